Context: an optimization exercise on an open-source flow, tuned for small area and a short achievable clock period. The choices shown serve that exercise and are no tape-out recipe. Runs are listed by start time; runs that overlapped did not see each other's results, and the first one shown may already differ from the original design. Some runs may be left out. An edit can pass the tests and still lose a function that they never use. No functional check of the RTL was part of any run shown here. No activity file was given, so power comes from the tool's default toggle rates.

**config.mk**
```make
export PLATFORM = sky130hd
export DESIGN_NAME = ModulatorFrontEnd
export DESIGN_NICKNAME = ModulatorFrontEnd
export VERILOG_FILES = /design/flow/design.v
export SDC_FILE = /design/flow/constraint.sdc
export NUM_CORES = 4
export LEC_CHECK = 0
export ABC_AREA = 1
export CAP_MARGIN = 20
export CORE_MARGIN = 2
export CORE_UTILIZATION = 40
export SLEW_MARGIN = 20
```
**constraint.sdc**
```tcl
create_clock -name core_clock -period 4.5 [get_ports {SYMBOL_CLK}]
set_input_delay 0.9000 -clock core_clock [delete_from_list [all_inputs] [get_ports {SYMBOL_CLK}]]
set_output_delay 0.9000 -clock core_clock [all_outputs]
set_load 0.01 [all_outputs]
```
**design.v**
```verilog
`timescale 1 ns / 1 ps
module ModulatorFrontEnd(
	input SYMBOL_CLK,
	input RST,
	input [15:0] SUBCARRIER_INDEX,
	input [3:0] ALLOCATED_BIT_NUM,
	input [9:0] PARALLEL_BIT_IN,
	input PARALLEL_BIT_IN_VALID,
	output [27:0] DATA_OUT_RE,
	output [27:0] DATA_OUT_IM,
	output [15:0] DATA_OUT_INDEX,
	output DATA_OUT_VALID,
	output [27:0] DATA_OUT_RE_HER,
	output [27:0] DATA_OUT_IM_HER,
	output [15:0] DATA_OUT_INDEX_HER,
	output DATA_OUT_VALID_HER
);
wire en = (SUBCARRIER_INDEX >= 16'd3) && (SUBCARRIER_INDEX <= 16'd49);
wire [3:0] nb = ALLOCATED_BIT_NUM;
wire s_re = (nb == 4'd1) ? ~PARALLEL_BIT_IN[9] :
		(nb == 4'd2) ? ~PARALLEL_BIT_IN[9] :
		(nb == 4'd3) ? ~PARALLEL_BIT_IN[9] :
		(nb == 4'd4) ? ~PARALLEL_BIT_IN[9] :
		(nb == 4'd5) ? ~PARALLEL_BIT_IN[9] :
		(nb == 4'd6) ? ~PARALLEL_BIT_IN[9] :
		(nb == 4'd7) ? ~PARALLEL_BIT_IN[9] :
		(nb == 4'd8) ? ~PARALLEL_BIT_IN[9] :
		1'b0;
wire [12:0] m_re = en ? ((nb == 4'd1) ? 13'd4096 :
		(nb == 4'd2) ? 13'd2896 :
		(nb == 4'd3) ? (PARALLEL_BIT_IN[8] ? 13'd1672 : 13'd5017) :
		(nb == 4'd4) ? (PARALLEL_BIT_IN[8] ? 13'd1295 : 13'd3886) :
		(nb == 4'd5) ? (PARALLEL_BIT_IN[8] ? (PARALLEL_BIT_IN[7] ? 13'd2748 : 13'd916) : (PARALLEL_BIT_IN[7] ? 13'd4579 : (PARALLEL_BIT_IN[5] ? 13'd916 : 13'd2748))) :
		(nb == 4'd6) ? (PARALLEL_BIT_IN[8] ? (PARALLEL_BIT_IN[7] ? 13'd1896 : 13'd632) : (PARALLEL_BIT_IN[7] ? 13'd3160 : 13'd4424)) :
		(nb == 4'd7) ? (PARALLEL_BIT_IN[8] ? (PARALLEL_BIT_IN[7] ? (PARALLEL_BIT_IN[6] ? 13'd2262 : 13'd3166) : (PARALLEL_BIT_IN[6] ? 13'd1357 : 13'd452)) : (PARALLEL_BIT_IN[7] ? (PARALLEL_BIT_IN[6] ? 13'd4976 : 13'd4071) : (PARALLEL_BIT_IN[6] ? (PARALLEL_BIT_IN[4] ? 13'd1357 : 13'd2262) : (PARALLEL_BIT_IN[4] ? 13'd452 : 13'd3166)))) :
		(nb == 4'd8) ? (PARALLEL_BIT_IN[8] ? (PARALLEL_BIT_IN[7] ? (PARALLEL_BIT_IN[6] ? 13'd1571 : 13'd2199) : (PARALLEL_BIT_IN[6] ? 13'd942 : 13'd314)) : (PARALLEL_BIT_IN[7] ? (PARALLEL_BIT_IN[6] ? 13'd3456 : 13'd2827) : (PARALLEL_BIT_IN[6] ? 13'd4084 : 13'd4712))) :
		13'd0) : 13'd0;
wire [12:0] l_re;
assign l_re[0] = 1'b0;
genvar g_re;
generate for (g_re = 1; g_re < 13; g_re = g_re + 1) begin : low_re
	assign l_re[g_re] = l_re[g_re-1] | m_re[g_re-1];
end endgenerate
wire nz_re = l_re[12] | m_re[12];
wire [13:0] p_re = {s_re & nz_re, m_re ^ ({13{s_re}} & l_re)};
wire [13:0] n_re = {~s_re & nz_re, m_re ^ ({13{~s_re}} & l_re)};
wire s_im = (nb == 4'd1) ? 1'b0 :
		(nb == 4'd2) ? PARALLEL_BIT_IN[8] :
		(nb == 4'd3) ? PARALLEL_BIT_IN[7] :
		(nb == 4'd4) ? PARALLEL_BIT_IN[7] :
		(nb == 4'd5) ? PARALLEL_BIT_IN[6] :
		(nb == 4'd6) ? PARALLEL_BIT_IN[6] :
		(nb == 4'd7) ? PARALLEL_BIT_IN[5] :
		(nb == 4'd8) ? PARALLEL_BIT_IN[5] :
		1'b0;
wire [12:0] m_im = en ? ((nb == 4'd1) ? 13'd0 :
		(nb == 4'd2) ? 13'd2896 :
		(nb == 4'd3) ? 13'd1672 :
		(nb == 4'd4) ? (PARALLEL_BIT_IN[6] ? 13'd1295 : 13'd3886) :
		(nb == 4'd5) ? (PARALLEL_BIT_IN[8] ? (PARALLEL_BIT_IN[5] ? 13'd916 : 13'd2748) : (PARALLEL_BIT_IN[7] ? (PARALLEL_BIT_IN[5] ? 13'd916 : 13'd2748) : 13'd4579)) :
		(nb == 4'd6) ? (PARALLEL_BIT_IN[5] ? (PARALLEL_BIT_IN[4] ? 13'd1896 : 13'd632) : (PARALLEL_BIT_IN[4] ? 13'd3160 : 13'd4424)) :
		(nb == 4'd7) ? (PARALLEL_BIT_IN[8] ? (PARALLEL_BIT_IN[4] ? (PARALLEL_BIT_IN[3] ? 13'd1357 : 13'd452) : (PARALLEL_BIT_IN[3] ? 13'd2262 : 13'd3166)) : (PARALLEL_BIT_IN[7] ? (PARALLEL_BIT_IN[4] ? (PARALLEL_BIT_IN[3] ? 13'd1357 : 13'd452) : (PARALLEL_BIT_IN[3] ? 13'd2262 : 13'd3166)) : (PARALLEL_BIT_IN[3] ? 13'd4976 : 13'd4071))) :
		(nb == 4'd8) ? (PARALLEL_BIT_IN[4] ? (PARALLEL_BIT_IN[3] ? (PARALLEL_BIT_IN[2] ? 13'd1571 : 13'd2199) : (PARALLEL_BIT_IN[2] ? 13'd942 : 13'd314)) : (PARALLEL_BIT_IN[3] ? (PARALLEL_BIT_IN[2] ? 13'd3456 : 13'd2827) : (PARALLEL_BIT_IN[2] ? 13'd4084 : 13'd4712))) :
		13'd0) : 13'd0;
wire [12:0] l_im;
assign l_im[0] = 1'b0;
genvar g_im;
generate for (g_im = 1; g_im < 13; g_im = g_im + 1) begin : low_im
	assign l_im[g_im] = l_im[g_im-1] | m_im[g_im-1];
end endgenerate
wire nz_im = l_im[12] | m_im[12];
wire [13:0] p_im = {s_im & nz_im, m_im ^ ({13{s_im}} & l_im)};
wire [13:0] n_im = {~s_im & nz_im, m_im ^ ({13{~s_im}} & l_im)};
reg [13:0] q_re, q_im, q_imn;
reg [15:0] q_index;
reg q_valid;
always @(posedge SYMBOL_CLK) begin
	q_re <= p_re;
	q_im <= p_im;
	q_imn <= n_im;
	q_index <= SUBCARRIER_INDEX;
	q_valid <= PARALLEL_BIT_IN_VALID & ~RST;
end
assign DATA_OUT_RE = {{2{q_re[13]}}, q_re, 12'd0};
assign DATA_OUT_IM = {{2{q_im[13]}}, q_im, 12'd0};
assign DATA_OUT_RE_HER = {{2{q_re[13]}}, q_re, 12'd0};
assign DATA_OUT_IM_HER = {{2{q_imn[13]}}, q_imn, 12'd0};
assign DATA_OUT_INDEX = q_index;
assign DATA_OUT_INDEX_HER = q_index;
assign DATA_OUT_VALID = q_valid;
assign DATA_OUT_VALID_HER = q_valid;
endmodule
```
**flow/run.sh**
```bash
#!/bin/bash
# Standard ORFS layout, with the port buffers made of buf_1 cells instead of
# the delay buffers buffer_ports picks by default.
set -euo pipefail
bash standard.sh BUFFER_PORTS_ARGS="-buffer_cell sky130_fd_sc_hd__buf_1" finish > standard.log 2>&1
```
**standard.sh**
```bash
#!/bin/bash
# synth_recipe.tcl (not shown) runs the flow's synth.tcl, then flattens the netlist and writes it again
# the make line also repeats each setting of config.mk as NAME=value (left out here)
make -C /OpenROAD-flow-scripts/flow DESIGN_CONFIG=/design/flow/config.mk WORK_HOME=/design/flow/orfs CLKGATE_MAP_FILE= SYNTH_SCRIPT=/design/flow/synth_recipe.tcl "${@:-finish}"
```
==> results.sh, run 1 <==
export IMPL_core_um2=10400
export IMPL_synth_seq_cells=58
export IMPL_syn_to_final_growth_pct=7.20
export IMPL_placed_cells=838
export IMPL_cts_hold_buf=0
export IMPL_cts_sinks=58
export IMPL_cts_tree="built"
export IMPL_hold_viol_final=0
export IMPL_met2_length_um=5130
export IMPL_drc=0
export IMPL_finalSetupViolCount=0
export IMPL_nNetsFinal=764
export IMPL_dr_pass1_iters=6
export IMPL_drt_initial_drc_count=210
export IMPL_initial_core_util_pct=41.6
export IMPL_syn_area_per_cell_um2=6.94
export IMPL_grt_pass1_wl_um=16900
export IMPL_grt_max_degree=16
export IMPL_start_kind="primary input"
export IMPL_cts_made_buffers=9
export IMPL_worst_pin_slew_ns=0.686
export IMPL_cp_required_ns=4.73
export IMPL_ctsResizeCount=0
export IMPL_final_common_cell="nand2_1"
export IMPL_cp_arrival_ns=3.48
export IMPL_layout_drive_gt1_share_pct=8.77
export IMPL_diodes=0
export IMPL_outcome="complete, no violations"
export IMPL_hpwl_um=8780
export IMPL_grt_antenna_before_repair=0
export IMPL_die_w_um=108
export IMPL_rsz0062_at_grt="no"
export IMPL_finalCritPeriodShare_pct=72.2
export IMPL_rows=37
export IMPL_die_area_um2=11700
export IMPL_synth_distinct_cells=47
export IMPL_ys_warn_count=1
export IMPL_top_layer="met4"
export IMPL_dr_wl_met3_um=740
export IMPL_final_cell_mix="nand2_1, buf_1, inv_1"
export IMPL_stdcell_count=854
export IMPL_fmax_mhz=308
export IMPL_cp_end_kind="flip-flop"
export IMPL_synth_edf_count=0
export IMPL_p_leak_nw=2.42
export IMPL_root_buffer="clkbuf_8"
export IMPL_slew_viol_final=0
export IMPL_ios=179
export IMPL_num_vias=3912
export IMPL_drtAntennaViolNets=0
export IMPL_hp_start="SUBCARRIER_INDEX[15]"
export IMPL_ir_worst_vdd_v=0.000251
export IMPL_maxCapViolations=0
export IMPL_wl_per_cell_um=12.6
export IMPL_wirelength_um=10800
export IMPL_wl_met1_um=4770
export IMPL_nFillCells=1137
export IMPL_grt_overflow=0
export IMPL_clock_path_buffers=2
export IMPL_slew_headroom_pct=54.3
export IMPL_crit_start="PARALLEL_BIT_IN[8]"
export IMPL_postCtsSetupBuffers=0
export IMPL_synth_ff_type="dfxtp_1"
export IMPL_path_class="primary input to flip-flop"
export IMPL_gp_congestion=0.921
export IMPL_min_path_type="primary input to flip-flop"
export IMPL_finalSetupTns_ns=0
export IMPL_cts_clk_slew_worst_paths_ns=0.06
export IMPL_fin_crit_ns=3.25
export IMPL_vias_per_cell=4.58
export IMPL_die_y_um=108
export IMPL_cts_htree_levels=3
export IMPL_syn_area_um2=4330
export IMPL_grt_use_total_pct=18.2
export IMPL_p_per_area_nw_per_um2=251
export IMPL_postSynth_asyncResetShare_pct=0
export IMPL_crit_path_max_fanout=14
export IMPL_yosysSeqAreaShare_pct=26.8
export IMPL_synthesis_instances=624
export IMPL_grt_pass1_vias=3466
export IMPL_port_buffers=128
layer usage:
layer | track usage, % | vias up
li1 | - | 1994
met3 | 2.41 | 10
met4 | 5.31 | 0
met2 | 31.2 | 170
met1 | 23.8 | 1738
met5 | 0 | -
critical path, stage by stage:
cell      delay [ns]
buf_1           0.46
inv_1           0.25
ha_1            0.32
o211ai_1        0.26
nand3_1         0.14
nand4_1         0.20
nand3_4         0.17
nor2_8          0.15
nand4_4         0.18
o21bai_2        0.25
nand2_1         0.08
nand2_1         0.07
inv_1           0.04
flip-flops by register name, indices dropped and copies added, names as in the netlist:
| register | cells |
|---|---|
| q_re | 14 |
| q_valid | 1 |
| q_im | 13 |
| q_imn | 14 |
| q_index | 16 |
power breakdown:
part / leakage (nW) / switching, W / internal (W)
logic: 1.86 / 0.000129 / 0.0000478
clock network: 0.0954 / 0.000206 / 0.000254
registers: 0.473 / 0.00000385 / 0.000522
total: 2.42 / 0.000340 / 0.000823
stage by stage:
| stage | area, um2 | power [W] | hold slack (ns) | worst slack [ns] | utilization, % |
|---|---|---|---|---|---|
| 6_report | 4640 | 0.00116 | 0.687 | 1.25 | 44.6 |
| 5_1_grt | 4640 | 0.00122 | 0.684 | 0.949 | 44.6 |
| 4_1_cts | 4640 | 0.00118 | 0.664 | 1.28 | 44.6 |
| 3_5_place_dp | 4450 | 0.000712 | 1.02 | 0.915 | 42.7 |
| 3_3_place_gp | 4450 | 0.000712 | 1.02 | 0.916 | 42.7 |
| 2_1_floorplan | 4510 | 0.000697 | 0.928 | 1.73 | - |
synthesized netlist by cell type, types with 5 or more instances:
| library cell | number | area [um2] |
|---|---|---|
| xor2_1 | 13 | 114 |
| a21oi_1 | 14 | 70.1 |
| buf_4 | 90 | 676 |
| dfxtp_1 | 58 | 1160 |
| ha_1 | 18 | 225 |
| inv_2 | 9 | 33.8 |
| buf_2 | 5 | 25.0 |
| nor2_1 | 46 | 173 |
| inv_1 | 81 | 304 |
| nor2_2 | 5 | 31.3 |
| o21ai_0 | 34 | 170 |
| nand2_2 | 8 | 50.1 |
| xnor2_1 | 5 | 43.8 |
| nand3_1 | 35 | 175 |
| o211ai_1 | 8 | 60.1 |
| nand2_1 | 139 | 522 |
area by class of cell:
type | instances | area [um2] | share of cell area [%]
flip-flops and latches | 58 | 1160 | 25.0
well taps | 136 | 170 | 3.67
clock buffers | 9 | 124 | 2.67
repair buffers | 130 | 495 | 10.7
inverters | 91 | 347 | 7.47
clock inverters | 7 | 68.8 | 1.48
multi-input cells | 423 | 2270 | 49.0
kinds of logic (layout without fill, tap and decap cells):
family          Yosys count  in the layout  share of synthesized area (%)
xor+xnor                 18             18                           3.64
mux                       2              2                          0.520
other cells               1             48                         0.0866
fa+ha+maj                18             18                           5.20
buf+inv                 190            237                           24.7
simple gates            260            260                           27.7
flops                    58             58                           26.8
compound gates           77             77                           11.4
path summary, 6_finish.rpt:
check,endpoint,slack (ns),cells after the start
setup / recovery,q_re[12],1.25,13
hold / removal,q_index[15],0.69,1
==> run 2, diff against run 1 <==
==> design.v (replaced) <==
`timescale 1 ns / 1 ps
module ModulatorFrontEnd(
	input SYMBOL_CLK,
	input RST,
	input [15:0] SUBCARRIER_INDEX,
	input [3:0] ALLOCATED_BIT_NUM,
	input [9:0] PARALLEL_BIT_IN,
	input PARALLEL_BIT_IN_VALID,
	output [27:0] DATA_OUT_RE,
	output [27:0] DATA_OUT_IM,
	output [15:0] DATA_OUT_INDEX,
	output DATA_OUT_VALID,
	output [27:0] DATA_OUT_RE_HER,
	output [27:0] DATA_OUT_IM_HER,
	output [15:0] DATA_OUT_INDEX_HER,
	output DATA_OUT_VALID_HER
);
reg [15:0] ix;
reg [3:0] nbx;
reg [9:2] bx;
reg vx;
always @(posedge SYMBOL_CLK) begin
	ix <= SUBCARRIER_INDEX;
	nbx <= ALLOCATED_BIT_NUM;
	bx <= PARALLEL_BIT_IN[9:2];
	vx <= PARALLEL_BIT_IN_VALID & ~RST;
end
wire [5:0] sl = ix[5:0];
wire en = ~|ix[15:6] & (sl[5] ? (sl[4] ? (sl[3] ? 1'b0 : (sl[2] ? 1'b0 : (sl[1] ? 1'b0 : 1'b1))) : 1'b1) : (sl[4] ? 1'b1 : (sl[3] ? 1'b1 : (sl[2] ? 1'b1 : (sl[1] ? (sl[0] ? 1'b1 : 1'b0) : 1'b0)))));
wire [3:0] nb = nbx;
wire [8:1] D;
assign D[1] = en & (nb == 4'd1);
assign D[2] = en & (nb == 4'd2);
assign D[3] = en & (nb == 4'd3);
assign D[4] = en & (nb == 4'd4);
assign D[5] = en & (nb == 4'd5);
assign D[6] = en & (nb == 4'd6);
assign D[7] = en & (nb == 4'd7);
assign D[8] = en & (nb == 4'd8);
wire s_re = ({1{D[1]}} & ~bx[9]) |
		({1{D[2]}} & ~bx[9]) |
		({1{D[3]}} & ~bx[9]) |
		({1{D[4]}} & ~bx[9]) |
		({1{D[5]}} & ~bx[9]) |
		({1{D[6]}} & ~bx[9]) |
		({1{D[7]}} & ~bx[9]) |
		({1{D[8]}} & ~bx[9]);
wire [12:0] m_re = ({13{D[1]}} & 13'd4096) |
		({13{D[2]}} & 13'd2896) |
		({13{D[3]}} & (bx[8] ? 13'd1672 : 13'd5017)) |
		({13{D[4]}} & (bx[8] ? 13'd1295 : 13'd3886)) |
		({13{D[5]}} & (bx[8] ? (bx[7] ? 13'd2748 : 13'd916) : (bx[7] ? 13'd4579 : (bx[5] ? 13'd916 : 13'd2748)))) |
		({13{D[6]}} & (bx[8] ? (bx[7] ? 13'd1896 : 13'd632) : (bx[7] ? 13'd3160 : 13'd4424))) |
		({13{D[7]}} & (bx[8] ? (bx[7] ? (bx[6] ? 13'd2262 : 13'd3166) : (bx[6] ? 13'd1357 : 13'd452)) : (bx[7] ? (bx[6] ? 13'd4976 : 13'd4071) : (bx[6] ? (bx[4] ? 13'd1357 : 13'd2262) : (bx[4] ? 13'd452 : 13'd3166))))) |
		({13{D[8]}} & (bx[8] ? (bx[7] ? (bx[6] ? 13'd1571 : 13'd2199) : (bx[6] ? 13'd942 : 13'd314)) : (bx[7] ? (bx[6] ? 13'd3456 : 13'd2827) : (bx[6] ? 13'd4084 : 13'd4712))));
wire [12:0] l_re = ({13{D[2]}} & 13'd8160) |
		({13{D[3]}} & (bx[8] ? 13'd8176 : 13'd8190)) |
		({13{D[4]}} & (bx[8] ? 13'd8190 : 13'd8188)) |
		({13{D[5]}} & (bx[8] ? 13'd8184 : (bx[7] ? 13'd8190 : 13'd8184))) |
		({13{D[6]}} & 13'd8176) |
		({13{D[7]}} & (bx[8] ? (bx[7] ? 13'd8188 : (bx[6] ? 13'd8190 : 13'd8184)) : (bx[7] ? (bx[6] ? 13'd8160 : 13'd8190) : (bx[6] ? (bx[4] ? 13'd8190 : 13'd8188) : (bx[4] ? 13'd8184 : 13'd8188))))) |
		({13{D[8]}} & (bx[8] ? (bx[7] ? 13'd8190 : 13'd8188) : (bx[7] ? (bx[6] ? 13'd7936 : 13'd8190) : (bx[6] ? 13'd8184 : 13'd8176))));
wire nz_re = l_re[12] | m_re[12];
wire [13:0] p_re = {s_re & nz_re, m_re ^ ({13{s_re}} & l_re)};
wire [13:0] n_re = {~s_re & nz_re, m_re ^ ({13{~s_re}} & l_re)};
wire s_im = ({1{D[2]}} & bx[8]) |
		({1{D[3]}} & bx[7]) |
		({1{D[4]}} & bx[7]) |
		({1{D[5]}} & bx[6]) |
		({1{D[6]}} & bx[6]) |
		({1{D[7]}} & bx[5]) |
		({1{D[8]}} & bx[5]);
wire [12:0] m_im = ({13{D[2]}} & 13'd2896) |
		({13{D[3]}} & 13'd1672) |
		({13{D[4]}} & (bx[6] ? 13'd1295 : 13'd3886)) |
		({13{D[5]}} & (bx[8] ? (bx[5] ? 13'd916 : 13'd2748) : (bx[7] ? (bx[5] ? 13'd916 : 13'd2748) : 13'd4579))) |
		({13{D[6]}} & (bx[5] ? (bx[4] ? 13'd1896 : 13'd632) : (bx[4] ? 13'd3160 : 13'd4424))) |
		({13{D[7]}} & (bx[8] ? (bx[4] ? (bx[3] ? 13'd1357 : 13'd452) : (bx[3] ? 13'd2262 : 13'd3166)) : (bx[7] ? (bx[4] ? (bx[3] ? 13'd1357 : 13'd452) : (bx[3] ? 13'd2262 : 13'd3166)) : (bx[3] ? 13'd4976 : 13'd4071)))) |
		({13{D[8]}} & (bx[4] ? (bx[3] ? (bx[2] ? 13'd1571 : 13'd2199) : (bx[2] ? 13'd942 : 13'd314)) : (bx[3] ? (bx[2] ? 13'd3456 : 13'd2827) : (bx[2] ? 13'd4084 : 13'd4712))));
wire [12:0] l_im = ({13{D[2]}} & 13'd8160) |
		({13{D[3]}} & 13'd8176) |
		({13{D[4]}} & (bx[6] ? 13'd8190 : 13'd8188)) |
		({13{D[5]}} & (bx[8] ? 13'd8184 : (bx[7] ? 13'd8184 : 13'd8190))) |
		({13{D[6]}} & 13'd8176) |
		({13{D[7]}} & (bx[8] ? (bx[4] ? (bx[3] ? 13'd8190 : 13'd8184) : 13'd8188) : (bx[7] ? (bx[4] ? (bx[3] ? 13'd8190 : 13'd8184) : 13'd8188) : (bx[3] ? 13'd8160 : 13'd8190)))) |
		({13{D[8]}} & (bx[4] ? (bx[3] ? 13'd8190 : 13'd8188) : (bx[3] ? (bx[2] ? 13'd7936 : 13'd8190) : (bx[2] ? 13'd8184 : 13'd8176))));
wire nz_im = l_im[12] | m_im[12];
wire [13:0] p_im = {s_im & nz_im, m_im ^ ({13{s_im}} & l_im)};
wire [13:0] n_im = {~s_im & nz_im, m_im ^ ({13{~s_im}} & l_im)};
reg [13:0] q_re, q_im, q_imn;
reg [15:0] q_index;
reg q_valid;
always @(posedge SYMBOL_CLK) begin
	q_re <= p_re;
	q_im <= p_im;
	q_imn <= n_im;
	q_index <= ix;
	q_valid <= vx & ~RST;
end
assign DATA_OUT_RE = {{2{q_re[13]}}, q_re, 12'd0};
assign DATA_OUT_IM = {{2{q_im[13]}}, q_im, 12'd0};
assign DATA_OUT_RE_HER = {{2{q_re[13]}}, q_re, 12'd0};
assign DATA_OUT_IM_HER = {{2{q_imn[13]}}, q_imn, 12'd0};
assign DATA_OUT_INDEX = q_index;
assign DATA_OUT_INDEX_HER = q_index;
assign DATA_OUT_VALID = q_valid;
assign DATA_OUT_VALID_HER = q_valid;
endmodule
--- a/config.mk
+++ b/config.mk
@@ -9,4 +9,4 @@
 export CAP_MARGIN = 20
 export CORE_MARGIN = 2
-export CORE_UTILIZATION = 40
+export CORE_UTILIZATION = 30
 export SLEW_MARGIN = 20
==> results.sh, run 2 <==
export IMPL_outcome="complete, no violations"
export IMPL_nNetsFinal=838
export IMPL_place_area_um2=5140
export IMPL_stdcell_count=1011
export IMPL_crit_path_max_fanout=42
export IMPL_clk_latency_ns=0.35
export IMPL_synth_top_family_by_area="simple AND/OR/NAND/NOR gates"
export IMPL_hpwl_um=8860
export IMPL_layout_drive_gt1_share_pct=5.69
export IMPL_worst_pin_slew_ns=0.911
export IMPL_cts_hold_buf=0
export IMPL_synth_xor_area_share_pct=0.881
export IMPL_grt_overflow=0
export IMPL_synth_seq_cells=87
export IMPL_hp_start="ix[9]"
export IMPL_yosys_top_cells_count="nand2_1, buf_4, dfxtp_1"
export IMPL_fin_ws_ns=1.68
export IMPL_yosysSeqAreaShare_pct=35.0
export IMPL_cts_htree_levels=3
export IMPL_drc=0
export IMPL_whs_ns=0.350
export IMPL_wirelength_um=11800
export IMPL_synthesis_instances=706
export IMPL_finalSetupViolCount=0
export IMPL_reg2reg_from="ix[3]"
export IMPL_min_path_type="flip-flop to flip-flop"
export IMPL_ys_warn_count=1
export IMPL_ir_worst_vdd_v=0.000176
export IMPL_slew_headroom_pct=39.2
export IMPL_path_class="flip-flop to flip-flop"
export IMPL_grt_pass1_vias=3655
export IMPL_grt_use_total_pct=13.1
export IMPL_start_kind="flip-flop"
export IMPL_syn_area_um2=4970
export IMPL_p_leak_nw=2.81
export IMPL_vias_per_cell=4.32
export IMPL_die_area_um2=17600
export IMPL_p_sw_share_pct=26.2
export IMPL_grt_max_degree=43
export IMPL_final_cell_mix="nand2_1, buf_1, dfxtp_1"
export IMPL_synth_top_area_share_pct=35.0
export IMPL_cts_made_buffers=9
export IMPL_grt_antenna_before_repair=0
export IMPL_die_y_um=133
export IMPL_synth_fa_ha_area_share_pct=4.78
export IMPL_post_place_ws_ns=1.66
export IMPL_cts_clk_slew_worst_paths_ns=0.07
export IMPL_synth_mux_area_share_pct=0
export IMPL_maxCapViolations=0
export IMPL_p_per_area_nw_per_um2=302
export IMPL_syn_to_final_growth_pct=9.28
export IMPL_skew_ns=0.00923
export IMPL_reg_top3="ix: 16 flops, q_index: 16 flops"
export IMPL_wl_per_cell_um=11.6
export IMPL_gp_congestion=0.913
export IMPL_synth_ff_type="dfxtp_1"
export IMPL_diodes=0
export IMPL_cts_sinks=87
export IMPL_rsz0062_at_grt="no"
export IMPL_grt_pass1_wl_um=18300
export IMPL_slew_viol_final=0
export IMPL_finalSetupTns_ns=0
export IMPL_fin_crit_ns=2.82
export IMPL_cp_arrival_ns=3.06
export IMPL_design_area_um2=5440
export IMPL_combPwrFrac_pct=6.9
export IMPL_yosysMostFrequentCell="nand2_1"
export IMPL_crit_start="ix[3]"
export IMPL_root_buffer="clkbuf_16"
export IMPL_cp_required_ns=4.74
export IMPL_synth_compound_area_share_pct=4.48
export IMPL_hold_viol_final=0
export IMPL_synth_edf_count=0
export IMPL_final_common_cell="nand2_1"
export IMPL_synthSimpleGateAreaFrac_pct=32.3
export IMPL_ctsResizeCount=0
export IMPL_cellInternalPower_w=0.00121
export IMPL_port_buffers=128
export IMPL_placed_cells=995
export IMPL_pwr_share_clk_pct=43.6
export IMPL_finalCritPeriodShare_pct=62.7
export IMPL_synth_distinct_cells=32
export IMPL_num_vias=4366
export IMPL_syn_area_per_cell_um2=7.04
export IMPL_postSynth_asyncResetShare_pct=0
export IMPL_core_um2=16400
export IMPL_cts_tree="built"
export IMPL_postCtsSetupBuffers=0
export IMPL_die_w_um=133
export IMPL_share_seq_of_total_power_pct=49.5
export IMPL_drtAntennaViolNets=0
export IMPL_ios=179
export IMPL_clock_path_buffers=2
export IMPL_cp_end_kind="flip-flop"
export IMPL_synth_area_leaders="dfxtp_1, buf_4, nand2_1"
export IMPL_fmax_mhz=355
export IMPL_drt_initial_drc_count=291
export IMPL_synth_area_leader_cell="dfxtp_1"
export IMPL_initial_core_util_pct=30.3
export IMPL_power_net_switching_w=0.000431
export IMPL_rows=47
export IMPL_dr_pass1_iters=5
[run 2: cell type report]
type / instances / area (um2)
Inverter: 85 / 319
Fill cell: 1806 / 11000
Clock inverter: 7 / 67.6
Multi-Input combinational cell: 471 / 2300
Sequential cell: 87 / 1740
Timing Repair Buffer: 132 / 510
Clock buffer: 9 / 225
Tap cell: 220 / 275
[run 2: worst paths after layout]
kind	endpoint	slack (ns)	cells past startpoint
setup / recovery	q_re[8]	1.68	12
hold / removal	q_index[9]	0.35	0
setup reg to reg	q_re[8]	1.68	12
hold reg to reg	q_index[9]	0.35	0
[run 2: power groups by stage]
stage	sequential, W	clock, W	combinational (W)
2_1_floorplan	0.000826	0	0.000119
3_3_place_gp	0.000830	0	0.000112
3_5_place_dp	0.000831	0	0.000112
4_1_cts	0.000813	0.000748	0.000113
5_1_grt	0.000816	0.000773	0.000128
6_report	0.000813	0.000715	0.000113
[run 2: cell families (layout without fill, tap and decap cells)]
| group | after synthesis | count (layout) |
|---|---|---|
| simple gates | 361 | 361 |
| buf+inv | 195 | 233 |
| fa+ha+maj | 19 | 19 |
| other cells | 1 | 48 |
| xor+xnor | 5 | 5 |
| compound gates | 38 | 38 |
| flops | 87 | 87 |
[run 2: per-stage QoR]
stage,total power [W],util (%)
6_report,0.00164,33.1
5_1_grt,0.00172,33.1
4_1_cts,0.00167,33.1
3_5_place_dp,0.000943,31.3
3_3_place_gp,0.000943,31.3
2_1_floorplan,0.000946,-
[run 2: metal layers]
layer / GRT usage (%) / wire, um
met5: 0 / 0
met4: 4.84 / 202
met3: 3.45 / 899
met2: 20.6 / 5340
met1: 17.3 / 5320
[run 2: critical path, stage by stage, from the launching register on]
cell	delay, ns
dfxtp_1	0.31
nor2_1	0.15
nand2_1	0.07
nand2_1	0.05
nand2_1	0.11
nor2_4	0.69
o21ai_1	0.37
nand2_1	0.16
nor2_1	0.07
nor2_4	0.34
nand2_1	0.20
nand2_1	0.10
nand2_1	0.05
==> run 3, diff against run 2 <==
--- a/config.mk
+++ b/config.mk
@@ -10,3 +10,5 @@
 export CORE_MARGIN = 2
 export CORE_UTILIZATION = 30
+export SETUP_SLACK_MARGIN = 2.0
 export SLEW_MARGIN = 20
+export TNS_END_PERCENT = 100
==> results.sh, run 3 <==
export IMPL_slew_headroom_pct=56.4
export IMPL_grt_use_total_pct=13.5
export IMPL_grt_antenna_before_repair=0
export IMPL_synth_area_leader_cell="dfxtp_1"
export IMPL_finalCritPeriodShare_pct=50.8
export IMPL_hpwl_um=8860
export IMPL_drtAntennaViolNets=0
export IMPL_crit_family="flip-flops"
export IMPL_path_class="flip-flop to flip-flop"
export IMPL_maxCapViolations=0
export IMPL_ys_warn_count=1
export IMPL_worst_pin_slew_ns=0.647
export IMPL_synth_ff_type="dfxtp_1"
export IMPL_initial_core_util_pct=30.3
export IMPL_clk_latency_ns=0.35
export IMPL_slew_viol_final=0
export IMPL_cp_arrival_ns=2.52
export IMPL_yosysSeqAreaShare_pct=35.0
export IMPL_syn_area_um2=4970
export IMPL_yosysMostFrequentCell="nand2_1"
export IMPL_crit_path_max_fanout=17
export IMPL_start_kind="flip-flop"
export IMPL_synth_distinct_cells=32
export IMPL_cts_tree="built"
export IMPL_cts_made_buffers=9
export IMPL_dr_pass1_iters=5
export IMPL_cts_clk_slew_worst_paths_ns=0.07
export IMPL_cp_required_ns=4.73
export IMPL_p_leak_nw=2.87
export IMPL_reg2reg_from="bx[4]"
export IMPL_port_buffers=128
export IMPL_grt_max_degree=26
export IMPL_reg_top3="ix: 16 flops, q_index: 16 flops"
export IMPL_finalSetupTns_ns=0
export IMPL_die_w_um=133
export IMPL_final_cell_mix="nand2_1, buf_1, dfxtp_1"
export IMPL_final_common_cell="nand2_1"
export IMPL_rsz0062_at_grt="no"
export IMPL_clock_path_buffers=2
export IMPL_drc=0
export IMPL_ir_worst_vdd_v=0.000176
export IMPL_die_area_um2=17600
export IMPL_hold_viol_final=0
export IMPL_die_y_um=133
export IMPL_synth_edf_count=0
export IMPL_fmax_mhz=437
export IMPL_postSynth_asyncResetShare_pct=0
export IMPL_core_um2=16400
export IMPL_whs_ns=0.350
export IMPL_yosys_top_cells_count="nand2_1, buf_4, dfxtp_1"
export IMPL_grt_use_met1_pct=17.9
export IMPL_nNetsFinal=853
export IMPL_gr_usage_met3_pct=3.45
export IMPL_path_cells="clkinv_1 > ha_1 > nor2_1 > o21ai_0 > nor2_1 > clkinv_1 > nand2_1 > nand2_1"
export IMPL_busiest_layer="met2"
export IMPL_min_path_type="flip-flop to flip-flop"
export IMPL_synth_top_area_share_pct=35.0
export IMPL_p_per_area_nw_per_um2=295
export IMPL_cts_hold_buf=0
export IMPL_path_buf_inv=2
export IMPL_synth_seq_cells=87
export IMPL_cp_slowest_cell="dfxtp_2"
export IMPL_cts_sinks=87
export IMPL_outcome="complete, no violations"
export IMPL_rows=47
export IMPL_wl_per_cell_um=11.9
export IMPL_cpPeakStageDelay_ns=0.58
export IMPL_synthesis_instances=706
export IMPL_grt_pass1_wl_um=18700
export IMPL_grt_util_met2_pct=21.2
export IMPL_cts_htree_levels=3
export IMPL_gp_congestion=0.913
export IMPL_layout_drive_gt1_share_pct=8.06
export IMPL_skew_ns=0.00915
export IMPL_syn_to_final_growth_pct=12.1
export IMPL_crit_start="bx[4]"
export IMPL_drt_initial_drc_count=316
export IMPL_ios=179
export IMPL_diodes=0
export IMPL_cp_end_kind="flip-flop"
export IMPL_syn_area_per_cell_um2=7.04
export IMPL_finalSetupViolCount=0
export IMPL_grt_pass1_vias=3698
export IMPL_grt_overflow=0
export IMPL_wirelength_um=12200
export IMPL_num_vias=4457
export IMPL_vias_per_cell=4.34
export IMPL_fin_crit_ns=2.29
export IMPL_root_buffer="clkbuf_16"
export IMPL_hp_start="ix[9]"
export IMPL_nFillCells=1800
export IMPL_synth_area_leaders="dfxtp_1, buf_4, nand2_1"
==> run 3: cell counts after synthesis <==
Identical to the previous run, type by type.
==> run 3: final cells by class <==
cell class	count	area, um2	share of cell area [%]
Timing Repair inverter	1	5.00	0.0897
Clock buffer	9	225	4.04
Tap cell	220	275	4.94
Multi-Input combinational cell	473	2320	41.7
Clock inverter	7	67.6	1.21
Inverter	85	323	5.79
Sequential cell	87	1740	31.3
Timing Repair Buffer	144	613	11.0
==> run 3: path summary, 6_finish.rpt <==
path | endpoint | slack, ns | depth (start not counted)
setup / recovery | q_imn[7] | 2.21 | 8
hold / removal | q_index[9] | 0.35 | 0
setup reg to reg | q_imn[7] | 2.21 | 8
hold reg to reg | q_index[9] | 0.35 | 0
==> run 3: logic make-up (layout without fill, tap and decap cells) <==
| group | count (synthesis) | count (layout) | share of synthesized area (%) |
|---|---|---|---|
| AOI/OAI and AO/OA | 38 | 38 | 4.48 |
| and+or+nand+nor | 361 | 363 | 32.3 |
| buffers and inverters | 195 | 246 | 22.5 |
| DFF | 87 | 87 | 35.0 |
| xor gates and xnor gates | 5 | 5 | 0.880 |
| adders and majority gates | 19 | 19 | 4.78 |
| other | 1 | 48 | 0.0754 |
==> run 3: report_power, final <==
group / internal, W / switching (W) / total [W] / leakage (nW)
clock network: 0.000387 / 0.000328 / 0.000716 / 0.145
logic: 0.0000326 / 0.0000838 / 0.000116 / 2.00
registers: 0.000792 / 0.0000216 / 0.000814 / 0.718
total: 0.00121 / 0.000434 / 0.00165 / 2.87
==> run 3: repair_timing <==
item | CTS | global route
gates cloned | 2 | 1
setup buffers | 0 | 12
resized for setup | 2 | 5
pin swaps | 1 | 3
setup endpoints to repair | 34 | 32
==> run 3: per-stage QoR <==
step	power (W)	instances	worst slack (ns)	utilization, %	area (um2)
6_report	0.00165	1026	2.21	34.0	5580
4_1_cts	0.00167	1013	2.10	33.2	5450
3_3_place_gp	0.000943	995	1.74	31.3	5140
5_1_grt	0.00172	1026	2.01	34.0	5580
2_1_floorplan	0.000946	753	2.65	-	5150
3_5_place_dp	0.000943	995	1.66	31.3	5140
==> run 3: per-layer routing <==
metal | share of wire (%) | wire length (um)
met5 | 0 | 0
met4 | 1.5 | 182
met3 | 7.5 | 922
met2 | 47 | 5710
met1 | 44 | 5420
==> run 4, diff against run 3 <==
--- a/config.mk
+++ b/config.mk
@@ -10,5 +10,5 @@
 export CORE_MARGIN = 2
 export CORE_UTILIZATION = 30
-export SETUP_SLACK_MARGIN = 2.0
+export SETUP_SLACK_MARGIN = 2.8
 export SLEW_MARGIN = 20
 export TNS_END_PERCENT = 100
==> results.sh, run 4 <==
export IMPL_outcome="complete, no violations"
export IMPL_grt_pass1_wl_um=21800
export IMPL_final_seq_area_um2=1830
export IMPL_root_buffer="clkbuf_16"
export IMPL_hold_path_depth=0
export IMPL_synth_area_leader_cell="dfxtp_1"
export IMPL_r2r_end="q_im[9]"
export IMPL_grt_use_total_pct=15.7
export IMPL_clock_path_buffers=2
export IMPL_final_cell_mix="nand2_1, buf_6, inv_1"
export IMPL_post_place_ws_ns=1.84
export IMPL_p_leak_nw=3.65
export IMPL_grt_pass1_vias=4277
export IMPL_slew_headroom_pct=57.9
export IMPL_yosysMostFrequentCell="nand2_1"
export IMPL_p_per_area_nw_per_um2=249
export IMPL_synth_area_leaders="dfxtp_1, buf_4, nand2_1"
export IMPL_min_path_type="flip-flop to flip-flop"
export IMPL_port_buffers=128
export IMPL_syn_area_per_cell_um2=7.04
export IMPL_multi_input_area_um2=2650
export IMPL_met2_length_um=6960
export IMPL_synth_top_area_share_pct=35.0
export IMPL_synth_distinct_cells=32
export IMPL_syn_to_final_growth_pct=42.0
export IMPL_fin_crit_ns=1.92
export IMPL_core_um2=16400
export IMPL_finalSetupViolCount=0
export IMPL_cts_made_buffers=9
export IMPL_drc=0
export IMPL_cp_arrival_ns=2.14
export IMPL_cts_hold_buf=0
export IMPL_finalCritPeriodShare_pct=42.7
export IMPL_vias_per_cell=4.52
export IMPL_crit_path_max_fanout=8
export IMPL_nFillCells=1616
export IMPL_cts_clk_slew_worst_paths_ns=0.07
export IMPL_whs_ns=0.343
export IMPL_wl_met1_um=5710
export IMPL_postSynth_asyncResetShare_pct=0
export IMPL_reg2reg_from="ix[2]"
export IMPL_crit_start="ix[2]"
export IMPL_initial_core_util_pct=30.3
export IMPL_clk_latency_ns=0.35
export IMPL_cts_tree="built"
export IMPL_hp_start="ix[14]"
export IMPL_fmax_mhz=520
export IMPL_maxCapViolations=0
export IMPL_cp_required_ns=4.72
export IMPL_drtAntennaViolNets=0
export IMPL_syn_area_um2=4970
export IMPL_fin_ws_ns=2.58
export IMPL_yosysSeqAreaShare_pct=35.0
export IMPL_dr_wl_met3_um=1380
export IMPL_cp_end_kind="flip-flop"
export IMPL_diodes=0
export IMPL_synth_edf_count=0
export IMPL_slew_viol_final=0
export IMPL_hold_viol_final=0
export IMPL_ir_worst_vdd_v=0.000174
export IMPL_post_route_util_pct=43.0
export IMPL_cts_sinks=87
export IMPL_start_kind="flip-flop"
export IMPL_wirelength_um=14500
export IMPL_die_y_um=133
export IMPL_synthesis_instances=706
export IMPL_cts_htree_levels=3
export IMPL_reg_top3="ix: 16 flops, q_index: 16 flops"
export IMPL_grt_max_degree=30
export IMPL_skew_ns=0.00728
export IMPL_final_common_cell="nand2_1"
export IMPL_nNetsFinal=885
export IMPL_dr_pass1_iters=7
export IMPL_finalSetupTns_ns=0
export IMPL_r2r_cells=12
export IMPL_worst_pin_slew_ns=0.630
export IMPL_grt_overflow=0
export IMPL_hold_end="q_index[14]"
export IMPL_p_total_w=0.00176
export IMPL_wl_per_cell_um=13.7
export IMPL_layout_drive_gt1_share_pct=36.0
export IMPL_die_area_um2=17600
export IMPL_die_w_um=133
export IMPL_rsz0062_at_grt="yes"
export IMPL_gp_congestion=0.883
export IMPL_top_layer="met4"
export IMPL_path_class="flip-flop to flip-flop"
export IMPL_yosys_top_cells_count="nand2_1, buf_4, dfxtp_1"
export IMPL_synth_ff_type="dfxtp_1"
export IMPL_hpwl_um=8910
export IMPL_drt_initial_drc_count=438
export IMPL_num_vias=4784
export IMPL_synth_seq_cells=87
export IMPL_r2r_setup_slack_ns=2.58
export IMPL_ios=179
export IMPL_ys_warn_count=1
export IMPL_grt_antenna_before_repair=0
export IMPL_rows=47
-- run 4: cell counts after synthesis --
No cell type changed its count.
-- run 4: how the worst max path moves through the flow --
stage | to | slack, ns | depth (start not counted)
6_report | q_im[9] | 2.58 | 12
5_1_grt | q_imn[3] | 2.42 | 15
4_1_cts | q_re[4] | 2.59 | 15
3_5_place_dp | q_imn[8] | 1.84 | 12
3_3_place_gp | q_imn[8] | 1.82 | 12
2_1_floorplan | q_re[10] | 2.82 | 15
-- run 4: critical path: stages, from the launching register on --
cell	delay, ns
dfxtp_2	0.33
nor2_4	0.11
nand2_1	0.06
nand2_1	0.10
nand2_4	0.07
nor2_4	0.15
buf_6	0.14
buf_12	0.12
o211ai_1	0.09
nand2_2	0.17
nor2_4	0.10
buf_4	0.16
xor2_1	0.16
-- run 4: final cells by class --
class                      count  share of cell area, %
inverter                      85                   4.84
sequential                    87                   25.9
multi-input combinational    475                   37.6
timing repair inverter         1                 0.0709
clock inverter                 7                   1.21
clock buffer                   9                   3.19
tap                          220                   3.90
timing repair buffer         174                   23.3
-- run 4: layer usage --
layer | up-vias | GRT usage [%]
li1 | 2351 | -
met3 | 40 | 4.98
met1 | 2154 | 19.6
met4 | 0 | 6.03
met2 | 239 | 25.4
met5 | - | 0
-- run 4: timing repair --
item	in CTS	in global routing
setup endpoints to repair	134	131
resized for setup	259	80
setup buffers	28	10
pin swaps	10	33
gates cloned	7	4
-- run 4: logic make-up after synthesis --
logic type | Yosys count | share of synthesized area [%]
AO/OA/AOI/OAI | 38 | 4.48
flip-flops | 87 | 35.0
adder cells (fa/ha/maj) | 19 | 4.78
buffers and inverters | 195 | 22.5
other | 1 | 0.0754
XOR/XNOR | 5 | 0.880
AND/OR/NAND/NOR | 361 | 32.3
-- run 4: where the power goes --
| group | leakage [nW] | internal (W) | switching [W] |
|---|---|---|---|
| Clock | 0.146 | 0.000442 | 0.000332 |
| Combinational | 2.77 | 0.0000648 | 0.0000981 |
| Sequential | 0.733 | 0.000792 | 0.0000275 |
| Total | 3.65 | 0.00130 | 0.000457 |
-- run 4: stage by stage --
stage	cells	instance area (um2)
floorplan	753	5160
global placement	993	5130
detailed placement	993	5130
CTS	1044	6590
global route	1058	7060
finish	1058	7060
==> run 5, diff against run 4 <==
==> design.v (replaced) <==
`timescale 1 ns / 1 ps
module ModulatorFrontEnd(
	input SYMBOL_CLK,
	input RST,
	input [15:0] SUBCARRIER_INDEX,
	input [3:0] ALLOCATED_BIT_NUM,
	input [9:0] PARALLEL_BIT_IN,
	input PARALLEL_BIT_IN_VALID,
	output [27:0] DATA_OUT_RE,
	output [27:0] DATA_OUT_IM,
	output [15:0] DATA_OUT_INDEX,
	output DATA_OUT_VALID,
	output [27:0] DATA_OUT_RE_HER,
	output [27:0] DATA_OUT_IM_HER,
	output [15:0] DATA_OUT_INDEX_HER,
	output DATA_OUT_VALID_HER
);
wire [15:0] ix = SUBCARRIER_INDEX;
wire [3:0] nbx = ALLOCATED_BIT_NUM;
wire [9:2] bx = PARALLEL_BIT_IN[9:2];
wire vx = PARALLEL_BIT_IN_VALID;
wire [5:0] sl = ix[5:0];
wire en = ~|ix[15:6] & (sl[5] ? (sl[4] ? (sl[3] ? 1'b0 : (sl[2] ? 1'b0 : (sl[1] ? 1'b0 : 1'b1))) : 1'b1) : (sl[4] ? 1'b1 : (sl[3] ? 1'b1 : (sl[2] ? 1'b1 : (sl[1] ? (sl[0] ? 1'b1 : 1'b0) : 1'b0)))));
wire [3:0] nb = nbx;
wire [8:1] D;
assign D[1] = (nb == 4'd1);
assign D[2] = (nb == 4'd2);
assign D[3] = (nb == 4'd3);
assign D[4] = (nb == 4'd4);
assign D[5] = (nb == 4'd5);
assign D[6] = (nb == 4'd6);
assign D[7] = (nb == 4'd7);
assign D[8] = (nb == 4'd8);
wire s_re = ({1{D[1]}} & ~bx[9]) |
		({1{D[2]}} & ~bx[9]) |
		({1{D[3]}} & ~bx[9]) |
		({1{D[4]}} & ~bx[9]) |
		({1{D[5]}} & ~bx[9]) |
		({1{D[6]}} & ~bx[9]) |
		({1{D[7]}} & ~bx[9]) |
		({1{D[8]}} & ~bx[9]);
wire [12:0] m_re = en ? (({13{D[1]}} & 13'd4096) |
		({13{D[2]}} & 13'd2896) |
		({13{D[3]}} & (bx[8] ? 13'd1672 : 13'd5017)) |
		({13{D[4]}} & (bx[8] ? 13'd1295 : 13'd3886)) |
		({13{D[5]}} & (bx[8] ? (bx[7] ? 13'd2748 : 13'd916) : (bx[7] ? 13'd4579 : (bx[5] ? 13'd916 : 13'd2748)))) |
		({13{D[6]}} & (bx[8] ? (bx[7] ? 13'd1896 : 13'd632) : (bx[7] ? 13'd3160 : 13'd4424))) |
		({13{D[7]}} & (bx[8] ? (bx[7] ? (bx[6] ? 13'd2262 : 13'd3166) : (bx[6] ? 13'd1357 : 13'd452)) : (bx[7] ? (bx[6] ? 13'd4976 : 13'd4071) : (bx[6] ? (bx[4] ? 13'd1357 : 13'd2262) : (bx[4] ? 13'd452 : 13'd3166))))) |
		({13{D[8]}} & (bx[8] ? (bx[7] ? (bx[6] ? 13'd1571 : 13'd2199) : (bx[6] ? 13'd942 : 13'd314)) : (bx[7] ? (bx[6] ? 13'd3456 : 13'd2827) : (bx[6] ? 13'd4084 : 13'd4712))))) : 13'd0;
wire [12:0] l_re = en ? (({13{D[2]}} & 13'd8160) |
		({13{D[3]}} & (bx[8] ? 13'd8176 : 13'd8190)) |
		({13{D[4]}} & (bx[8] ? 13'd8190 : 13'd8188)) |
		({13{D[5]}} & (bx[8] ? 13'd8184 : (bx[7] ? 13'd8190 : 13'd8184))) |
		({13{D[6]}} & 13'd8176) |
		({13{D[7]}} & (bx[8] ? (bx[7] ? 13'd8188 : (bx[6] ? 13'd8190 : 13'd8184)) : (bx[7] ? (bx[6] ? 13'd8160 : 13'd8190) : (bx[6] ? (bx[4] ? 13'd8190 : 13'd8188) : (bx[4] ? 13'd8184 : 13'd8188))))) |
		({13{D[8]}} & (bx[8] ? (bx[7] ? 13'd8190 : 13'd8188) : (bx[7] ? (bx[6] ? 13'd7936 : 13'd8190) : (bx[6] ? 13'd8184 : 13'd8176))))) : 13'd0;
wire nz_re = l_re[12] | m_re[12];
wire [13:0] p_re = {s_re & nz_re, m_re ^ ({13{s_re}} & l_re)};
wire [13:0] n_re = {~s_re & nz_re, m_re ^ ({13{~s_re}} & l_re)};
wire s_im = ({1{D[2]}} & bx[8]) |
		({1{D[3]}} & bx[7]) |
		({1{D[4]}} & bx[7]) |
		({1{D[5]}} & bx[6]) |
		({1{D[6]}} & bx[6]) |
		({1{D[7]}} & bx[5]) |
		({1{D[8]}} & bx[5]);
wire [12:0] m_im = en ? (({13{D[2]}} & 13'd2896) |
		({13{D[3]}} & 13'd1672) |
		({13{D[4]}} & (bx[6] ? 13'd1295 : 13'd3886)) |
		({13{D[5]}} & (bx[8] ? (bx[5] ? 13'd916 : 13'd2748) : (bx[7] ? (bx[5] ? 13'd916 : 13'd2748) : 13'd4579))) |
		({13{D[6]}} & (bx[5] ? (bx[4] ? 13'd1896 : 13'd632) : (bx[4] ? 13'd3160 : 13'd4424))) |
		({13{D[7]}} & (bx[8] ? (bx[4] ? (bx[3] ? 13'd1357 : 13'd452) : (bx[3] ? 13'd2262 : 13'd3166)) : (bx[7] ? (bx[4] ? (bx[3] ? 13'd1357 : 13'd452) : (bx[3] ? 13'd2262 : 13'd3166)) : (bx[3] ? 13'd4976 : 13'd4071)))) |
		({13{D[8]}} & (bx[4] ? (bx[3] ? (bx[2] ? 13'd1571 : 13'd2199) : (bx[2] ? 13'd942 : 13'd314)) : (bx[3] ? (bx[2] ? 13'd3456 : 13'd2827) : (bx[2] ? 13'd4084 : 13'd4712))))) : 13'd0;
wire [12:0] l_im = en ? (({13{D[2]}} & 13'd8160) |
		({13{D[3]}} & 13'd8176) |
		({13{D[4]}} & (bx[6] ? 13'd8190 : 13'd8188)) |
		({13{D[5]}} & (bx[8] ? 13'd8184 : (bx[7] ? 13'd8184 : 13'd8190))) |
		({13{D[6]}} & 13'd8176) |
		({13{D[7]}} & (bx[8] ? (bx[4] ? (bx[3] ? 13'd8190 : 13'd8184) : 13'd8188) : (bx[7] ? (bx[4] ? (bx[3] ? 13'd8190 : 13'd8184) : 13'd8188) : (bx[3] ? 13'd8160 : 13'd8190)))) |
		({13{D[8]}} & (bx[4] ? (bx[3] ? 13'd8190 : 13'd8188) : (bx[3] ? (bx[2] ? 13'd7936 : 13'd8190) : (bx[2] ? 13'd8184 : 13'd8176))))) : 13'd0;
wire nz_im = l_im[12] | m_im[12];
wire [13:0] p_im = {s_im & nz_im, m_im ^ ({13{s_im}} & l_im)};
wire [13:0] n_im = {~s_im & nz_im, m_im ^ ({13{~s_im}} & l_im)};
wire [13:0] pe_re = p_re;
wire [13:0] pe_im = p_im;
wire [13:0] ne_im = n_im;
reg [13:0] q_re, q_im, q_imn;
reg [15:0] q_index;
reg q_valid;
always @(posedge SYMBOL_CLK) begin
	q_re <= pe_re;
	q_im <= pe_im;
	q_imn <= ne_im;
	q_index <= ix;
	q_valid <= vx & ~RST;
end
assign DATA_OUT_RE = {{2{q_re[13]}}, q_re, 12'd0};
assign DATA_OUT_IM = {{2{q_im[13]}}, q_im, 12'd0};
assign DATA_OUT_RE_HER = {{2{q_re[13]}}, q_re, 12'd0};
assign DATA_OUT_IM_HER = {{2{q_imn[13]}}, q_imn, 12'd0};
assign DATA_OUT_INDEX = q_index;
assign DATA_OUT_INDEX_HER = q_index;
assign DATA_OUT_VALID = q_valid;
assign DATA_OUT_VALID_HER = q_valid;
endmodule
==> flow/run.sh (replaced) <==
#!/bin/bash
# Own flow: synthesis with Yosys and the ABC script flow/synth.abc, then the standard flow's
# standard ORFS layout of that netlist. flow/tie_buffers.tcl replaces the
# flow's port buffering: buf_2 on each input, buf_1 on each output, and the
# constant outputs share one tie cell with a buf_1 of their own each (instead
# of a tie cell each). Timing repair only resizes gates and swaps pins
# (SETUP_MOVE_SEQUENCE), so a setup margin adds no buffers. Registers are
# named after the wires they drive, as the standard synthesis names them.
set -euo pipefail
W=$(pwd)
LIB=$FLOW_HOME/platforms/$FLOW_PLATFORM/lib/sky130_fd_sc_hd__tt_025C_1v80.lib
DU=$(cat "$W/flow/dont_use.txt" | sed "s/^/-dont_use /" | tr "\n" " ")
yosys -l "$W/own_synth.log" -p "read_verilog -defer $FLOW_DESIGN; hierarchy -top $FLOW_TOP; \
  synth -flatten -nofsm -noshare -top $FLOW_TOP; rename -wire; opt -purge; \
  dfflibmap -liberty $LIB $DU; opt; \
  abc -script $W/flow/synth.abc -liberty $LIB $DU; opt_clean -purge; \
  hilomap -singleton -hicell sky130_fd_sc_hd__conb_1 HI -locell sky130_fd_sc_hd__conb_1 LO; \
  splitnets; opt_clean -purge; rename -hide w:*\$func\$*; stat -liberty $LIB; \
  write_verilog -noattr -nohex -nodec $W/own_synth.v" > /dev/null
bash standard.sh SYNTH_NETLIST_FILES="$W/own_synth.v" \
  DONT_BUFFER_PORTS=1 \
  SETUP_MOVE_SEQUENCE=sizeup,swap SKIP_REPAIR_TIE_FANOUT=1 PRE_GLOBAL_PLACE_TCL="$W/flow/tie_buffers.tcl" \
  finish > "$W/standard.log" 2>&1
==> flow/dont_use.txt (new file) <==
sky130_fd_sc_hd__probe_p_8
sky130_fd_sc_hd__probec_p_8
sky130_fd_sc_hd__lpflow_bleeder_1
sky130_fd_sc_hd__lpflow_clkbufkapwr_1
sky130_fd_sc_hd__lpflow_clkbufkapwr_16
sky130_fd_sc_hd__lpflow_clkbufkapwr_2
sky130_fd_sc_hd__lpflow_clkbufkapwr_4
sky130_fd_sc_hd__lpflow_clkbufkapwr_8
sky130_fd_sc_hd__lpflow_clkinvkapwr_1
sky130_fd_sc_hd__lpflow_clkinvkapwr_16
sky130_fd_sc_hd__lpflow_clkinvkapwr_2
sky130_fd_sc_hd__lpflow_clkinvkapwr_4
sky130_fd_sc_hd__lpflow_clkinvkapwr_8
sky130_fd_sc_hd__lpflow_decapkapwr_12
sky130_fd_sc_hd__lpflow_decapkapwr_3
sky130_fd_sc_hd__lpflow_decapkapwr_4
sky130_fd_sc_hd__lpflow_decapkapwr_6
sky130_fd_sc_hd__lpflow_decapkapwr_8
sky130_fd_sc_hd__lpflow_inputiso0n_1
sky130_fd_sc_hd__lpflow_inputiso0p_1
sky130_fd_sc_hd__lpflow_inputiso1n_1
sky130_fd_sc_hd__lpflow_inputiso1p_1
sky130_fd_sc_hd__lpflow_inputisolatch_1
sky130_fd_sc_hd__lpflow_isobufsrc_1
sky130_fd_sc_hd__lpflow_isobufsrc_16
sky130_fd_sc_hd__lpflow_isobufsrc_2
sky130_fd_sc_hd__lpflow_isobufsrc_4
sky130_fd_sc_hd__lpflow_isobufsrc_8
sky130_fd_sc_hd__lpflow_isobufsrckapwr_16
sky130_fd_sc_hd__lpflow_lsbuf_lh_hl_isowell_tap_1
sky130_fd_sc_hd__lpflow_lsbuf_lh_hl_isowell_tap_2
sky130_fd_sc_hd__lpflow_lsbuf_lh_hl_isowell_tap_4
sky130_fd_sc_hd__lpflow_lsbuf_lh_isowell_4
sky130_fd_sc_hd__lpflow_lsbuf_lh_isowell_tap_1
sky130_fd_sc_hd__lpflow_lsbuf_lh_isowell_tap_2
sky130_fd_sc_hd__lpflow_lsbuf_lh_isowell_tap_4
sky130_fd_sc_hd__fill_1
sky130_fd_sc_hd__fill_2
sky130_fd_sc_hd__fill_4
sky130_fd_sc_hd__fill_8
==> flow/synth.abc (new file) <==
strash
dch
map -a
topo
buffer -p
upsize
dnsize
==> flow/tie_buffers.tcl (new file) <==
# Give each output port that carries a constant its own buf_1, driven by the
# design's tie cell, so that every output port has a buffer (buffer_ports
# skips ports driven by tie cells).
set block [ord::get_db_block]
set master [[ord::get_db] findMaster sky130_fd_sc_hd__buf_1]
set count 0
foreach bterm [$block getBTerms] {
  if { [$bterm getIoType] != "OUTPUT" } { continue }
  set net [$bterm getNet]
  if { $net == "NULL" } { continue }
  set tie 0
  foreach it [$net getITerms] {
    if { [$it isOutputSignal] && [[[$it getInst] getMaster] getName] == "sky130_fd_sc_hd__conb_1" } {
      set tie 1
    }
  }
  if { !$tie } { continue }
  set inst [odb::dbInst_create $block $master "tie_obuf_$count"]
  set onet [odb::dbNet_create $block "tie_onet_$count"]
  $bterm disconnect
  $bterm connect $onet
  [$inst findITerm A] connect $net
  [$inst findITerm X] connect $onet
  incr count
}
puts "Inserted $count buffers on constant output ports."

# Port buffers (in place of the flow's own buffer_ports): buf_2 on the inputs,
# which fan out widely, and buf_1 on the outputs.
buffer_ports -inputs -buffer_cell sky130_fd_sc_hd__buf_2
buffer_ports -outputs -buffer_cell sky130_fd_sc_hd__buf_1
--- a/config.mk
+++ b/config.mk
@@ -6,9 +6,9 @@
 export NUM_CORES = 4
 export LEC_CHECK = 0
-export ABC_AREA = 1
 export CAP_MARGIN = 20
 export CORE_MARGIN = 2
-export CORE_UTILIZATION = 30
-export SETUP_SLACK_MARGIN = 2.8
+export CORE_UTILIZATION = 25
+export GPL_TIMING_DRIVEN = 0
+export SETUP_SLACK_MARGIN = 1.8
 export SLEW_MARGIN = 20
 export TNS_END_PERCENT = 100
==> results.sh, run 5 <==
export IMPL_fin_crit_ns=2.57
export IMPL_p_leak_nw=1.72
export IMPL_p_total_w=0.00146
export IMPL_ys_warn_count=0
export IMPL_diodes=0
export IMPL_drt_initial_drc_count=203
export IMPL_finalCritPeriodShare_pct=57.1
export IMPL_cp_end_kind="flip-flop"
export IMPL_wl_per_cell_um=14.9
export IMPL_crit_family="simple AND/OR/NAND/NOR gates"
export IMPL_finalSetupViolCount=0
export IMPL_die_area_um2=12900
export IMPL_hpwl_um=8720
export IMPL_ios=179
export IMPL_syn_area_per_cell_um2=7.49
export IMPL_final_cell_mix="buf_1, nor2_1, dfxtp_1"
export IMPL_cts_htree_levels=3
export IMPL_dr_pass1_iters=5
export IMPL_hold_end="q_index[15]"
export IMPL_p_per_area_nw_per_um2=349
export IMPL_nNetsFinal=620
export IMPL_whs_ns=0.694
export IMPL_cts_made_buffers=9
export IMPL_grt_pass1_vias=3233
export IMPL_postCtsSetupBuffers=0
export IMPL_cp_arrival_ns=2.79
export IMPL_grt_max_degree=49
export IMPL_fmax_mhz=389
export IMPL_wirelength_um=11000
export IMPL_grt_overflow=0
export IMPL_die_w_um=113
export IMPL_largest_reg_flops=16
export IMPL_synthesis_instances=400
export IMPL_path_cells="buf_2 > inv_2 > nor2_4 > inv_1 > nor2_1 > nor2_1 > inv_1 > nor2_1 > nor4_1 > nor3_1 > a21o_1"
export IMPL_hp_start="SUBCARRIER_INDEX[15]"
export IMPL_cts_sinks=58
export IMPL_path_class="primary input to flip-flop"
export IMPL_hold_viol_final=0
export IMPL_port_buffers=128
export IMPL_maxCapViolations=0
export IMPL_slew_headroom_pct=42.0
export IMPL_initial_core_util_pct=25.9
export IMPL_root_buffer="clkbuf_16"
export IMPL_crit_start="PARALLEL_BIT_IN[7]"
export IMPL_num_vias=3627
export IMPL_ir_worst_vdd_v=0.000132
export IMPL_cpPeakStageDelay_ns=0.38
export IMPL_gp_congestion=0.928
export IMPL_crit_path_max_fanout=9
export IMPL_vias_per_cell=4.93
export IMPL_grt_use_total_pct=16.6
export IMPL_top_register="q_index"
export IMPL_clock_path_buffers=2
export IMPL_cp_required_ns=4.72
export IMPL_hold_path_depth=1
export IMPL_grt_pass1_wl_um=16500
export IMPL_slew_viol_final=0
export IMPL_drc=0
export IMPL_grt_antenna_before_repair=0
export IMPL_path_buf_inv=4
export IMPL_drtAntennaViolNets=0
export IMPL_finalSetupTns_ns=0
export IMPL_outcome="complete, no violations"
export IMPL_rows=39
export IMPL_reg_top3="q_index: 16 flops, q_im: 14 flops, q_re: 14 flops"
export IMPL_cp_slowest_cell="nor4_1"
export IMPL_cpMostUsedCell="nor2_1"
export IMPL_layout_drive_gt1_share_pct=16.7
export IMPL_core_um2=11600
export IMPL_min_path_type="primary input to flip-flop"
export IMPL_syn_area_um2=2990
export IMPL_syn_to_final_growth_pct=40.0
export IMPL_die_y_um=113
export IMPL_cts_tree="built"
export IMPL_worst_pin_slew_ns=0.848
export IMPL_rsz0062_at_grt="no"
export IMPL_final_common_cell="buf_1"
export IMPL_cts_hold_buf=0
export IMPL_start_kind="primary input"
export IMPL_cts_clk_slew_worst_paths_ns=0.05
-- run 5: through the flow --
| step | cell area, um2 | worst slack (ns) | utilization [%] | std cells |
|---|---|---|---|---|
| global route | 4190 | 1.81 | 36.2 | 735 |
| detailed placement | 3870 | 1.66 | 33.5 | 719 |
| finish | 4190 | 1.93 | 36.2 | 735 |
| floorplan | 2990 | 2.25 | - | 400 |
| CTS | 4190 | 1.99 | 36.2 | 735 |
| global placement | 3870 | 1.61 | 33.5 | 719 |
-- run 5: worst max-delay path by stage --
stage / to / slack (ns) / depth (start not counted)
finish: q_re[1] / 1.93 / 11
global route: q_re[1] / 1.81 / 11
CTS: q_re[10] / 1.99 / 6
detailed placement: q_re[10] / 1.66 / 6
global placement: q_re[10] / 1.61 / 6
floorplan: q_imn[5] / 2.25 / 10
-- run 5: where the power goes --
part,switching [W],total (W),internal [W]
clock,0.000235,0.000717,0.000482
combinational,0.000148,0.000210,0.0000620
sequential,0.00000665,0.000534,0.000527
-- run 5: cell type report --
class                   count  area, um2
flip-flops and latches     58       1160
multi-input cells         288       1600
inverters                  44        175
well taps                 143        179
clock buffers               9        225
repair buffers            128        518
clock inverters             7       93.8
plain buffers              58        240
fillers                  1249       7370
-- run 5: routing by layer --
layer	GRT usage [%]	vias up	wire length [um]
li1	-	1761	-
met1	19.3	1602	4560
met2	29.1	236	5220
met3	3.93	28	881
met4	7.07	0	318
met5	0	-	0
-- run 5: timing repair --
action                     CTS  global route
hold endpoints to repair     0             0
gates resized for setup      0             1
setup endpoints to repair    0             1
==> run 6, diff against run 5 <==
--- a/config.mk
+++ b/config.mk
@@ -10,5 +10,5 @@
 export CORE_UTILIZATION = 25
 export GPL_TIMING_DRIVEN = 0
-export SETUP_SLACK_MARGIN = 1.8
+export SETUP_SLACK_MARGIN = 2.2
 export SLEW_MARGIN = 20
 export TNS_END_PERCENT = 100
==> results.sh, run 6 <==
export IMPL_outcome="complete, no violations"
export IMPL_grt_overflow=0
export IMPL_cp_arrival_ns=2.52
export IMPL_start_kind="primary input"
export IMPL_grt_use_total_pct=16.8
export IMPL_cp_required_ns=4.71
export IMPL_cts_sinks=58
export IMPL_syn_to_final_growth_pct=48.0
export IMPL_cts_tree="built"
export IMPL_die_w_um=113
export IMPL_finalSetupTns_ns=0
export IMPL_wirelength_um=11200
export IMPL_wl_per_cell_um=15.2
export IMPL_post_place_ws_ns=1.66
export IMPL_finalSetupViolCount=0
export IMPL_ios=179
export IMPL_synthesis_instances=400
export IMPL_ir_worst_vdd_v=0.000133
export IMPL_rsz0062_at_grt="yes"
export IMPL_hold_path_depth=1
export IMPL_reg_top3="q_index: 16 flops, q_im: 14 flops, q_re: 14 flops"
export IMPL_gp_congestion=0.928
export IMPL_drtAntennaViolNets=0
export IMPL_cts_htree_levels=3
export IMPL_fin_ws_ns=2.19
export IMPL_p_total_w=0.00148
export IMPL_initial_core_util_pct=25.9
export IMPL_grt_max_degree=49
export IMPL_grt_pass1_vias=3293
export IMPL_hpwl_um=8720
export IMPL_die_area_um2=12900
export IMPL_slew_headroom_pct=65.6
export IMPL_design_area_um2=4430
export IMPL_core_um2=11600
export IMPL_clock_path_buffers=2
export IMPL_grt_pass1_wl_um=16800
export IMPL_drt_initial_drc_count=190
export IMPL_crit_path_max_fanout=11
export IMPL_layout_drive_gt1_share_pct=22.6
export IMPL_rows=39
export IMPL_syn_area_per_cell_um2=7.49
export IMPL_p_leak_nw=1.75
export IMPL_port_buffers=128
export IMPL_fmax_mhz=432
export IMPL_slew_viol_final=0
export IMPL_place_area_um2=3870
export IMPL_num_vias=3653
export IMPL_cts_made_buffers=9
export IMPL_largest_reg_flops=16
export IMPL_fin_crit_ns=2.31
export IMPL_diodes=0
export IMPL_nNetsFinal=620
export IMPL_top_register="q_index"
export IMPL_min_path_type="primary input to flip-flop"
export IMPL_cp_end_kind="flip-flop"
export IMPL_vias_per_cell=4.97
export IMPL_hold_viol_final=0
export IMPL_path_class="primary input to flip-flop"
export IMPL_maxCapViolations=0
export IMPL_dr_pass1_iters=5
export IMPL_grt_antenna_before_repair=0
export IMPL_drc=0
export IMPL_die_y_um=113
export IMPL_final_cell_mix="buf_1, dfxtp_1, nor2_1"
export IMPL_postCtsSetupBuffers=0
export IMPL_worst_pin_slew_ns=0.514
export IMPL_syn_area_um2=2990
export IMPL_root_buffer="clkbuf_16"
export IMPL_finalCritPeriodShare_pct=51.4
export IMPL_cts_clk_slew_worst_paths_ns=0.05
export IMPL_p_per_area_nw_per_um2=334
export IMPL_ys_warn_count=0
export IMPL_final_common_cell="buf_1"
## run 6: cell count changes in the layout (fill, tap and decap cells not counted), moves of 5 or more
cell / previous run / this run
clkbuf_4: 0 / 6
nor2_2: 6 / 15
o21ai_0: 42 / 34
a2111oi_2: 0 / 5
o21ai_1: 2 / 8
nor2_1: 63 / 50
buf_2: 36 / 24
## run 6: repair_timing
action | 4_1_cts | 5_1_grt
hold buffers | 0 | 0
resized for setup | 30 | 47
endpoints found under the setup margin | 23 | 36
pin swaps | 8 | 11
## run 6: where the power goes
| group | internal [W] | leakage, nW | switching (W) |
|---|---|---|---|
| Clock | 0.000482 | 0.151 | 0.000234 |
| Sequential | 0.000527 | 0.475 | 0.00000669 |
| Combinational | 0.0000725 | 1.13 | 0.000158 |
## run 6: final timing paths
| path | slack [ns] | start | to |
|---|---|---|---|
| worst max-delay path | 2.19 | PARALLEL_BIT_IN[8] | q_imn[11] |
| worst min-delay path | 0.69 | SUBCARRIER_INDEX[15] | q_index[15] |
## run 6: critical path: stages
cell and delay [ns]:
clkbuf_4 0.21, nor2_4 0.27, inv_4 0.10, nor2_2 0.12
nor2_2 0.07, o21ai_1 0.14, nand3_1 0.14, a311oi_2 0.32
or2_1 0.17, o21ai_1 0.07
## run 6: cell type report
type / count / area [um2]
fill: 1219 / 7130
multi-input combinational: 288 / 1770
sequential: 58 / 1160
timing repair buffer: 128 / 557
buffer: 58 / 260
clock buffer: 9 / 225
inverter: 44 / 190
tap: 143 / 179
clock inverter: 7 / 93.8
## run 6: metal layers
layer  track usage [%]  share of wire, %
met4              6.75               3.4
met3              3.93               8.6
met5                 0                 0
met1              19.7                41
met2              29.6                47
## run 6: metrics by stage
step	cells	util [%]	hold WS, ns
2_1_floorplan	400	-	0.928
3_3_place_gp	719	33.5	1.02
3_5_place_dp	719	33.5	1.02
6_report	735	38.3	0.695
5_1_grt	735	38.3	0.684
4_1_cts	735	37.1	0.678
==> run 7, diff against run 6 <==
--- a/design.v
+++ b/design.v
@@ -16,8 +16,14 @@
 	output DATA_OUT_VALID_HER
 );
-wire [15:0] ix = SUBCARRIER_INDEX;
-wire [3:0] nbx = ALLOCATED_BIT_NUM;
-wire [9:2] bx = PARALLEL_BIT_IN[9:2];
-wire vx = PARALLEL_BIT_IN_VALID;
+reg [15:0] ix;
+reg [3:0] nbx;
+reg [9:2] bx;
+reg vx;
+always @(posedge SYMBOL_CLK) begin
+	ix <= SUBCARRIER_INDEX;
+	nbx <= ALLOCATED_BIT_NUM;
+	bx <= PARALLEL_BIT_IN[9:2];
+	vx <= PARALLEL_BIT_IN_VALID & ~RST;
+end
 wire [5:0] sl = ix[5:0];
 wire en = ~|ix[15:6] & (sl[5] ? (sl[4] ? (sl[3] ? 1'b0 : (sl[2] ? 1'b0 : (sl[1] ? 1'b0 : 1'b1))) : 1'b1) : (sl[4] ? 1'b1 : (sl[3] ? 1'b1 : (sl[2] ? 1'b1 : (sl[1] ? (sl[0] ? 1'b1 : 1'b0) : 1'b0)))));
--- a/config.mk
+++ b/config.mk
@@ -10,5 +10,5 @@
 export CORE_UTILIZATION = 25
 export GPL_TIMING_DRIVEN = 0
-export SETUP_SLACK_MARGIN = 2.2
+export SETUP_SLACK_MARGIN = 2.4
 export SLEW_MARGIN = 20
 export TNS_END_PERCENT = 100
==> results.sh, run 7 <==
export IMPL_finalSetupTns_ns=0
export IMPL_cp_arrival_ns=2.36
export IMPL_syn_area_um2=3470
export IMPL_slew_headroom_pct=59.6
export IMPL_clk_latency_ns=0.34
export IMPL_grt_antenna_before_repair=0
export IMPL_worst_pin_slew_ns=0.601
export IMPL_syn_area_per_cell_um2=8.17
export IMPL_clock_path_buffers=2
export IMPL_reg_top3="ix: 16 flops, q_index: 16 flops"
export IMPL_slew_viol_final=0
export IMPL_p_per_area_nw_per_um2=352
export IMPL_p_total_w=0.00173
export IMPL_combPwrFrac_pct=11.5
export IMPL_power_net_switching_w=0.000482
export IMPL_ios=179
export IMPL_grt_use_total_pct=14.1
export IMPL_maxCapViolations=0
export IMPL_min_path_type="flip-flop to flip-flop"
export IMPL_whs_ns=0.349
export IMPL_nFillCells=1466
export IMPL_wl_per_cell_um=13.5
export IMPL_share_seq_of_total_power_pct=47.5
export IMPL_synthesis_instances=425
export IMPL_vias_per_cell=4.74
export IMPL_grt_overflow=0
export IMPL_initial_core_util_pct=25.3
export IMPL_hold_viol_final=0
export IMPL_design_area_um2=4920
export IMPL_cts_hold_buf=0
export IMPL_pwr_share_clk_pct=40.9
export IMPL_syn_to_final_growth_pct=41.6
export IMPL_wirelength_um=10800
export IMPL_path_buf_inv=5
export IMPL_cts_sinks=87
export IMPL_layout_drive_gt1_share_pct=19.9
export IMPL_dr_pass1_iters=6
export IMPL_finalCritPeriodShare_pct=46.4
export IMPL_p_leak_nw=1.93
export IMPL_grt_pass1_wl_um=16100
export IMPL_cts_made_buffers=9
export IMPL_core_um2=13700
export IMPL_crit_path_max_fanout=10
export IMPL_crit_family="simple AND/OR/NAND/NOR gates"
export IMPL_skew_ns=0.00821
export IMPL_path_cells="inv_6 > nor2_8 > inv_4 > nor3_4 > inv_2 > buf_6 > nor2_4 > inv_2 > nor2_4 > nor3_1 > o311ai_1 > a31oi_1 > or2_1 > o21ai_1"
export IMPL_drc=0
export IMPL_die_y_um=122
export IMPL_cp_slowest_cell="dfxtp_4"
export IMPL_grt_pass1_vias=3149
export IMPL_fmax_mhz=479
export IMPL_num_vias=3775
export IMPL_diodes=0
export IMPL_final_common_cell="buf_1"
export IMPL_cp_end_kind="flip-flop"
export IMPL_path_class="flip-flop to flip-flop"
export IMPL_cts_clk_slew_worst_paths_ns=0.07
export IMPL_final_seq_area_um2=1760
export IMPL_cp_required_ns=4.77
export IMPL_multi_input_area_um2=1700
export IMPL_drtAntennaViolNets=0
export IMPL_grt_max_degree=49
export IMPL_cts_htree_levels=3
export IMPL_nNetsFinal=645
export IMPL_ys_warn_count=0
export IMPL_place_area_um2=4390
export IMPL_port_buffers=128
export IMPL_cpPeakStageDelay_ns=0.39
export IMPL_die_w_um=122
export IMPL_gp_congestion=0.946
export IMPL_rsz0062_at_grt="yes"
export IMPL_die_area_um2=14800
export IMPL_outcome="complete, no violations"
export IMPL_cellInternalPower_w=0.00125
export IMPL_root_buffer="clkbuf_16"
export IMPL_finalSetupViolCount=0
export IMPL_drt_initial_drc_count=500
export IMPL_cts_tree="built"
export IMPL_final_cell_mix="buf_1, dfxtp_1, nor2_1"
export IMPL_ir_worst_vdd_v=0.000169
export IMPL_p_sw_share_pct=27.8
export IMPL_fin_crit_ns=2.09
export IMPL_rows=43
export IMPL_start_kind="flip-flop"
export IMPL_hpwl_um=8150
[run 7: cell count changes in the layout (fill, tap and decap cells not counted), moves of 6 or more]
| cell | delta |
|---|---|
| dfxtp_1 | +21 |
| nand2_1 | +18 |
| buf_2 | +8 |
| nor2_2 | -8 |
| a21oi_2 | +7 |
| nand3_1 | -7 |
| nor3_1 | -7 |
| inv_1 | +6 |
[run 7: layout make-up]
type                    instances  share of cell area, %
repair buffers                128                   10.5
multi-input cells             287                   34.6
inverters                      43                   3.54
clock buffers                   9                   4.58
well taps                     180                   4.58
flip-flops and latches         87                   35.8
plain buffers                  56                   5.09
clock inverters                 7                   1.25
[run 7: layer usage]
metal  wire length, um  GRT usage [%]  share of wire [%]  vias to the layer above
met1              4620           17.9                 43                     1610
met5                 0              0                  0                        -
met3              1280           5.06                 12                       29
li1                  -              -                  -                     1857
met2              4620           21.9                 43                      279
met4               234           5.53                2.2                        0
[run 7: power groups by stage]
| stage | combinational (W) | sequential (W) | clock, W |
|---|---|---|---|
| global route | 0.000218 | 0.000826 | 0.000772 |
| CTS | 0.000191 | 0.000822 | 0.000739 |
| finish | 0.000199 | 0.000823 | 0.000709 |
| floorplan | 0.0000977 | 0.000848 | 0 |
| global placement | 0.000182 | 0.000839 | 0 |
| detailed placement | 0.000181 | 0.000839 | 0 |
[run 7: path summary, 6_finish.rpt]
kind | slack [ns] | cells after the start | startpoint | endpoint
setup / recovery | 2.41 | 14 | nbx[2] | q_im[11]
hold / removal | 0.35 | 0 | ix[0] | q_index[0]
setup reg to reg | 2.41 | 14 | nbx[2] | q_im[11]
hold reg to reg | 0.35 | 0 | ix[0] | q_index[0]
[run 7: through the flow]
stage	instances	util [%]	worst slack (ns)
floorplan	425	-	2.66
global placement	781	32.0	1.93
detailed placement	781	32.0	1.90
CTS	797	35.1	2.34
global route	797	35.8	2.25
finish	797	35.8	2.41
[run 7: worst register-to-register path, cell delays in order (launching register included)]
cell and delay [ns]:
dfxtp_4 0.39, inv_6 0.05, nor2_8 0.12, inv_4 0.06, nor3_4 0.28, inv_2 0.07
buf_6 0.16, nor2_4 0.09, inv_2 0.07, nor2_4 0.08, nor3_1 0.06, o311ai_1 0.08
a31oi_1 0.12, or2_1 0.26, o21ai_1 0.13
[run 7: what timing repair did]
item / 4_1_cts / 5_1_grt
resized for setup: 46 / 31
pin swaps: 11 / 11
hold endpoints to repair: 0 / 0
setup endpoints to repair: 34 / 36
cloned: 0 / 0
setup buffers: 0 / 0
==> run 8, diff against run 7 <==
--- a/config.mk
+++ b/config.mk
@@ -10,5 +10,5 @@
 export CORE_UTILIZATION = 25
 export GPL_TIMING_DRIVEN = 0
-export SETUP_SLACK_MARGIN = 2.4
+export SETUP_SLACK_MARGIN = 2.7
 export SLEW_MARGIN = 20
 export TNS_END_PERCENT = 100
==> results.sh, run 8 <==
export IMPL_reg2reg_from="nbx[2]"
export IMPL_finalCritPeriodShare_pct=48.6
export IMPL_hold_end="q_index[2]"
export IMPL_grt_pass1_wl_um=17000
export IMPL_outcome="complete, no violations"
export IMPL_reg_top3="ix: 16 flops, q_index: 16 flops"
export IMPL_ys_warn_count=0
export IMPL_die_area_um2=14800
export IMPL_grt_util_met2_pct=25.0
export IMPL_path_class="flip-flop to flip-flop"
export IMPL_cp_required_ns=4.77
export IMPL_fmax_mhz=458
export IMPL_postCtsSetupBuffers=0
export IMPL_dr_pass1_iters=5
export IMPL_clock_path_buffers=2
export IMPL_hold_path_depth=0
export IMPL_clk_latency_ns=0.35
export IMPL_r2r_cells=14
export IMPL_slew_headroom_pct=55.2
export IMPL_gp_congestion=0.974
export IMPL_maxCapViolations=0
export IMPL_wl_per_cell_um=14.0
export IMPL_root_buffer="clkbuf_16"
export IMPL_num_vias=3848
export IMPL_grt_max_degree=49
export IMPL_grt_overflow=0
export IMPL_fin_crit_ns=2.18
export IMPL_nFillCells=1424
export IMPL_syn_area_um2=3470
export IMPL_cts_hold_buf=0
export IMPL_min_path_type="flip-flop to flip-flop"
export IMPL_diodes=0
export IMPL_wirelength_um=11200
export IMPL_cts_made_buffers=9
export IMPL_ios=179
export IMPL_cts_tree="built"
export IMPL_synthesis_instances=425
export IMPL_die_y_um=122
export IMPL_drc=0
export IMPL_nNetsFinal=645
export IMPL_core_um2=13700
export IMPL_final_cell_mix="buf_1, dfxtp_1, nor2_1"
export IMPL_syn_to_final_growth_pct=51.8
export IMPL_rows=43
export IMPL_gr_usage_met3_pct=4.73
export IMPL_final_common_cell="buf_1"
export IMPL_grt_pass1_vias=3339
export IMPL_syn_area_per_cell_um2=8.17
export IMPL_die_w_um=122
export IMPL_cts_sinks=87
export IMPL_finalSetupViolCount=0
export IMPL_layout_drive_gt1_share_pct=30.4
export IMPL_grt_use_total_pct=14.9
export IMPL_hpwl_um=8330
export IMPL_cts_clk_slew_worst_paths_ns=0.07
export IMPL_skew_ns=0.0105
export IMPL_cp_end_kind="flip-flop"
export IMPL_post_route_util_pct=38.4
export IMPL_r2r_setup_slack_ns=2.32
export IMPL_ir_worst_vdd_v=0.000153
export IMPL_worst_pin_slew_ns=0.666
export IMPL_crit_path_max_fanout=10
export IMPL_p_leak_nw=2.05
export IMPL_drtAntennaViolNets=0
export IMPL_finalSetupTns_ns=0
export IMPL_hp_start="ix[2]"
export IMPL_initial_core_util_pct=25.3
export IMPL_cts_htree_levels=3
export IMPL_busiest_layer="met2"
export IMPL_hold_viol_final=0
export IMPL_p_per_area_nw_per_um2=349
export IMPL_slew_viol_final=0
export IMPL_cp_arrival_ns=2.46
export IMPL_vias_per_cell=4.83
export IMPL_start_kind="flip-flop"
export IMPL_port_buffers=128
export IMPL_drt_initial_drc_count=409
export IMPL_grt_use_met1_pct=17.8
export IMPL_r2r_end="q_imn[11]"
export IMPL_grt_antenna_before_repair=0
export IMPL_rsz0062_at_grt="yes"
[run 8: cell types whose count changed in the layout (fill, tap and decap cells not counted), moves of 8 or more]
cell	delta
a21oi_2	+8
o21ai_0	-10
nor2_1	-11
a21oi_1	-8
buf_1	-14
clkbuf_2	+10
[run 8: where the power goes]
part           leakage [nW]  switching (W)  internal (W)
logic                  1.18       0.000148     0.0000734
clock network         0.153       0.000305      0.000487
registers             0.723      0.0000265      0.000797
total                  2.05       0.000480       0.00136
[run 8: cell type report]
cell class,count,area [um2],area share (%)
multi-input combinational,287,1970,37.3
tap,180,225,4.27
buffer,56,263,4.99
sequential,87,1770,33.6
clock buffer,9,225,4.27
timing repair buffer,128,536,10.2
clock inverter,6,93.8,1.78
inverter,43,189,3.58
[run 8: worst max-delay path by stage]
stage	start	endpoint	slack, ns	cells past startpoint
after floorplan	nbx[3]	q_re[6]	2.71	9
after global placement	nbx[3]	q_re[9]	1.92	9
after detailed placement	nbx[3]	q_re[9]	1.99	9
after CTS	nbx[1]	q_re[6]	2.34	10
after global routing	nbx[2]	q_imn[11]	2.15	14
final	nbx[2]	q_imn[11]	2.32	14
[run 8: worst max-delay path, cell delays in order (launching register included)]
cell	delay [ns]
dfxtp_4	0.39
inv_6	0.05
nor2_8	0.12
inv_4	0.06
nor3_4	0.31
inv_2	0.10
buf_8	0.17
nor2_4	0.11
inv_4	0.07
nor2_4	0.10
nor3_2	0.05
o311ai_1	0.08
a31oi_1	0.13
or2_1	0.25
o21ai_1	0.12
[run 8: routing by layer]
metal	part of all wire [%]	wire [um]
met1	40	4470
met2	47	5250
met3	11	1230
met4	2.0	221
met5	0	0
[run 8: repair_timing]
item | CTS | global route
pin swaps | 13 | 26
gates resized for setup | 91 | 86
setup endpoints to repair | 49 | 57
[run 8: through the flow]
stage / cells / hold slack (ns) / instance area [um2] / total power, W / setup WS [ns]
after floorplan: 425 / 0.323 / 3470 / 0.000946 / 2.71
after global placement: 781 / 0.325 / 4400 / 0.00102 / 1.92
after detailed placement: 781 / 0.332 / 4400 / 0.00102 / 1.99
after CTS: 796 / 0.350 / 5020 / 0.00184 / 2.34
after global routing: 796 / 0.352 / 5270 / 0.00192 / 2.15
final: 796 / 0.345 / 5270 / 0.00184 / 2.32

-- static timing again, ports no longer ideal --
The results above use ideal ports. As a check the final layouts listed here were re-extracted and re-timed, cells and wires unchanged.
Step 1 (the two cells are an assumption about what drives the block):
set clk [get_ports {SYMBOL_CLK}]
set_driving_cell -lib_cell sky130_fd_sc_hd__clkbuf_16 $clk
set_driving_cell -lib_cell sky130_fd_sc_hd__buf_2 [delete_from_list [all_inputs] $clk]
Step 2 times the ports against the registers' clock, not the clock port: input delays grow and output delays shrink by t, the midpoint of the rising clock arrivals with the driver on.
Slacks: ideal / step 1 / step 2; pairs: ideal / step 1.
| run | t (ns) | setup slack, ns | worst hold slack (ns) | slew at the worst register clock pin (ns) | worst data-port slew with drivers (ns) |
|---|---|---|---|---|---|
| run 1 | 0.359 | 1.252 / 1.255 / 0.896 | 0.687 / 0.683 / 1.042 | 0.07 / 0.07 | 0.04 |
| run 2 | 0.380 | 1.680 / 1.680 / 1.680 | 0.350 / 0.350 / 0.350 | 0.07 / 0.07 | 0.04 |
| run 3 | 0.380 | 2.214 / 2.214 / 2.214 | 0.350 / 0.350 / 0.350 | 0.07 / 0.07 | 0.04 |
| run 4 | 0.390 | 2.578 / 2.578 / 2.578 | 0.343 / 0.343 / 0.343 | 0.07 / 0.07 | 0.06 |
| run 5 | 0.362 | 1.928 / 1.940 / 1.577 | 0.694 / 0.677 / 1.040 | 0.05 / 0.05 | 0.05 |
| run 6 | 0.359 | 2.187 / 2.201 / 1.842 | 0.695 / 0.679 / 1.038 | 0.05 / 0.05 | 0.06 |
| run 7 | 0.380 | 2.413 / 2.413 / 2.413 | 0.349 / 0.349 / 0.349 | 0.07 / 0.07 | 0.04 |
| run 8 | 0.378 | 2.315 / 2.315 / 2.315 | 0.345 / 0.345 / 0.345 | 0.07 / 0.07 | 0.04 |
After both steps setup and hold are still met in every run listed. For run 1, which loses most, drivers alone change the setup slack by +0.003 ns; drivers and shift together by -0.356 ns.
